Source: an optimization exercise on an open RTL-to-GDS flow (aim: a short achievable clock period and few clock cycles). Production flows keep margins and buffers that such runs may drop.
Where RTL was checked, it was by simulation tests only, not by an equivalence proof against the original.
The runs stand in the order in which they began. Some may have run side by side, so a run need not build on the results above it, and the first need not be the original design.
The series may have gaps, and a smaller design here may also do less where the tests do not look.
For runs 4 to 7, only the layout was checked, not whether the RTL still works.
Power figures rest on the tool's default switching activity, not on a simulated workload.

### flow/design.v
module ArithUnit
(input[31:0] inpa,	input[31:0] inpb, input cin, input addsub, input carryop,	output[31:0] outp, output cout, output overflow);
	wire [32:0] temp;
  assign temp = addsub ? inpa+inpb+(carryop ? cin : 0) : inpa-inpb-(carryop? (cin ? 0 : 1) : 0);
  assign cout = temp[32];
  assign outp = temp[31:0];
  assign overflow = (inpa[31]^outp[31])&(inpb[31]^outp[31]);
endmodule
module ALUopdecoder(
 input[3:0] instop,
 output reg[2:0] aluop);
	always @ (*)
		case(instop)
		0 : aluop='b011;
		1 : aluop='b111;
		2 : aluop='b000;
		4 : aluop='b001;
		5 : aluop='b101;
		6 : aluop='b100;
		10 : aluop='b000;
		12 : aluop='b010;
		13 : aluop='b001;
		default : aluop='b000;
		endcase
endmodule 
module LogicUnit
(input[31:0] inpa, input[31:0] inpb, input andor, input xorop, output[31:0] outp);
  assign outp = xorop ? inpa^inpb : andor ? inpa&inpb : inpa|inpb;
endmodule
module ALU32bit
(input[31:0] inpa,	input[31:0] inpb,	input cin, input[2:0] aluop,	output[31:0] result, output negative, output zero, output cout, output overflow);
  wire[31:0] resultl;
  wire[31:0] resulta;
  wire carrya, overflowa;
  wire carryl = cin;
  wire overflowl = 1'b0; 
  wire al = aluop[1];  
  LogicUnit logicop(inpa,	inpb,	aluop[0], aluop[2],	resultl);
  ArithUnit arithop(inpa,	inpb,	cin, aluop[0], aluop[2],	resulta, carrya, overflowa);
  assign result = al ? resultl : resulta;
  assign negative = result[31];
  assign zero = (result=='h00000000) ? 'b1 : 'b0; 
  assign cout = al ? carryl : carrya;
  assign overflow = al ? overflowl : overflowa;
endmodule
module signalcontrol(
	input[11:0] flags,
	input zero,
	output reg [2:0] total,  
	output reg [19:0] s2,
	output reg [19:0] s3,
	output reg [19:0] s4);
 always @ (*) begin
  if((flags[11]&flags[10]&flags[9])||(flags[8]^zero)) begin
   if(flags[7]) begin  
    if(~flags[4]) begin  
    s2=20'b00010110001001000100;
    s3=20'b00000000000000000000;
    s4=20'b00000000000000000000;
    total=2;
    end
   else begin  
    s2=20'b00011001001001000100;
    s3=20'b00010101000000000000;
    s4=20'b00000000000000000000;
    total=3;
   end
  end
  else if(flags[6]) begin  
   s2={10'b0001010101,(flags[5]==1 ? 2'b11 : 2'b10),(flags[3]==1 ? 4'b0100 : 4'b0010), 3'b001, (flags[0]==1 ? 1'b0 : 1'b1)};
   if(~flags[0]) begin  
    s3=20'b10000000000000000000;
    s4=20'b00000000000000000000;
    total=3;
   end
   else begin  
    s3=20'b00100000000000000000;
    s4=20'b00010000000000000000;
    total=4;
   end 
  end
  else  
   case(flags[4:1])
    10 : begin  
    s2={10'b0001010101, (flags[5]==1 ? 2'b10 : 2'b11), 8'b00101000};
    s3=20'b00000000000000000000;
    s4=20'b00000000000000000000;
    total=2;
    end
    13 : begin  
    s2={10'b0001010110, (flags[5]==1 ? 2'b10 : 2'b11), 4'b0100 ,flags[0], 3'b000};
    s3=20'b00010001000000000000;
    s4=20'b00000000000000000000;
    total=3; 
    end
    default : begin  
     s2={10'b0001010101, (flags[5]==1 ? 2'b10 : 2'b11), flags[4:0], 3'b000};
     s3=20'b00010001000000000000;
     s4=20'b00000000000000000000;
     total=3;
    end
   endcase
  end
  else begin  
   s2=20'b00010101000000000000;
   s3=20'b00000000000000000000;
   s4=20'b00000000000000000000;
   total=2;
  end
 end
endmodule 
module oneAdder(
	input clk,  
	input reset,  
	input [2:0] current, 
	output reg[2:0] regout);
	wire last;
	assign last=current==regout;
	always @ (posedge clk)
	if(reset)
		regout<='b000;
	else if(last)
		regout<='b000;
	else
		regout<=regout+'b001;	
endmodule
module signalunit
	(input clk, 
	 input reset,  
	 input[11:0] flags,  
	 input zero,
	 output Mwrite,  
	 output IRwrite, 
	 output Mread,  
	 output regwrite,  
	 output[1:0] regdst,  
	 output[1:0] regsrc,  
	 output[1:0] ALUsrcA,  
	 output[1:0] ALUsrcB,  
	 output[3:0] ALUop,  
	 output NZCVwrite,  
	 output [1:0] immsrc,  
	 output regbdst);  
  wire [19:0] s [7:0];  
  assign s[5] = 20'b0;
  assign s[6] = 20'b0;
  assign s[7] = 20'b0;
  assign s[0] = 20'b01110110000101000000;  
  assign s[1] = 20'b00000000000000100000;  
  wire [2:0] total;  
  wire [2:0] step;  
  oneAdder Step(.clk (clk), .reset (reset), .current (total), .regout (step));  
  signalcontrol bringSignal(  
	.flags (flags),
	.zero (zero),
	.total (total),
	.s2 (s[2]),  
	.s3 (s[3]),  
	.s4 (s[4]));    
  assign Mwrite=s[step][19];  
  assign IRwrite=s[step][18];  
  assign Mread=s[step][17];  
  assign regwrite=s[step][16];  
  assign regdst=s[step][15:14];  
  assign regsrc=s[step][13:12];  
  assign ALUsrcA=s[step][11:10];  
  assign ALUsrcB=s[step][9:8];  
  assign ALUop=s[step][7:4];  
  assign NZCVwrite=s[step][3];  
  assign immsrc=s[step][2:1];  
  assign regbdst=s[step][0];  
endmodule
 module signextmux(
	 input [23:0] in,
	 input [1:0] select,
	 output reg[31:0] extVal);
	integer i;
	always @ (*) begin
	case(select)
	0 : begin
		extVal[7:0]=in[7:0];
		for(i=8;i<32;i=i+1) extVal[i]=in[7];
		end
	1 : begin
		extVal[11:0]=in[11:0];
		for(i=12;i<32;i=i+1) extVal[i]='b0;
		end
	2 : begin
		extVal[1:0]=2'b00;
		extVal[25:2]=in[23:0];
		for(i=26;i<32;i=i+1) extVal[i]=in[23];
		end
	default : extVal='h00000000;
	endcase
	end
endmodule
module register_1bit(
	input regin,
	input clk,
	input write,
	input reset,
	output reg regout);
	always @ (posedge clk)
	if(reset) begin
		regout<=0;
	end
	else if(write) begin
		regout<=regin;
	end
endmodule
module register(
	input[31:0] regin,
	input clk,
	input write,
	input reset,
	output reg[31:0] regout);
	always @ (posedge clk)
	if(reset)
		regout<='h0000;
	else if(write)
		regout<=regin;
endmodule
module decoder_4to16(
	input[3:0] in,
	output reg[15:0] out);
	always @ (*)
	case(in)
	0 : out='h0001;
	1 : out='h0002;
	2 : out='h0004;
	3 : out='h0008;
	4 : out='h0010;
	5 : out='h0020;
	6 : out='h0040;
	7 : out='h0080;
	8 : out='h0100;
	9 : out='h0200;
   10 : out='h0400;
   11 : out='h0800;
   12 : out='h1000;
   13 : out='h2000;
   14 : out='h4000;
   15 : out='h8000;
    endcase
endmodule
module registerfile(
	input[3:0] reg1,
	input[3:0] reg2,
	input[3:0] regdst,
	input[31:0] regsrc,
	input clk,
	input reset,
	input we,  
	output[31:0] out1,
	output[31:0] out2,
	output[31:0] pc);
	wire[15:0] write;  
	wire[31:0] registers [15:0];  
	decoder_4to16 selecter(.in (regdst), .out (write));  
	register register0 (.regin (regsrc), .write (write[0]&we), .clk (clk), .reset (reset), .regout (registers[0]));
	register register1 (.regin (regsrc), .write (write[1]&we), .clk (clk), .reset (reset), .regout (registers[1]));
	register register2 (.regin (regsrc), .write (write[2]&we), .clk (clk), .reset (reset), .regout (registers[2]));
	register register3 (.regin (regsrc), .write (write[3]&we), .clk (clk), .reset (reset), .regout (registers[3]));
	register register4 (.regin (regsrc), .write (write[4]&we), .clk (clk), .reset (reset), .regout (registers[4]));
	register register5 (.regin (regsrc), .write (write[5]&we), .clk (clk), .reset (reset), .regout (registers[5]));
	register register6 (.regin (regsrc), .write (write[6]&we), .clk (clk), .reset (reset), .regout (registers[6]));
	register register7 (.regin (regsrc), .write (write[7]&we), .clk (clk), .reset (reset), .regout (registers[7]));
	register register8 (.regin (regsrc), .write (write[8]&we), .clk (clk), .reset (reset), .regout (registers[8]));
	register register9 (.regin (regsrc), .write (write[9]&we), .clk (clk), .reset (reset), .regout (registers[9]));
	register register10 (.regin (regsrc), .write (write[10]&we), .clk (clk), .reset (reset), .regout (registers[10]));
	register register11 (.regin (regsrc), .write (write[11]&we), .clk (clk), .reset (reset), .regout (registers[11]));
	register register12 (.regin (regsrc), .write (write[12]&we), .clk (clk), .reset (reset), .regout (registers[12]));
	register register13 (.regin (regsrc), .write (write[13]&we), .clk (clk), .reset (reset), .regout (registers[13]));
	register register14 (.regin (regsrc), .write (write[14]&we), .clk (clk), .reset (reset), .regout (registers[14]));
	register register15 (.regin (regsrc), .write (write[15]&we), .clk (clk), .reset (reset), .regout (registers[15]));
	assign out1=registers[reg1];
	assign out2=registers[reg2];
	assign pc=registers[15];
endmodule
module armreduced(
	input clk,
	input reset,
	output[31:0] pc,
	input[31:0] inst,
	input nIRQ,
	output [3:0] be,
	output[31:0] memaddr,
	output memwrite,
	output memread,
	output[31:0] writedata,
	input[31:0] readdata);
  wire IRwrite,regwrite,NZCVwrite;
  wire [1:0] regdst,regsrc,ALUsrcA,immsrc,ALUsrcB;
  wire [2:0] ALUop;
  wire [3:0] instop;
  wire regBdst;
  wire[31:0] imm;
  wire [3:0] ALUflags;
  wire [31:0] ALUresult,readA,readB;
  wire [3:0] RFdst [2:0]; 
  wire [31:0] RFsrc [3:0];
  wire [31:0] ALUnum1 [2:0];
  wire [31:0] ALUnum2 [3:0];
  wire [3:0] regBread [1:0];
  assign be = 4'b1111;
  wire[31:0] A,B,instructions,mdr,ALUout;
  reg n,v;
  wire z,c;
  register MDR(.regin (readdata), .write ('b1), .clk (clk), .reset (reset), .regout (mdr));
  register ALUoutRegister(.regin (ALUresult), .write ('b1), .clk (clk), .reset (reset), .regout (ALUout));
  register A_Register(.regin (readA), .write ('b1), .clk (clk), .reset (reset), .regout (A));
  register B_Register(.regin (readB), .write ('b1), .clk (clk), .reset (reset), .regout (B));
  register InstructionRegister(.regin (inst), .write (IRwrite), .clk (clk), .reset (reset), .regout (instructions));
  register_1bit Z(.regin (ALUflags[2]), .reset (reset), .clk (clk), .write (NZCVwrite), .regout (z));
  register_1bit C(.regin (ALUflags[1]), .reset (reset), .clk (clk), .write (NZCVwrite), .regout (c));
	assign RFdst[0]=instructions[15:12];  
	assign RFdst[1]=4'b1111;  
	assign RFdst[2]=4'b1110;  
	assign RFsrc[0]=mdr; 
	assign RFsrc[1]=ALUout;  
	assign RFsrc[2]=ALUresult;  
	assign RFsrc[3]=B;  
	assign regBread[0]=instructions[3:0];
	assign regBread[1]=instructions[15:12];
	assign ALUnum1[0]=pc;
	assign ALUnum1[1]=A;
	assign ALUnum1[2]='h00000000;
	assign ALUnum2[0]='h00000004;
	assign ALUnum2[1]='h00000008;
	assign ALUnum2[2]=imm;
	assign ALUnum2[3]=B<<instructions[11:7];
	assign writedata=B;
	assign memaddr=ALUout;
	signalunit SignalControl(
		.clk (clk),
		.reset (reset),
		.flags (instructions[31:20]),
		.zero (z),
		.Mwrite (memwrite),
		.IRwrite (IRwrite),
		.Mread (memread),
		.regwrite (regwrite),
		.regdst (regdst),
		.regsrc (regsrc),
		.ALUsrcA (ALUsrcA),
		.ALUsrcB (ALUsrcB),
		.ALUop (instop),
		.NZCVwrite (NZCVwrite),
		.immsrc (immsrc),
		.regbdst (regBdst));  
	registerfile RegisterFile(
		.reg1 (instructions[19:16]),
		.reg2 (regBread[regBdst]),
		.regdst (RFdst[regdst]),
		.regsrc (RFsrc[regsrc]),
		.clk (clk),
		.reset (reset),
		.we (regwrite),
		.out1 (readA),
		.out2 (readB),
		.pc (pc));
	signextmux Immidiate(instructions[23:0],immsrc,imm);
	ALUopdecoder ALUopDecoder(
		.instop (instop),
		.aluop (ALUop));
	ALU32bit ALU(
		.inpa (ALUnum1[ALUsrcA]),
		.inpb (ALUnum2[ALUsrcB]),
		.cin (c),
		.aluop (ALUop),
		.result (ALUresult),
		.negative (ALUflags[3]),
		.zero (ALUflags[2]),
		.cout (ALUflags[1]),
		.overflow (ALUflags[0]));
endmodule
### flow/run.sh
#!/bin/bash
# synth_recipe.tcl (not shown) runs the flow's synth.tcl, then flattens the netlist and writes it again
# the make line also repeats each setting of config.mk as NAME=value (left out here)
make -C /OpenROAD-flow-scripts/flow DESIGN_CONFIG=/design/flow/config.mk WORK_HOME=/design/flow/orfs CLKGATE_MAP_FILE= SYNTH_SCRIPT=/design/flow/synth_recipe.tcl finish
### flow/config.mk
export PLATFORM = sky130hd
export DESIGN_NAME = armreduced
export DESIGN_NICKNAME = armreduced
export VERILOG_FILES = /design/flow/design.v
export SDC_FILE = /design/flow/constraint.sdc
export NUM_CORES = 4
export LEC_CHECK = 0
export CAP_MARGIN = 20
export CORE_MARGIN = 2
export CORE_UTILIZATION = 40
export SLEW_MARGIN = 20
### flow/constraint.sdc
create_clock -name core_clock -period 12.0 [get_ports {clk}]
set_input_delay 2.4000 -clock core_clock [delete_from_list [all_inputs] [get_ports {clk}]]
set_output_delay 2.4000 -clock core_clock [all_outputs]
set_load 0.01 [all_outputs]
==> results of run 1 <==
==> Yosys cell counts, types with 12 or more instances <==
cell type  count  area, um^2
o22a_1        13         114
nor2_1       507        1900
nand3b_1      72         541
buf_1         26        97.6
a21o_1        29         218
a31oi_1       21         131
nand2b_1      21         131
mux2i_1       42         420
nor3_1        97         485
a21oi_1      530        2650
nand3_1       79         395
dfxtp_1      677       13600
a22o_1        85         744
nand2_1      794        2980
o22ai_1       13        81.3
xnor2_1       27         236
o21ai_1       33         165
o211ai_1      23         173
nor2b_1       62         388
a22oi_1      345        2590
inv_1        118         443
nor3_2        17         170
ha_1         133        1660
and3_1        14        87.6
and2_1        12        75.1
buf_4         15         113
xor2_1        18         158
nand4_1       90         563
a211oi_1     188        1410
mux4_2        16         360
buf_2         83         415
o21a_1        21         158
clkbuf_1     280        1050
o21ai_0      121         606
a221oi_1      60         526
==> cell type report <==
cell class	count	area share, %
clock inverter	25	0.869
inverter	121	1.06
antenna	2	0.0116
multi-input combinational	3678	51.9
tap	1254	3.65
clock buffer	109	5.34
sequential	677	31.5
timing repair buffer	269	5.71
==> power groups by stage <==
stage / sequential, W / clock (W) / combinational, W
6_report: 0.00300 / 0.00251 / 0.00557
3_5_place_dp: 0.00304 / 0 / 0.00536
2_1_floorplan: 0.00290 / 0 / 0.00330
3_3_place_gp: 0.00303 / 0 / 0.00534
5_1_grt: 0.00304 / 0.00260 / 0.00584
4_1_cts: 0.00299 / 0.00252 / 0.00538
==> critical path, delay by kind of cell, from the launching register on <==
kind | cells | cell delay (ps)
flip-flops | 1 | 440
adder cells (fa/ha/maj) | 4 | 1360
AND/OR/NAND/NOR | 5 | 1920
AO/OA/AOI/OAI | 12 | 3840
XOR/XNOR | 1 | 170
buffers and inverters | 2 | 860
==> metal layers <==
| metal | part of all wire (%) | vias up |
|---|---|---|
| li1 | - | 17438 |
| met1 | 38 | 18645 |
| met2 | 42 | 2655 |
| met3 | 12 | 769 |
| met4 | 7.9 | 10 |
| met5 | 0.035 | - |
==> worst min-delay path by stage <==
stage,from,slack (ps),depth (start not counted),to
6_report,RegisterFile.register0.regout[29]$_SDFFE_PP0P_,470,2,RegisterFile.register0.regout[29]$_SDFFE_PP0P_
5_1_grt,RegisterFile.register9.regout[10]$_SDFFE_PP0P_,490,2,RegisterFile.register9.regout[10]$_SDFFE_PP0P_
3_3_place_gp,RegisterFile.register0.regout[25]$_SDFFE_PP0P_,460,2,RegisterFile.register0.regout[25]$_SDFFE_PP0P_
4_1_cts,RegisterFile.register3.regout[29]$_SDFFE_PP0P_,470,2,RegisterFile.register3.regout[29]$_SDFFE_PP0P_
2_1_floorplan,RegisterFile.register3.regout[29]$_SDFFE_PP0P_,440,2,RegisterFile.register3.regout[29]$_SDFFE_PP0P_
3_5_place_dp,RegisterFile.register9.regout[5]$_SDFFE_PP0P_,460,2,RegisterFile.register9.regout[5]$_SDFFE_PP0P_
==> stage by stage <==
step                      setup WS, ps  hold slack (ps)  total power (W)
after global placement            3650              456          0.00837
after floorplan                   5840              444          0.00620
after CTS                         3540              470           0.0109
after detailed placement          3580              462          0.00839
after global routing              2940              488           0.0115
final                             3200              469           0.0111
==> kinds of logic after synthesis <==
logic type,after synthesis
fa+ha+maj,137
mux,69
compound gates,1594
xor+xnor,46
flops,677
simple gates,1828
buf+inv,529
other cells,1
==> flow_metrics.tcl, run 1 <==
set metrics [dict create \
    status "timing/DRC/antenna clean" \
    final_common_cell "nand2_1" \
    avgSynthCellArea_um2 7.71 \
    p_switching_w 0.00529 \
    async_reset_ff_share_pct 0 \
    p_per_area_nw_per_um2 258 \
    dr.pass1.iters 6 \
    antenna_left 0 \
    synth_ff_type "dfxtp_1" \
    critPathLaunch "SignalControl.Step.regout[1]$_SDFF_PP0_" \
    drt-initial-drc-count 5690 \
    ctsHoldBuffers 0 \
    gp_congestion 1.00 \
    clock_power_share_pct 22.7 \
    finalSetupViolCount 0 \
    viasPerCell 6.44 \
    crit_chain "ha_1 -> nor2b_1 -> o211ai_2 -> nor2_1 -> nand2_1 -> ha_1 -> buf_4 -> nor2b_2 -> buf_4 -> a22o_1 -> ha_1 -> ha_1 -> o211ai_1 -> o21ai_1 -> o221ai_1 -> o211a_1 -> a31oi_2 -> a31oi_1 -> xnor2_1 -> a211oi_1 -> a21oi_1 -> a21oi_1 -> or2_1 -> o21ai_0" \
    antenna_found_initial 10 \
    final_cell_mix "793 x nand2_1, 676 x dfxtp_1, 530 x a21oi_1, 476 x nor2_1, 345 x a22oi_1" \
    synth_cell_type_count 97 \
    synth_fa_ha_area_share_pct 4.63 \
    synth-simple-area-share_pct 21.8 \
    ctsHtreeMaxLevel 3 \
    ys_ff_latch 677 \
    r2r_slack_ps 3200 \
    finalSetupTns_ps 0 \
    rsz0062_at_grt "false" \
    syn_inst 4881 \
    worstSetupPathType "register to register" \
    clock_latency_ps 680 \
    fin_area_um2 43000 \
    synth.area.mux_share_pct 2.40 \
    hold_violations 0 \
    ys_seq_area_share_pct 36.0 \
    cp_common_cell "ha_1" \
    start_util_pct 40.3 \
    die_width_um 311 \
    drc 0 \
    drive_gt1_share_pct 7.89 \
    fin_crit_sh_pct 73.4 \
    core_um2 93300 \
    critPathMaxFanout 35 \
    start_kind "register" \
    wirelength_um 179000 \
    regArea_um2 13600 \
    worstSetupEndpointType "register" \
    io_buffer_count 163 \
    layout.nets 5028 \
    cts_resized 0 \
    relSlewSlack_pct 14.1 \
    multi_input_area_um2 22300 \
    grt_overflow 0 \
    worstSetupEndpoint "RegisterFile.register13.regout[24]$_SDFFE_PP0P_" \
    grt_busiest_layer "met2" \
    stdcell_count 6135 \
    r2r-end "RegisterFile.register13.regout[24]$_SDFFE_PP0P_" \
    syn2layout_area_growth_pct 14.3 \
    cts_buffers 77 \
    holdCritPathClass "register to register" \
    synth_top_family_by_area "compound AO/OA/AOI/OAI gates" \
    utilization_pct 46.1 \
    p_leak_nw 14.9 \
    die_area_um2 96600 \
    grt_use_met3_pct 9.99 \
    crit_arrival_ps 9330 \
    dp_cells 5999 \
    hpwl_um 108000 \
    grt_pass1_wl_um 256000 \
    rows 112 \
    cts-root-buf "clkbuf_16" \
    yosys.area_share.xor_xnor_pct 1.09 \
    synth_area_um2 37600 \
    synth-edff-count 0 \
    avgRoutedWirePerCell_um 29.2 \
    cts_max_path_buffers 3 \
    rr_worst_depth 24 \
    cts_tree "built" \
    postCtsSetupBuffers 0 \
    die_h_um 311 \
    irDropWorstVdd_uv 160 \
    ios 169 \
    path_clk_slew_ps 60 \
    slowest_stage "or2_1" \
    use_met2_pct 53.3 \
    first_global_vias 36470 \
    intPower_w 0.00579 \
    num_vias 39517 \
    slew_violations 0 \
    grt.met1_usage_pct 45.0 \
    crit_required_ps 12520 \
    skew_ps 36.2 \
    p_sw_share_pct 47.7 \
    p_comb_share_pct 50.2 \
    yosysWarnings 10 \
    clock-sinks 677 \
    grtUsageTotal_pct 35.5 \
    fmax_ghz 0.114 \
    postPlaceCellArea_um2 40300 \
    synth_compound_area_share_pct 28.3 \
    max-cap-violations 0 \
    tightest_slew_ps 1280 \
    r2r-start "SignalControl.Step.regout[1]$_SDFF_PP0_" \
    slowest_delay_ps 690 \
    period_needed_ps 8800 \
    nFillCells 9450 \
    sequentialPowerShare_pct 27.1 \
    grt_max_degree 210 \
]
Testbench counts, summed over its fixed seeds: cycles 130,166.
==> inputs of run 2 (changes only) <==
==> flow/design.v (replaced) <==
module alu (
  input  [31:0] a,
  input  [31:0] b,
  input  [4:0]  sh,
  input         sub,       
  input         usec,      
  input         cflag,
  input  [1:0]  lop,       
  output [31:0] result,
  output        cout);
  wire [31:0] op2 = b << sh;
  wire [31:0] b2 = sub ? ~op2 : op2;
  wire        cin = usec ? cflag : sub;
  wire [32:0] sum = {1'b0, a} + {1'b0, b2} + {32'b0, cin};
  reg  [31:0] lres;
  always @(*)
    case (lop)
      2'd1: lres = a & op2;
      2'd2: lres = a ^ op2;
      default: lres = a | op2;
    endcase
  assign result = (lop == 2'd0) ? sum[31:0] : lres;
  assign cout = sub ? ~sum[32] : sum[32];
endmodule
module decode (
  input  [31:0] inst,
  output        isbr,
  output        isld,
  output        isst,
  output        use_rn,
  output        use_rm,
  output        use_rd,      
  output        wreg,        
  output [3:0]  wrd,
  output        setf,        
  output        setc,        
  output        sub,
  output        usec,
  output [1:0]  lop,
  output        zeroa,       
  output        useimm,
  output [31:0] imm);
  wire       b27 = inst[27];
  wire       b26 = inst[26];
  wire       i   = inst[25];
  wire [3:0] op  = inst[24:21];
  wire       s   = inst[20];
  wire       isdp = ~b27 & ~b26;
  wire       ismem = ~b27 & b26;
  assign isbr = b27;
  assign isld = ismem & inst[20];
  assign isst = ismem & ~inst[20];
  wire is_mov = (op == 4'd13);
  wire is_cmp = (op == 4'd10);
  wire is_and = (op == 4'd0);
  wire is_eor = (op == 4'd1);
  wire is_orr = (op == 4'd12);
  wire is_add = (op == 4'd4);
  wire is_adc = (op == 4'd5);
  wire is_sbc = (op == 4'd6);
  wire logic_op = is_and | is_eor | is_orr;
  assign use_rn = ismem | (isdp & ~is_mov);
  assign use_rm = (isdp & ~i) | (ismem & i);
  assign use_rd = isst;
  assign wreg = (isdp & ~is_cmp) | isld | (b27 & inst[24]);
  assign wrd = b27 ? 4'd14 : inst[15:12];
  assign setf = isdp & (s | is_cmp);
  assign setc = isdp & (s | is_cmp) & ~logic_op;
  assign sub = ismem ? ~inst[23] : (isdp & ~(is_add | is_adc | is_mov));
  assign usec = isdp & (is_adc | is_sbc);
  assign lop = ~isdp ? 2'd0 : is_and ? 2'd1 : is_eor ? 2'd2 : is_orr ? 2'd3 : 2'd0;
  assign zeroa = isdp & is_mov;
  assign useimm = b27 | (isdp & i) | (ismem & ~i);
  assign imm = b27 ? 32'd0 : isdp ? {{24{inst[7]}}, inst[7:0]} : {20'd0, inst[11:0]};
endmodule
module armreduced(
  input clk,
  input reset,
  output [31:0] pc,
  input [31:0] inst,
  input nIRQ,
  output [3:0] be,
  output [31:0] memaddr,
  output memwrite,
  output memread,
  output [31:0] writedata,
  input [31:0] readdata);
  reg [31:2] pcf;
  reg [32*15-1:0] rf;           
  reg zf, cf;
  reg        e_valid, e_br, e_ld, e_st, e_wreg, e_setf, e_setc, e_sub, e_usec, e_pt;
  reg [1:0]  e_lop;
  reg [3:0]  e_cond, e_rd;
  reg [4:0]  e_sh;
  reg [31:0] e_a, e_b, e_s;
  reg [31:2] e_tgt;
  reg        e_fa, e_fb, e_fs, e_fsl;
  reg        m_wen, m_ld, m_st, m_setz;
  reg [3:0]  m_rd;
  reg [31:0] m_res, m_sd;
  assign be = 4'b1111;
  assign memaddr = m_res;
  assign memwrite = m_st;
  assign memread = m_ld;
  assign writedata = m_sd;
  assign pc = {pcf, 2'b00};
  wire [31:0] wdata = m_ld ? readdata : m_res;
  wire zeff = m_setz ? (m_res == 32'd0) : zf;
  wire f_br, f_ld, f_st, f_urn, f_urm, f_urd, f_wreg, f_setf, f_setc, f_sub, f_usec, f_zeroa, f_useimm;
  wire [1:0] f_lop;
  wire [3:0] f_wrd;
  wire [31:0] f_imm;
  decode dec (.inst(inst), .isbr(f_br), .isld(f_ld), .isst(f_st), .use_rn(f_urn), .use_rm(f_urm),
    .use_rd(f_urd), .wreg(f_wreg), .wrd(f_wrd), .setf(f_setf), .setc(f_setc), .sub(f_sub),
    .usec(f_usec), .lop(f_lop), .zeroa(f_zeroa), .useimm(f_useimm), .imm(f_imm));
  wire [3:0] rn = inst[19:16];
  wire [3:0] rm = inst[3:0];
  wire [3:0] rd = inst[15:12];
  wire [31:2] pc4 = pcf + 30'd1;
  wire [31:2] pc8 = pcf + 30'd2;
  wire [31:0] vn = (rn == 4'd15) ? {pc8, 2'b00} : (m_wen && m_rd == rn) ? wdata : rf[rn*32 +: 32];
  wire [31:0] vm = (rm == 4'd15) ? {pc8, 2'b00} : (m_wen && m_rd == rm) ? wdata : rf[rm*32 +: 32];
  wire [31:0] vd = (rd == 4'd15) ? {pc8, 2'b00} : (m_wen && m_rd == rd) ? wdata : rf[rd*32 +: 32];
  wire e_w = e_valid & e_wreg;
  wire hit_n = e_w & (e_rd == rn);
  wire hit_m = e_w & (e_rd == rm);
  wire hit_d = e_w & (e_rd == rd);
  wire stall = e_valid & e_ld & ((f_urn & hit_n) | (f_urm & hit_m));
  wire zpred = (e_valid & e_setf) ? 1'b0 : zeff;
  wire f_cok = (inst[31:29] == 3'b111) | (inst[28] ^ zpred);
  wire f_taken = f_br & f_cok;
  wire [31:2] f_tgt = pc8 + {{6{inst[23]}}, inst[23:0]};
  wire e_cok = (e_cond[3:1] == 3'b111) | (e_cond[0] ^ zeff);
  wire e_exec = e_valid & e_cok;
  wire redirect = e_valid & e_br & (e_cok != e_pt);
  wire [31:2] rtgt = e_cok ? e_tgt : e_a[31:2];
  wire [31:0] ea = (e_fa & m_wen) ? m_res : e_a;
  wire [31:0] eb = (e_fb & m_wen) ? m_res : e_b;
  wire [31:0] es = (e_fs & m_wen) ? wdata : e_s;
  wire [31:0] alu_res;
  wire        alu_c;
  alu ex (.a(ea), .b(eb), .sh(e_sh), .sub(e_sub), .usec(e_usec), .cflag(cf), .lop(e_lop),
    .result(alu_res), .cout(alu_c));
  integer k;
  always @(posedge clk) begin
    if (reset) begin
      pcf <= 30'd0;
      rf <= {(32*15){1'b0}};
      zf <= 1'b0;
      cf <= 1'b0;
      e_valid <= 1'b0;
      m_wen <= 1'b0;
      m_ld <= 1'b0;
      m_st <= 1'b0;
      m_setz <= 1'b0;
    end else begin
      if (m_wen)
        for (k = 0; k < 15; k = k + 1)
          if (m_rd == k) rf[k*32 +: 32] <= wdata;
      zf <= zeff;
      if (e_exec & e_setc) cf <= alu_c;
      m_wen <= e_exec & e_wreg;
      m_ld <= e_exec & e_ld;
      m_st <= e_exec & e_st;
      m_setz <= e_exec & e_setf;
      e_valid <= ~redirect & ~stall;
      if (redirect) pcf <= rtgt;
      else if (stall) pcf <= pcf;
      else if (f_taken) pcf <= f_tgt;
      else pcf <= pc4;
    end
    m_rd <= e_rd;
    m_res <= alu_res;
    m_sd <= es;
    e_br <= f_br;
    e_ld <= f_ld;
    e_st <= f_st;
    e_wreg <= f_wreg;
    e_setf <= f_setf;
    e_setc <= f_setc;
    e_sub <= f_sub;
    e_usec <= f_usec;
    e_lop <= f_lop;
    e_pt <= f_taken;
    e_cond <= inst[31:28];
    e_rd <= f_wrd;
    e_sh <= f_useimm ? 5'd0 : inst[11:7];
    e_a <= f_br ? {pc4, 2'b00} : f_zeroa ? 32'd0 : vn;
    e_b <= f_useimm ? f_imm : vm;
    e_s <= vd;
    e_tgt <= f_tgt;
    e_fa <= hit_n & ~f_br & ~f_zeroa;
    e_fb <= hit_m & ~f_useimm;
    e_fs <= hit_d;
  end
endmodule
==> flow_metrics.tcl, run 2 <==
set metrics [dict create \
    tightest_slew_ps 1150 \
    rows 124 \
    synth_area_um2 46300 \
    io_buffer_count 161 \
    dp_cells 6111 \
    grt_overflow 0 \
    path_clk_slew_ps 60 \
    fin_crit_sh_pct 51.0 \
    die_area_um2 119000 \
    min_path_cells 0 \
    viasPerCell 6.29 \
    avgSynthCellArea_um2 9.66 \
    postCtsSetupBuffers 0 \
    grt_max_degree 192 \
    yosysWarnings 2 \
    worstSetupPathType "register to register" \
    p_per_area_nw_per_um2 138 \
    timing.hold.ws_ps 429 \
    antenna_left 0 \
    start_util_pct 40.4 \
    hold_violations 0 \
    synth_common_cells "738 x dfxtp_1, 663 x nor2_1, 529 x a211oi_1" \
    clock-sinks 738 \
    ios 169 \
    drc 0 \
    hpwl_um 113000 \
    hold_start "e_rd[2]$_SDFF_PP1_" \
    cts_max_path_buffers 3 \
    r2r_slack_ps 5880 \
    nFillCells 10856 \
    rr_worst_depth 19 \
    r2r-end "cf$_SDFFE_PP0P_" \
    p_total_w 0.00718 \
    cts-root-buf "clkbuf_16" \
    stdcell_count 6274 \
    cts_buffers 88 \
    p_leak_nw 18.3 \
    irDropWorstVdd_uv 96.9 \
    holdCritPathClass "register to register" \
    period_needed_ps 6120 \
    crit_arrival_ps 6710 \
    cts_tree "built" \
    ctsHtreeMaxLevel 3 \
    rsz0062_at_grt "false" \
    max-cap-violations 0 \
    synth_cell_type_count 80 \
    ctsHoldBuffers 0 \
    synth_ff_type "dfxtp_1" \
    wirelength_um 174000 \
    antenna_found_initial 5 \
    dr.pass1.iters 6 \
    skew_ps 49.6 \
    die_h_um 344 \
    fmax_ghz 0.163 \
    relSlewSlack_pct 23.3 \
    async_reset_ff_share_pct 0 \
    drt-initial-drc-count 4615 \
    grtUsageTotal_pct 28.8 \
    syn2layout_area_growth_pct 12.6 \
    slew_violations 0 \
    synth_most_common_cell "dfxtp_1" \
    crit_required_ps 12590 \
    ys_seq_area_share_pct 31.9 \
    die_width_um 344 \
    postPlaceCellArea_um2 49000 \
    clock_latency_ps 710 \
    synth_top_area_cell "dfxtp_1" \
    yosysTopAreaCellShare_pct 31.9 \
    r2r-start "m_wen$_SDFF_PP0_" \
    final_common_cell "dfxtp_1" \
    diodes 0 \
    start_kind "register" \
    status "timing/DRC/antenna clean" \
    critPathMaxFanout 20 \
    finalSetupTns_ps 0 \
    avgRoutedWirePerCell_um 27.8 \
    layout.nets 4888 \
    ys_ff_latch 738 \
    syn_inst 4799 \
    drive_gt1_share_pct 16.2 \
    synth-edff-count 0 \
    regMostFlops "rf" \
    ys_top_cells_by_area "dfxtp_1 32%, mux4_2 19%, a211oi_1 8.6%, mux2i_1 8.3%, nor2_1 5.4%" \
    gp_congestion 1.03 \
    fin_area_um2 52200 \
    final_cell_mix "733 x dfxtp_1, 650 x nor2_1, 529 x a211oi_1, 384 x mux4_2, 382 x mux2i_1" \
    cts_resized 0 \
    hold-path-endpoint "m_rd[2]$_DFF_P_" \
    finalSetupViolCount 0 \
    first_global_vias 37161 \
    grt_pass1_wl_um 254000 \
    worstSetupEndpointType "register" \
    largest_register_ffs 480 \
    core_um2 115000 \
    num_vias 39448 \
]
==> run 2: changes by cell type after synthesis, sizes merged, moves of 62 or more <==
cell	before	now
a211oi	190	529
a21oi	538	170
a22o	85	1
a22oi	345	6
clkbuf	282	351
mux2i	42	384
mux4	16	384
nand2	794	287
nand3b	72	6
nand4	90	28
nor2	517	663
nor3	114	25
o21ai	157	226
==> run 2: layout make-up <==
cell class,count,area (um^2),share of cell area (%)
Clock buffer,122,2520,4.83
Clock inverter,41,618,1.18
Timing Repair Buffer,273,2500,4.80
Sequential cell,738,14800,28.3
Multi-Input combinational cell,3479,29400,56.4
Tap cell,1512,1890,3.63
Inverter,109,409,0.784
==> run 2: logic make-up (layout without fill, tap and decap cells) <==
logic type / after synthesis / after routing / synth area share, %
compound gates: 1178 / 1178 / 17.2
xor+xnor: 162 / 162 / 3.11
fa+ha+maj: 132 / 132 / 3.61
buf+inv: 586 / 545 / 5.04
flops: 738 / 738 / 31.9
mux: 825 / 825 / 28.3
other cells: 2 / 6 / 0.0162
simple gates: 1176 / 1176 / 10.8
==> run 2: routing by layer <==
metal	global-route usage, %	vias up	part of all wire, %
met4	12.3	6	4.4
met1	39.8	19267	42
met5	0	-	0.021
met3	5.81	430	9.7
li1	-	17733	-
met2	43.8	2012	44
==> run 2: power breakdown <==
group	switching [W]	leakage, nW	internal (W)
sequential	0.000186	5.99	0.00257
clock	0.00118	1.54	0.00174
combinational	0.000955	10.7	0.000550
==> run 2: per-stage QoR <==
step	utilization [%]	setup WS, ps
after CTS	45.5	6070
final	45.5	5880
after global placement	42.8	5660
after detailed placement	42.8	5650
after floorplan	-	7020
after global routing	45.5	5640
==> run 2: worst max-delay path, cell delays in order, from the launching register on <==
cell	delay, ps
dfxtp_1	460
nand2_2	420
buf_4	460
mux2i_1	500
mux2i_1	170
mux2i_1	300
mux2i_1	190
mux2i_1	310
nor2_1	170
xor2_1	170
ha_1	440
o211ai_1	110
a21boi_0	230
a31oi_1	140
a31oi_2	460
a21oi_1	200
o31a_1	300
o41ai_1	620
xnor2_1	220
a21oi_1	90
==> run 2: worst max path at each step <==
| stage | start | end | slack (ps) |
|---|---|---|---|
| detailed placement | inst[16] | pcf[31]$_SDFFE_PP0P_ | 5650 |
| global placement | inst[16] | pcf[31]$_SDFFE_PP0P_ | 5660 |
| global route | m_wen$_SDFF_PP0_ | m_res[31]$_DFF_P_ | 5640 |
| floorplan | inst[0] | pcf[24]$_SDFFE_PP0P_ | 7020 |
| CTS | m_wen$_SDFF_PP0_ | cf$_SDFFE_PP0P_ | 6070 |
| finish | m_wen$_SDFF_PP0_ | cf$_SDFFE_PP0P_ | 5880 |
Testbench counts for the RTL of run 2, summed over its fixed seeds: cycles 35,682.
==> inputs of run 3 (changes only) <==
==> flow/flow/run.sh (new file) <==
#!/bin/bash
# Standard ORFS layout, with timing repair asked to leave extra setup margin
# so that it optimises the paths beyond what the 12 ns clock requires.
set -euo pipefail
bash standard.sh SETUP_SLACK_MARGIN=8 finish > standard.log 2>&1
==> flow/standard.sh (new file) <==
#!/bin/bash
# synth_recipe.tcl (not shown) runs the flow's synth.tcl, then flattens the netlist and writes it again
# the make line also repeats each setting of config.mk as NAME=value (left out here)
make -C /OpenROAD-flow-scripts/flow DESIGN_CONFIG=/design/flow/config.mk WORK_HOME=/design/flow/orfs CLKGATE_MAP_FILE= SYNTH_SCRIPT=/design/flow/synth_recipe.tcl "${@:-finish}"
removed: flow/run.sh
==> flow_metrics.tcl, run 3 <==
set metrics [dict create \
    ios 169 \
    cp_common_cell "buf_4" \
    avgSynthCellArea_um2 9.66 \
    crit_family "multiplexers" \
    die_area_um2 119000 \
    yosysTopAreaCellShare_pct 31.9 \
    r2r-start "m_wen$_SDFF_PP0_" \
    drive_gt1_share_pct 28.7 \
    synth_area_um2 46300 \
    crit_arrival_ps 5030 \
    ys_ff_latch 738 \
    ctsHtreeMaxLevel 3 \
    grt_max_degree 146 \
    synth_most_common_cell "dfxtp_1" \
    hpwl_um 116000 \
    period_needed_ps 4470 \
    slowest_delay_ps 450 \
    path_clk_slew_ps 60 \
    final_cell_mix "675 x dfxtp_1, 625 x nor2_1, 513 x a211oi_1, 384 x mux4_2, 331 x mux2i_1" \
    skew_ps 31.5 \
    avgRoutedWirePerCell_um 30.4 \
    status "timing/DRC/antenna clean" \
    final_common_cell "dfxtp_1" \
    start_util_pct 40.4 \
    hold-path-endpoint "m_rd[1]$_DFF_P_" \
    p_switching_w 0.00256 \
    ys_top_cells_by_area "dfxtp_1 32%, mux4_2 19%, a211oi_1 8.6%, mux2i_1 8.3%, nor2_1 5.4%" \
    cts_buffers 90 \
    synth_top_area_cell "dfxtp_1" \
    worstSetupEndpointType "register" \
    synth_common_cells "738 x dfxtp_1, 663 x nor2_1, 529 x a211oi_1" \
    max-cap-violations 0 \
    setup_ws_ps 7530 \
    layout.nets 5206 \
    rr_worst_depth 23 \
    min_path_cells 0 \
    cp_num_buf_inv 5 \
    cts_tree "built" \
    sequentialPowerShare_pct 36.2 \
    critPathMaxFanout 7 \
    cts-root-buf "clkbuf_16" \
    grt_pass1_wl_um 280000 \
    viasPerCell 6.51 \
    regMostFlops "rf" \
    crit_chain "buf_12 -> nand2_8 -> mux2i_2 -> mux2i_1 -> mux2i_1 -> buf_4 -> mux2i_2 -> inv_1 -> mux2_4 -> nor2_4 -> xor2_1 -> ha_1 -> buf_4 -> buf_4 -> nand2_4 -> o21ai_2 -> a21oi_2 -> o21a_1 -> a31oi_4 -> or4_4 -> a31oi_4 -> xnor2_1 -> o21ai_0" \
    finalSetupTns_ps 0 \
    start_kind "register" \
    gp_congestion 0.991 \
    hold_start "e_rd[1]$_SDFF_PP1_" \
    drt-initial-drc-count 5841 \
    synth_ff_type "dfxtp_1" \
    syn_inst 4799 \
    fmax_ghz 0.224 \
    worstSetupPathType "register to register" \
    grtUsageTotal_pct 32.2 \
    tightest_slew_ps 1130 \
    r2r_slack_ps 7530 \
    cp.depth 23 \
    antenna_left 0 \
    clock_power_share_pct 39.2 \
    relSlewSlack_pct 24.2 \
    dr.pass1.iters 8 \
    clock-sinks 738 \
    finalSetupViolCount 0 \
    dpl_worst_slack_ps 5850 \
    io_buffer_count 161 \
    yosysWarnings 2 \
    async_reset_ff_share_pct 0 \
    crit_required_ps 12560 \
    die_width_um 344 \
    p_comb_share_pct 24.5 \
    synth_cell_type_count 80 \
    grt_overflow 0 \
    slew_violations 0 \
    hold_violations 0 \
    fin_crit_sh_pct 37.2 \
    cts_max_path_buffers 3 \
    num_vias 42972 \
    p_sw_share_pct 33.1 \
    holdCritPathClass "register to register" \
    critPathLaunch "m_wen$_SDFF_PP0_" \
    rsz0062_at_grt "true" \
    syn2layout_area_growth_pct 27.6 \
    p_per_area_nw_per_um2 131 \
    rows 124 \
    antenna_found_initial 13 \
    intPower_w 0.00518 \
    nFillCells 10061 \
    largest_register_ffs 480 \
    wirelength_um 200000 \
    stdcell_count 6600 \
    die_h_um 344 \
    dp_cells 6115 \
    synth-edff-count 0 \
    fin_area_um2 59100 \
    clock_latency_ps 700 \
    slowest_stage "or4_4" \
    ys_seq_area_share_pct 31.9 \
    first_global_vias 39926 \
    r2r-end "m_res[25]$_DFF_P_" \
    drc 0 \
    irDropWorstVdd_uv 103 \
    core_um2 115000 \
    p_leak_nw 21.4 \
    postPlaceCellArea_um2 49200 \
]
run 3: cell count changes in the layout (fill, tap and decap cells not counted), moves of 54 or more:
| cell | previous run | this run |
|---|---|---|
| o21ai_0 | 225 | 152 |
| dfxtp_1 | 733 | 675 |
| clkdlybuf4s50_1 | 148 | 59 |
| dlygate4sd2_1 | 0 | 59 |
| buf_4 | 110 | 265 |
| o21ai_1 | 1 | 55 |
run 3: power by group through the flow:
stage / Clock [W] / Combinational, W / Sequential, W
after floorplan: 0 / 0.000944 / 0.00271
after global placement: 0 / 0.00141 / 0.00284
after detailed placement: 0 / 0.00142 / 0.00284
after CTS: 0.00305 / 0.00171 / 0.00279
after global routing: 0.00315 / 0.00198 / 0.00280
final: 0.00304 / 0.00190 / 0.00280
run 3: metrics by stage:
stage	total power [W]	hold WS [ps]	utilization, %
after CTS	0.00755	433	49.8
after global placement	0.00425	421	42.9
final	0.00774	439	51.6
after global routing	0.00794	440	51.6
after floorplan	0.00366	396	-
after detailed placement	0.00426	422	42.9
run 3: worst max-delay path by stage:
stage / end / slack, ps
2_1_floorplan: pcf[24]$_SDFFE_PP0P_ / 7250
3_3_place_gp: e_s[15]$_DFF_P_ / 5920
3_5_place_dp: e_a[12]$_DFF_P_ / 5850
4_1_cts: pcf[28]$_SDFFE_PP0P_ / 7560
5_1_grt: m_res[31]$_DFF_P_ / 7460
6_report: m_res[25]$_DFF_P_ / 7530
run 3: timing repair:
action | 4_1_cts | 5_1_grt
pin swaps | 115 | 119
hold buffers | 0 | 0
buffers inserted | 173 | 84
gates cloned | 41 | 14
resized for setup | 636 | 240
endpoints found under the setup margin | 323 | 199
run 3: final cells by class:
cell class | count | area (um^2) | area share (%)
inverters | 109 | 413 | 0.698
diodes | 3 | 7.51 | 0.0127
clock inverters | 45 | 663 | 1.12
flip-flops and latches | 738 | 15000 | 25.3
well taps | 1512 | 1890 | 3.20
multi-input cells | 3483 | 31600 | 53.5
repair buffers | 585 | 6950 | 11.7
clock buffers | 125 | 2620 | 4.42
run 3: worst register-to-register path, delay by kind of cell, from the launching register on:
family | cells | cell delay (ps)
compound gates | 6 | 820
xor+xnor | 2 | 300
fa+ha+maj | 1 | 320
buf+inv | 5 | 680
flops | 1 | 430
mux | 5 | 1050
simple gates | 4 | 720
run 3: cells by family (layout without fill, tap and decap cells):
| family | count (synthesis) | in the layout | synth area share [%] |
|---|---|---|---|
| adder cells (fa/ha/maj) | 132 | 132 | 3.61 |
| flip-flops | 738 | 738 | 31.9 |
| buffers and inverters | 586 | 864 | 5.04 |
| AND/OR/NAND/NOR | 1176 | 1180 | 10.8 |
| other | 2 | 9 | 0.0162 |
| XOR/XNOR | 162 | 162 | 3.11 |
| AO/OA/AOI/OAI | 1178 | 1178 | 17.2 |
| multiplexers | 825 | 825 | 28.3 |
run 3: layer usage:
| metal | global-route usage [%] | share of wire, % |
|---|---|---|
| met1 | 42.6 | 38 |
| met2 | 48.2 | 43 |
| met3 | 8.13 | 13 |
| met4 | 17.3 | 6.3 |
| met5 | 0 | 0.024 |
==> inputs of run 4 (changes only) <==
==> flow/design.v (replaced) <==
module alu (
  input  [31:0] a,
  input  [31:0] op2,
  input         sub,       
  input         usec,      
  input         cflag,
  input  [1:0]  lop,       
  output [31:0] result,
  output        cout,
  output        zero);
  wire [31:0] b2 = sub ? ~op2 : op2;
  wire        cin = usec ? cflag : sub;
  wire [32:0] sum = {1'b0, a} + {1'b0, b2} + {32'b0, cin};
  reg  [31:0] lres;
  always @(*)
    case (lop)
      2'd1: lres = a & op2;
      2'd2: lres = a ^ op2;
      default: lres = a | op2;
    endcase
  assign result = (lop == 2'd0) ? sum[31:0] : lres;
  assign cout = sub ? ~sum[32] : sum[32];
  wire [31:0] hs = a ^ b2;
  wire [31:0] cy = {a[30:0] | b2[30:0], cin};
  wire zarith = &(hs ~^ cy);
  assign zero = (lop == 2'd0) ? zarith : ~|lres;
endmodule
module decode (
  input  [31:0] inst,
  output        isbr,
  output        isld,
  output        isst,
  output        use_rn,
  output        use_rm,
  output        use_rd,      
  output        wreg,        
  output [3:0]  wrd,
  output        setf,        
  output        setc,        
  output        sub,
  output        usec,
  output [1:0]  lop,
  output        zeroa,       
  output        useimm,
  output [31:0] imm);
  wire       b27 = inst[27];
  wire       b26 = inst[26];
  wire       i   = inst[25];
  wire [3:0] op  = inst[24:21];
  wire       s   = inst[20];
  wire       isdp = ~b27 & ~b26;
  wire       ismem = ~b27 & b26;
  assign isbr = b27;
  assign isld = ismem & inst[20];
  assign isst = ismem & ~inst[20];
  wire is_mov = (op == 4'd13);
  wire is_cmp = (op == 4'd10);
  wire is_and = (op == 4'd0);
  wire is_eor = (op == 4'd1);
  wire is_orr = (op == 4'd12);
  wire is_add = (op == 4'd4);
  wire is_adc = (op == 4'd5);
  wire is_sbc = (op == 4'd6);
  wire logic_op = is_and | is_eor | is_orr;
  assign use_rn = ismem | (isdp & ~is_mov);
  assign use_rm = (isdp & ~i) | (ismem & i);
  assign use_rd = isst;
  assign wreg = (isdp & ~is_cmp) | isld | (b27 & inst[24]);
  assign wrd = b27 ? 4'd14 : inst[15:12];
  assign setf = isdp & (s | is_cmp);
  assign setc = isdp & (s | is_cmp) & ~logic_op;
  assign sub = ismem ? ~inst[23] : (isdp & ~(is_add | is_adc | is_mov));
  assign usec = isdp & (is_adc | is_sbc);
  assign lop = ~isdp ? 2'd0 : is_and ? 2'd1 : is_eor ? 2'd2 : is_orr ? 2'd3 : 2'd0;
  assign zeroa = isdp & is_mov;
  assign useimm = b27 | (isdp & i) | (ismem & ~i);
  assign imm = b27 ? 32'd0 : isdp ? {{24{inst[7]}}, inst[7:0]} : {20'd0, inst[11:0]};
endmodule
module armreduced(
  input clk,
  input reset,
  output [31:0] pc,
  input [31:0] inst,
  input nIRQ,
  output [3:0] be,
  output [31:0] memaddr,
  output memwrite,
  output memread,
  output [31:0] writedata,
  input [31:0] readdata);
  localparam NB = 8;            
  localparam LB = 3;
  reg [11:2] pcf;               
  reg [31:2] p_t, p_n, a_t, a_n;
  reg        p_s, a_s;
  reg [11:2] d_lo;              
  reg [32*15-1:0] rf;           
  reg zf, cf;
  reg [NB-1:0]    bt_v;
  reg [10*NB-1:0] bt_tag;
  reg [10*NB-1:0] bt_tgt;
  reg             bu_v;         
  reg [11:2]      bu_pc, bu_tgt;
  reg        d_valid, d_pt, d_setf;
  reg [31:0] ir;
  reg        e_valid, e_ld, e_st, e_wreg, e_setf, e_setc, e_sub, e_usec;
  reg [1:0]  e_lop;
  reg [3:0]  e_cond, e_rd;
  reg [31:0] e_a, e_b, e_s;
  reg        e_fa, e_fb, e_fs;
  reg        m_wen, m_ld, m_st;
  reg [3:0]  m_rd;
  reg [31:0] m_res, m_sd;
  assign be = 4'b1111;
  assign memaddr = m_res;
  assign memwrite = m_st;
  assign memread = m_ld;
  assign writedata = m_sd;
  assign pc = {20'd0, pcf, 2'b00};
  wire [31:0] wdata = m_ld ? readdata : m_res;
  wire e_cok = (e_cond[3:1] == 3'b111) | (e_cond[0] ^ zf);
  wire e_exec = e_valid & e_cok;
  wire [31:0] ea = e_fa ? m_res : e_a;
  wire [31:0] eb = e_fb ? m_res : e_b;
  wire [31:0] es = e_fs ? wdata : e_s;
  wire [31:0] alu_res;
  wire        alu_c, alu_z;
  alu ex (.a(ea), .op2(eb), .sub(e_sub), .usec(e_usec), .cflag(cf), .lop(e_lop),
    .result(alu_res), .cout(alu_c), .zero(alu_z));
  wire e_wz = e_exec & e_setf;
  wire znext = e_wz ? alu_z : zf;    
  wire [LB-1:0] bi = pcf[LB+1:2];
  wire          bhit = bt_v[bi] & (bt_tag[bi*10 +: 10] == pcf);
  wire [11:2]   bpred = bt_tgt[bi*10 +: 10];
  wire [11:2]   pcf4 = pcf + 10'd1;
  wire          i_zk = ~(d_valid & d_setf) & ~(e_valid & e_setf);
  wire          i_taken = inst[27] & ((inst[31:29] == 3'b111) | (i_zk & (inst[28] ^ zf)));
  wire [11:2]   i_tgt = pcf + 10'd2 + inst[9:0];
  wire f_br, f_ld, f_st, f_urn, f_urm, f_urd, f_wreg, f_setf, f_setc, f_sub, f_usec, f_zeroa, f_useimm;
  wire [1:0] f_lop;
  wire [3:0] f_wrd;
  wire [31:0] f_imm;
  decode dec (.inst(ir), .isbr(f_br), .isld(f_ld), .isst(f_st), .use_rn(f_urn), .use_rm(f_urm),
    .use_rd(f_urd), .wreg(f_wreg), .wrd(f_wrd), .setf(f_setf), .setc(f_setc), .sub(f_sub),
    .usec(f_usec), .lop(f_lop), .zeroa(f_zeroa), .useimm(f_useimm), .imm(f_imm));
  wire [3:0] rn = ir[19:16];
  wire [3:0] rm = ir[3:0];
  wire [3:0] rd = ir[15:12];
  wire [4:0] sh = ir[11:7];
  wire [31:2] off = {{6{ir[23]}}, ir[23:0]};
  wire [31:2] off2 = off + 30'd2;
  wire [31:2] d_pc8 = p_s ? p_t : p_n;
  wire [31:2] d_pc4 = p_s ? (p_t - 30'd1) : (p_n - 30'd1);
  wire [31:2] d_tgt = p_s ? (p_t + off) : (p_n + off);         
  wire [31:2] d_tgt8 = p_s ? (p_t + off2) : (p_n + off2);      
  wire [31:2] d_nxt8 = p_s ? (p_t + 30'd1) : (p_n + 30'd1);    
  wire [11:2] d_lo4 = d_lo + 10'd1;
  wire [31:0] vn = (rn == 4'd15) ? {d_pc8, 2'b00} : (m_wen && m_rd == rn) ? wdata : rf[rn*32 +: 32];
  wire [31:0] vm = (rm == 4'd15) ? {d_pc8, 2'b00} : (m_wen && m_rd == rm) ? wdata : rf[rm*32 +: 32];
  wire [31:0] vd = (rd == 4'd15) ? {d_pc8, 2'b00} : (m_wen && m_rd == rd) ? wdata : rf[rd*32 +: 32];
  wire e_w = e_valid & e_wreg;
  wire e_wx = e_exec & e_wreg;   
  wire hit_n = e_w & (e_rd == rn);
  wire hit_m = e_w & (e_rd == rm);
  wire hit_d = e_w & (e_rd == rd);
  wire stall = d_valid & ((f_urn & hit_n & e_ld) | (f_urm & hit_m & (e_ld | (sh != 5'd0))));
  wire d_cok = (ir[31:29] == 3'b111) | (ir[28] ^ znext);
  wire d_taken = f_br & d_cok;
  wire d_redirect = d_valid & (d_taken != d_pt);
  integer k;
  always @(posedge clk) begin
    if (reset) begin
      pcf <= 10'd0;
      a_n <= 30'd2;
      a_s <= 1'b0;
      rf <= {(32*15){1'b0}};
      zf <= 1'b0;
      cf <= 1'b0;
      bt_v <= {NB{1'b0}};
      bu_v <= 1'b0;
      d_valid <= 1'b0;
      e_valid <= 1'b0;
      m_wen <= 1'b0;
      m_ld <= 1'b0;
      m_st <= 1'b0;
    end else begin
      if (m_wen)
        for (k = 0; k < 15; k = k + 1)
          if (m_rd == k) rf[k*32 +: 32] <= wdata;
      if (e_wz) zf <= alu_z;
      if (e_exec & e_setc) cf <= alu_c;
      m_wen <= e_exec & e_wreg;
      m_ld <= e_exec & e_ld;
      m_st <= e_exec & e_st;
      e_valid <= d_valid & ~stall & (~f_br | f_wreg);
      if (d_redirect) d_valid <= 1'b0;
      else if (!stall) d_valid <= 1'b1;
      bu_v <= d_redirect & d_taken;
      if (bu_v)
        for (k = 0; k < NB; k = k + 1)
          if (bu_pc[LB+1:2] == k) begin
            bt_v[k] <= 1'b1;
            bt_tag[k*10 +: 10] <= bu_pc;
            bt_tgt[k*10 +: 10] <= bu_tgt;
          end
      if (d_redirect) pcf <= d_taken ? d_tgt[11:2] : d_lo4;
      else if (stall) pcf <= pcf;
      else if (i_taken) pcf <= i_tgt;
      else if (bhit) pcf <= bpred;
      else pcf <= pcf4;
    end
    if (!stall) begin
      ir <= inst;
      p_t <= d_valid ? d_tgt8 : a_t;
      p_n <= d_valid ? d_nxt8 : a_n;
      d_lo <= pcf;
      p_s <= d_valid ? d_taken : a_s;
      d_pt <= i_taken | bhit;
      d_setf <= ~inst[27] & ~inst[26] & (inst[20] | (inst[24:21] == 4'd10));
    end
    if (d_valid) begin
      a_t <= d_tgt8;
      a_n <= d_nxt8;
      a_s <= d_taken;
    end
    bu_pc <= d_lo;
    bu_tgt <= d_tgt[11:2];
    m_rd <= e_rd;
    m_res <= alu_res;
    m_sd <= es;
    e_ld <= f_ld;
    e_st <= f_st;
    e_wreg <= f_wreg;
    e_setf <= f_setf;
    e_setc <= f_setc;
    e_sub <= f_sub;
    e_usec <= f_usec;
    e_lop <= f_lop;
    e_cond <= ir[31:28];
    e_rd <= f_wrd;
    e_a <= f_br ? {d_pc4, 2'b00} : f_zeroa ? 32'd0 : vn;
    e_b <= f_useimm ? f_imm : (vm << sh);
    e_s <= vd;
    e_fa <= e_wx & (e_rd == rn) & ~f_br & ~f_zeroa;
    e_fb <= e_wx & (e_rd == rm) & ~f_useimm;
    e_fs <= e_wx & (e_rd == rd);
  end
endmodule
==> flow_metrics.tcl, run 4 <==
set metrics [dict create \
    async_reset_ff_share_pct 0 \
    critPathMaxFanout 8 \
    ys_seq_area_share_pct 39.6 \
    die_width_um 391 \
    slew_violations 0 \
    intPower_w 0.00771 \
    clock_latency_ps 790 \
    start_util_pct 40.4 \
    crit_arrival_ps 4760 \
    dpl_worst_slack_ps 6340 \
    gp_congestion 0.958 \
    r2r-end "pcf[11]$_SDFFE_PP0P_" \
    relSlewSlack_pct 16.5 \
    layout.nets 6093 \
    cts_tree "built" \
    path_clk_slew_ps 70 \
    rsz0062_at_grt "true" \
    slowest_delay_ps 390 \
    antenna_left 0 \
    final_cell_mix "749 x nor2_1, 692 x dfxtp_1, 517 x a211oi_1, 318 x mux4_2, 296 x edfxtp_1" \
    holdCritPathClass "register to register" \
    drc 0 \
    worstSetupEndpointType "register" \
    r2r_slack_ps 7920 \
    synth_area_um2 59800 \
    setup_ws_ps 7920 \
    crit_family "simple AND/OR/NAND/NOR gates" \
    synth-edff-count 296 \
    rows 141 \
    syn_inst 5779 \
    cp.depth 16 \
    io_buffer_count 141 \
    r2r-start "e_fb$_DFF_P_" \
    stdcell_count 7863 \
    tightest_slew_ps 1250 \
    p_leak_nw 26.2 \
    syn2layout_area_growth_pct 19.5 \
    p_sw_share_pct 35.4 \
    crit_required_ps 12680 \
    hold_start "ir[30]$_DFFE_PN_" \
    p_switching_w 0.00423 \
    finalSetupTns_ps 0 \
    p_per_area_nw_per_um2 167 \
    finalSetupViolCount 0 \
    skew_ps 72.2 \
    synth_top_area_cell "dfxtp_1" \
    grtUsageTotal_pct 28.2 \
    synth_ff_type "dfxtp_1" \
    synth_common_cells "774 x nor2_1, 740 x dfxtp_1, 523 x a211oi_1" \
    period_needed_ps 4080 \
    fmax_ghz 0.245 \
    hpwl_um 135000 \
    ios 169 \
    synth_cell_type_count 99 \
    reg.largest.list "rf: 480 flops, bt_tag: 80 flops, bt_tgt: 80 flops" \
    viasPerCell 6.25 \
    die_h_um 391 \
    worstSetupEndpoint "pcf[11]$_SDFFE_PP0P_" \
    first_global_vias 46288 \
    critPathLaunch "e_fb$_DFF_P_" \
    avgRoutedWirePerCell_um 28.2 \
    grt_overflow 0 \
    grt_pass1_wl_um 320000 \
    crit_chain "buf_12 -> clkbuf_16 -> mux2i_4 -> ha_4 -> a22oi_2 -> mux2i_4 -> nor4bb_4 -> nand4_1 -> o31ai_4 -> buf_12 -> mux2i_4 -> nand2_4 -> xnor2_4 -> buf_6 -> and2_4 -> o32ai_2" \
    cts_buffers 115 \
    fin_crit_sh_pct 34.0 \
    cp_num_buf_inv 4 \
    ys_top_cells_by_area "dfxtp_1 25%, edfxtp_1 15%, mux4_2 12%, a211oi_1 6.6%, mux2i_1 6.5%" \
    regMostFlops "rf" \
    synth_most_common_cell "nor2_1" \
    p_comb_share_pct 31.2 \
    dp_cells 7471 \
    cts_max_path_buffers 3 \
    wirelength_um 222000 \
    yosysTopAreaCellShare_pct 24.8 \
    clock_power_share_pct 31.7 \
    ctsHoldBuffers 0 \
    max-cap-violations 0 \
    status "timing/DRC/antenna clean" \
    worstSetupPathType "register to register" \
    final_common_cell "nor2_1" \
    cts-root-buf "clkbuf_16" \
    largest_register_ffs 480 \
    grt_max_degree 114 \
    hold_violations 0 \
    sequentialPowerShare_pct 37.1 \
    clock-sinks 1036 \
    avgSynthCellArea_um2 10.4 \
    irDropWorstVdd_uv 123 \
    ctsHtreeMaxLevel 3 \
    drt-initial-drc-count 6064 \
    drive_gt1_share_pct 23.7 \
    cp_common_cell "mux2i_4" \
    die_area_um2 153000 \
    num_vias 49154 \
    dr.pass1.iters 8 \
    antenna_found_initial 11 \
    start_kind "register" \
    rr_worst_depth 16 \
    core_um2 148000 \
    slowest_stage "nor4bb_4" \
    yosysWarnings 2 \
    ys_ff_latch 1036 \
]
## run 4: how the worst min path moves through the flow
stage | end | depth (start not counted)
final | e_cond[2]$_DFF_P_ | 0
after global placement | e_cond[2]$_DFF_P_ | 0
after floorplan | bu_pc[11]$_DFF_P_ | 0
after CTS | e_cond[2]$_DFF_P_ | 0
after detailed placement | e_cond[2]$_DFF_P_ | 0
after global routing | e_cond[2]$_DFF_P_ | 0
## run 4: per-stage QoR
step	total power [W]	hold WS, ps	area [um^2]	util [%]
2_1_floorplan	0.00635	369	60300	-
3_3_place_gp	0.00750	383	62900	42.5
3_5_place_dp	0.00754	387	62900	42.5
4_1_cts	0.0117	403	69800	47.1
5_1_grt	0.0124	424	71500	48.2
6_report	0.0119	405	71500	48.2
## run 4: repair_timing
action	in CTS	in global routing
gates cloned	20	3
pin swaps	52	89
setup endpoints to repair	502	231
gates resized for setup	469	260
setup buffers	104	48
## run 4: cells by family after synthesis
| family | after synthesis | synth area share [%] |
|---|---|---|
| xor+xnor | 250 | 3.66 |
| flops | 1036 | 39.6 |
| buf+inv | 712 | 5.28 |
| mux | 839 | 21.3 |
| other cells | 2 | 0.0125 |
| simple gates | 1355 | 9.92 |
| fa+ha+maj | 193 | 4.10 |
| compound gates | 1392 | 16.1 |
## run 4: area by class of cell
| class | instances | area, um^2 |
|---|---|---|
| timing repair buffer | 439 | 4650 |
| antenna | 1 | 2.50 |
| clock inverter | 58 | 744 |
| inverter | 184 | 723 |
| multi-input combinational | 4057 | 35800 |
| tap | 1930 | 2410 |
| clock buffer | 158 | 3330 |
| sequential | 1036 | 23900 |
| fill | 13340 | 76700 |
## run 4: worst register-to-register path, stage by stage (launching register included)
cell	delay, ps
dfxtp_4	370
buf_12	140
clkbuf_16	210
mux2i_4	320
ha_4	240
a22oi_2	190
mux2i_4	130
nor4bb_4	390
nand4_1	280
o31ai_4	350
buf_12	160
mux2i_4	260
nand2_4	140
xnor2_4	240
buf_6	170
and2_4	150
o32ai_2	250
## run 4: routing by layer
layer / global-route usage (%) / wire, um / vias to the layer above
met3: 6.29 / 23000 / 537
li1: - / - / 21689
met5: 0 / 44 / -
met1: 39.1 / 91500 / 24310
met2: 42.2 / 97300 / 2612
met4: 12.2 / 9900 / 6
## run 4: power groups by stage
stage	clock network, W	registers (W)	logic (W)
2_1_floorplan	0	0.00429	0.00206
3_3_place_gp	0	0.00442	0.00308
3_5_place_dp	0	0.00443	0.00310
4_1_cts	0.00384	0.00440	0.00345
5_1_grt	0.00397	0.00447	0.00393
6_report	0.00379	0.00443	0.00372
==> inputs of run 5 (changes only) <==
==> flow/flow/run.sh (replaced) <==
#!/bin/bash
# Standard ORFS layout, with timing repair asked to leave extra setup margin
# so that it optimises the paths beyond what the 12 ns clock requires.
set -euo pipefail
bash standard.sh SETUP_SLACK_MARGIN=10 finish > standard.log 2>&1
==> flow_metrics.tcl, run 5 <==
set metrics [dict create \
    irDropWorstVdd_uv 143 \
    hold-path-endpoint "e_cond[1]$_DFF_P_" \
    grtUsageTotal_pct 34.9 \
    utilization_pct 60.2 \
    cts_tree "built" \
    clock_power_share_pct 26.1 \
    reg.largest.list "rf: 480 flops, bt_tag: 80 flops, bt_tgt: 80 flops" \
    postPlaceCellArea_um2 66800 \
    cts_max_path_buffers 3 \
    grt_pass1_wl_um 387000 \
    tightest_slew_ps 1210 \
    finalSetupViolCount 0 \
    ctsHoldBuffers 0 \
    slowest_delay_ps 440 \
    cts-root-buf "clkbuf_16" \
    r2r-end "e_b[19]$_DFF_P_" \
    num_vias 56856 \
    largest_register_ffs 480 \
    grt_overflow 0 \
    regMostFlops "rf" \
    drive_gt1_share_pct 47.3 \
    antenna_found_initial 6 \
    cts_buffers 113 \
    p_leak_nw 33.2 \
    min_path_cells 0 \
    status "timing/DRC/antenna clean" \
    ios 169 \
    skew_ps 101 \
    drc 0 \
    final_cell_mix "718 x nor2_1, 657 x dfxtp_1, 481 x a211oi_2, 395 x buf_4, 320 x mux4_2" \
    drt-initial-drc-count 8493 \
    worstSetupEndpointType "register" \
    viasPerCell 6.61 \
    wirelength_um 281000 \
    fmax_ghz 0.242 \
    yosysWarnings 2 \
    layout.nets 6823 \
    synth_cell_type_count 99 \
    slew_violations 0 \
    intPower_w 0.00917 \
    io_buffer_count 141 \
    avgSynthCellArea_um2 10.4 \
    slowest_stage "edfxtp_1" \
    worstSetupPathType "register to register" \
    dpl_worst_slack_ps 6110 \
    r2r_slack_ps 7870 \
    path_clk_slew_ps 60 \
    ys_top_cells_by_area "dfxtp_1 25%, edfxtp_1 15%, mux4_2 12%, a211oi_1 6.6%, mux2i_1 6.5%" \
    synth-edff-count 296 \
    synth_most_common_cell "nor2_1" \
    synth_common_cells "774 x nor2_1, 740 x dfxtp_1, 523 x a211oi_1" \
    die_width_um 391 \
    clock_latency_ps 820 \
    p_comb_share_pct 43.7 \
    grt_max_degree 65 \
    p_total_w 0.0145 \
    hpwl_um 141000 \
    antenna_left 0 \
    hold_violations 0 \
    p_sw_share_pct 36.6 \
    critPathLaunch "ir[2]$_DFFE_PN_" \
    rr_worst_depth 16 \
    async_reset_ff_share_pct 0 \
    crit_required_ps 12630 \
    synth_ff_type "dfxtp_1" \
    synth_area_um2 59800 \
    dr.pass1.iters 9 \
    gp_congestion 0.959 \
    r2r-start "ir[2]$_DFFE_PN_" \
    max-cap-violations 0 \
    finalSetupTns_ps 0 \
    syn_inst 5779 \
    p_per_area_nw_per_um2 162 \
    final_common_cell "nor2_1" \
    period_needed_ps 4130 \
    hold_start "ir[29]$_DFFE_PN_" \
    critPathMaxFanout 7 \
    nFillCells 11156 \
    avgRoutedWirePerCell_um 32.7 \
    rsz0062_at_grt "true" \
    core_um2 148000 \
    rows 141 \
    crit_arrival_ps 4760 \
    start_kind "register" \
    first_global_vias 53700 \
    yosysTopAreaCellShare_pct 24.8 \
    ys_ff_latch 1036 \
    fin_area_um2 89100 \
    synth_top_area_cell "dfxtp_1" \
    p_switching_w 0.00529 \
    crit_chain "buf_12 -> buf_4 -> buf_12 -> buf_8 -> and3b_2 -> clkbuf_16 -> a221oi_2 -> a221o_1 -> nand3_2 -> a22oi_2 -> buf_4 -> o21a_1 -> mux2_2 -> mux2i_2 -> mux2_4 -> a221o_1" \
    die_h_um 391 \
    ctsHtreeMaxLevel 3 \
    ys_seq_area_share_pct 39.6 \
    clock-sinks 1036 \
    syn2layout_area_growth_pct 49.0 \
    die_area_um2 153000 \
    start_util_pct 40.4 \
    sequentialPowerShare_pct 30.2 \
    relSlewSlack_pct 19.1 \
    setup_ws_ps 7870 \
    fin_crit_sh_pct 34.4 \
    holdCritPathClass "register to register" \
]
run 5: timing repair:
item / 4_1_cts / 5_1_grt
buffers inserted: 555 / 188
gates resized for setup: 1849 / 426
gates cloned: 167 / 16
pin swaps: 240 / 218
endpoints found under the hold margin: 0 / 0
setup endpoints to repair: 1205 / 1170
run 5: cells by family (layout without fill, tap and decap cells):
group / count (synthesis) / after routing / synth area share [%]
adder cells (fa/ha/maj): 193 / 193 / 4.10
other: 2 / 33 / 0.0125
AND/OR/NAND/NOR: 1355 / 1379 / 9.92
buffers and inverters: 712 / 1545 / 5.28
AO/OA/AOI/OAI: 1392 / 1392 / 16.1
multiplexers: 839 / 841 / 21.3
XOR/XNOR: 250 / 250 / 3.66
flip-flops: 1036 / 1036 / 39.6
run 5: final cells by class:
type                    instances  area (um^2)  area share, %
inverters                     184          779          0.874
flip-flops and latches       1036        23900           26.8
multi-input cells            4081        41800           46.9
well taps                    1930         2410           2.71
clock buffers                 153         3190           3.58
repair buffers               1147        16200           18.2
diodes                          7         17.5         0.0197
clock inverters                61          791          0.887
run 5: worst max-delay path by stage:
stage,endpoint,slack (ps),depth (start not counted)
2_1_floorplan,pcf[11]$_SDFFE_PP0P_,7520,16
3_3_place_gp,rf[31]$_SDFFE_PP0P_,6180,5
3_5_place_dp,rf[88]$_SDFFE_PP0P_,6110,5
4_1_cts,p_t[29]$_DFFE_PN_,7930,18
5_1_grt,p_t[28]$_DFFE_PN_,7720,19
6_report,e_b[19]$_DFF_P_,7870,16
run 5: through the flow:
step / cells / hold slack, ps
floorplan: 5803 / 369
global placement: 7448 / 384
detailed placement: 7451 / 383
CTS: 8387 / 399
global route: 8592 / 407
finish: 8599 / 397
run 5: routing by layer:
layer	global-route usage (%)	wire, um	vias to the layer above
met1	46.0	104000	28174
met4	21.9	22200	6
li1	-	-	23304
met5	0	59	-
met2	50.2	117000	4218
met3	9.79	37600	1154
run 5: power by group through the flow:
stage	sequential, W	clock, W	combinational, W
5_1_grt	0.00440	0.00393	0.00651
6_report	0.00437	0.00377	0.00632
3_5_place_dp	0.00460	0	0.00346
4_1_cts	0.00435	0.00377	0.00566
3_3_place_gp	0.00459	0	0.00341
2_1_floorplan	0.00437	0	0.00263
run 5: worst max-delay path: cells and delay by family (launching register included):
kind / cells / cell delay, ps
DFF: 1 / 440
muxes: 3 / 560
and+or+nand+nor: 2 / 530
buffers and inverters: 6 / 1020
AOI/OAI and AO/OA: 5 / 1360
==> inputs of run 6 (changes only) <==
==> flow/design.v (replaced) <==
module alu (
  input  [31:0] a,
  input  [31:0] b2,
  input         sub,       
  input         usec,      
  input         cflag,
  input  [1:0]  lop,       
  output [31:0] result,
  output        cout,
  output        zero);
  wire        cin = usec ? cflag : sub;
  wire [33:0] sum2 = {1'b0, a, 1'b1} + {1'b0, b2, cin};
  wire [32:0] sum = sum2[33:1];
  reg  [31:0] lres;
  always @(*)
    case (lop)
      2'd1: lres = a & b2;
      2'd2: lres = a ^ b2;
      default: lres = a | b2;
    endcase
  assign result = (lop == 2'd0) ? sum[31:0] : lres;
  assign cout = sub ? ~sum[32] : sum[32];
  wire [31:0] hs = a ^ b2;
  wire [31:0] cy = {a[30:0] | b2[30:0], cin};
  wire zarith = &(hs ~^ cy);
  assign zero = (lop == 2'd0) ? zarith : ~|lres;
endmodule
module decode (
  input  [31:0] inst,
  output        isbr,
  output        isld,
  output        isst,
  output        use_rn,
  output        use_rm,
  output        use_rd,      
  output        wreg,        
  output [3:0]  wrd,
  output        setf,        
  output        setc,        
  output        sub,
  output        usec,
  output [1:0]  lop,
  output        zeroa,       
  output        useimm,
  output [31:0] imm);
  wire       b27 = inst[27];
  wire       b26 = inst[26];
  wire       i   = inst[25];
  wire [3:0] op  = inst[24:21];
  wire       s   = inst[20];
  wire       isdp = ~b27 & ~b26;
  wire       ismem = ~b27 & b26;
  assign isbr = b27;
  assign isld = ismem & inst[20];
  assign isst = ismem & ~inst[20];
  wire is_mov = (op == 4'd13);
  wire is_cmp = (op == 4'd10);
  wire is_and = (op == 4'd0);
  wire is_eor = (op == 4'd1);
  wire is_orr = (op == 4'd12);
  wire is_add = (op == 4'd4);
  wire is_adc = (op == 4'd5);
  wire is_sbc = (op == 4'd6);
  wire logic_op = is_and | is_eor | is_orr;
  assign use_rn = ismem | (isdp & ~is_mov);
  assign use_rm = (isdp & ~i) | (ismem & i);
  assign use_rd = isst;
  assign wreg = (isdp & ~is_cmp) | isld | (b27 & inst[24]);
  assign wrd = b27 ? 4'd14 : inst[15:12];
  assign setf = isdp & (s | is_cmp);
  assign setc = isdp & (s | is_cmp) & ~logic_op;
  assign sub = ismem ? ~inst[23] : (isdp & ~(is_add | is_adc | is_mov | logic_op));
  assign usec = isdp & (is_adc | is_sbc);
  assign lop = ~isdp ? 2'd0 : is_and ? 2'd1 : is_eor ? 2'd2 : is_orr ? 2'd3 : 2'd0;
  assign zeroa = isdp & is_mov;
  assign useimm = b27 | (isdp & i) | (ismem & ~i);
  assign imm = b27 ? 32'd0 : isdp ? {{24{inst[7]}}, inst[7:0]} : {20'd0, inst[11:0]};
endmodule
module armreduced(
  input clk,
  input reset,
  output [31:0] pc,
  input [31:0] inst,
  input nIRQ,
  output [3:0] be,
  output [31:0] memaddr,
  output memwrite,
  output memread,
  output [31:0] writedata,
  input [31:0] readdata);
  reg [11:2] pcf;               
  reg [32*15-1:0] rf;           
  reg zf, cf;
  reg [31:2] p_t, p_n, a_t, a_n;
  reg        p_s, a_s;
  reg        d_valid, d_pt, d_setf;
  reg [31:0] ir;
  reg [31:2] d_off2;            
  reg [11:2] d_lo;              
  reg        e_valid, e_ld, e_st, e_wreg, e_setf, e_setc, e_sub, e_usec;
  reg [1:0]  e_lop;
  reg [3:0]  e_cond, e_rd;
  reg [31:0] e_a, e_b, e_s;
  reg        e_fa, e_fb, e_fs;
  reg        m_wen, m_ld, m_st;
  reg [3:0]  m_rd;
  reg [31:0] m_res, m_sd;
  assign be = 4'b1111;
  assign memaddr = m_res;
  assign memwrite = m_st;
  assign memread = m_ld;
  assign writedata = m_sd;
  assign pc = {20'd0, pcf, 2'b00};
  wire [31:0] wdata = m_ld ? readdata : m_res;
  wire e_cok = (e_cond[3:1] == 3'b111) | (e_cond[0] ^ zf);
  wire e_exec = e_valid & e_cok;
  wire [31:0] ea = e_fa ? m_res : e_a;
  wire [31:0] eb = e_fb ? (m_res ^ {32{e_sub}}) : e_b;
  wire [31:0] es = e_fs ? wdata : e_s;
  wire [31:0] alu_res;
  wire        alu_c, alu_z;
  alu ex (.a(ea), .b2(eb), .sub(e_sub), .usec(e_usec), .cflag(cf), .lop(e_lop),
    .result(alu_res), .cout(alu_c), .zero(alu_z));
  wire e_wz = e_exec & e_setf;
  wire znext = e_wz ? alu_z : zf;    
  wire f_br, f_ld, f_st, f_urn, f_urm, f_urd, f_wreg, f_setf, f_setc, f_sub, f_usec, f_zeroa, f_useimm;
  wire [1:0] f_lop;
  wire [3:0] f_wrd;
  wire [31:0] f_imm;
  decode dec (.inst(ir), .isbr(f_br), .isld(f_ld), .isst(f_st), .use_rn(f_urn), .use_rm(f_urm),
    .use_rd(f_urd), .wreg(f_wreg), .wrd(f_wrd), .setf(f_setf), .setc(f_setc), .sub(f_sub),
    .usec(f_usec), .lop(f_lop), .zeroa(f_zeroa), .useimm(f_useimm), .imm(f_imm));
  wire [3:0] rn = ir[19:16];
  wire [3:0] rm = ir[3:0];
  wire [3:0] rd = ir[15:12];
  wire [4:0] sh = ir[11:7];
  wire [31:2] off = {{6{ir[23]}}, ir[23:0]};
  wire [31:2] d_pc8 = p_s ? p_t : p_n;
  wire [31:2] d_pc4 = p_s ? (p_t - 30'd1) : (p_n - 30'd1);
  wire [31:2] d_tgt = p_s ? (p_t + off) : (p_n + off);           
  wire [31:2] d_tgt8 = p_s ? (p_t + d_off2) : (p_n + d_off2);    
  wire [31:2] d_nxt8 = p_s ? (p_t + 30'd1) : (p_n + 30'd1);      
  wire [11:2] d_lo4 = d_lo + 10'd1;
  wire m_alu = m_wen & ~m_ld;
  wire ld_n = m_ld & m_wen & (m_rd == rn);
  wire ld_m = m_ld & m_wen & (m_rd == rm);
  wire ld_d = m_ld & m_wen & (m_rd == rd);
  wire [31:0] vn = (rn == 4'd15) ? {d_pc8, 2'b00} : (m_alu && m_rd == rn) ? m_res : rf[rn*32 +: 32];
  wire [31:0] vm = (rm == 4'd15) ? {d_pc8, 2'b00} : (m_alu && m_rd == rm) ? m_res : rf[rm*32 +: 32];
  wire [31:0] vd = (rd == 4'd15) ? {d_pc8, 2'b00} : (m_alu && m_rd == rd) ? m_res : rf[rd*32 +: 32];
  wire d_zek = (ir[31:29] == 3'b111) & (ir[27:25] == 3'b001) &
               ((ir[24:20] == 5'b00101) | (ir[24:21] == 4'd10)) &
               ~(e_valid & e_wreg & (e_rd == rn)) & ~(m_ld & m_wen & (m_rd == rn));
  wire d_ze = (vn == f_imm);
  wire [11:2]   pcf4 = pcf + 10'd1;
  wire          i_zk = ~(d_valid & d_setf) & ~(e_valid & e_setf);
  wire          i_z = (d_valid & d_setf) ? (d_zek & d_ze) : (i_zk & zf);
  wire          i_taken = inst[27] & ((inst[31:29] == 3'b111) | (inst[28] ^ i_z));
  wire [11:1]   i_tgt1 = {pcf4, 1'b1} + {inst[9:0], 1'b1};
  wire [11:2]   i_tgt = i_tgt1[11:2];
  wire e_w = e_valid & e_wreg;
  wire e_wx = e_exec & e_wreg;   
  wire hit_n = e_w & (e_rd == rn);
  wire hit_m = e_w & (e_rd == rm);
  wire nosh = (sh == 5'd0);
  wire stall = d_valid & ((f_urn & hit_n & e_ld) | (f_urm & hit_m & (e_ld | ~nosh)) |
                          (f_urm & ~f_useimm & ld_m & ~nosh));
  wire d_al = (ir[31:29] == 3'b111);
  wire taken1 = f_br & (d_al | ~ir[28]);
  wire taken0 = f_br & (d_al | ir[28]);
  wire red1 = d_valid & (taken1 != d_pt);
  wire red0 = d_valid & (taken0 != d_pt);
  wire d_taken = znext ? taken1 : taken0;
  wire d_redirect = znext ? red1 : red0;
  wire [11:2] pcf_seq = stall ? pcf : i_taken ? i_tgt : pcf4;
  wire [11:2] pcf_z1 = red1 ? (taken1 ? d_tgt[11:2] : d_lo4) : pcf_seq;
  wire [11:2] pcf_z0 = red0 ? (taken0 ? d_tgt[11:2] : d_lo4) : pcf_seq;
  integer k;
  always @(posedge clk) begin
    if (reset) begin
      pcf <= 10'd0;
      a_n <= 30'd2;
      a_s <= 1'b0;
      rf <= {(32*15){1'b0}};
      zf <= 1'b0;
      cf <= 1'b0;
      d_valid <= 1'b0;
      e_valid <= 1'b0;
      m_wen <= 1'b0;
      m_ld <= 1'b0;
      m_st <= 1'b0;
    end else begin
      if (m_wen)
        for (k = 0; k < 15; k = k + 1)
          if (m_rd == k) rf[k*32 +: 32] <= wdata;
      if (e_wz) zf <= alu_z;
      if (e_exec & e_setc) cf <= alu_c;
      m_wen <= e_exec & e_wreg;
      m_ld <= e_exec & e_ld;
      m_st <= e_exec & e_st;
      e_valid <= d_valid & ~stall & (~f_br | f_wreg);
      if (d_redirect) d_valid <= 1'b0;
      else if (!stall) d_valid <= 1'b1;
      pcf <= znext ? pcf_z1 : pcf_z0;
    end
    if (!stall) begin
      ir <= inst;
      d_off2 <= {{6{inst[23]}}, inst[23:0]} + 30'd2;
      d_pt <= i_taken;
      d_setf <= ~inst[27] & ~inst[26] & (inst[20] | (inst[24:21] == 4'd10));
      p_t <= d_valid ? d_tgt8 : a_t;
      p_n <= d_valid ? d_nxt8 : a_n;
      p_s <= d_valid ? d_taken : a_s;
      d_lo <= pcf;
    end
    if (d_valid) begin
      a_t <= d_tgt8;
      a_n <= d_nxt8;
      a_s <= d_taken;
    end
    m_rd <= e_rd;
    m_res <= alu_res;
    m_sd <= es;
    e_ld <= f_ld;
    e_st <= f_st;
    e_wreg <= f_wreg;
    e_setf <= f_setf;
    e_setc <= f_setc;
    e_sub <= f_sub;
    e_usec <= f_usec;
    e_lop <= f_lop;
    e_cond <= ir[31:28];
    e_rd <= f_wrd;
    e_a <= f_br ? {d_pc4, 2'b00} : f_zeroa ? 32'd0 : ld_n ? readdata : vn;
    e_b <= (f_useimm ? f_imm : ld_m ? readdata : (vm << sh)) ^ {32{f_sub}};
    e_s <= ld_d ? readdata : vd;
    e_fa <= e_wx & (e_rd == rn) & ~f_br & ~f_zeroa;
    e_fb <= e_wx & (e_rd == rm) & ~f_useimm;
    e_fs <= e_wx & (e_rd == rd);
  end
endmodule
==> flow/flow/run.sh (replaced) <==
#!/bin/bash
# Standard ORFS layout, with timing repair asked to leave extra setup margin
# so that it optimises the paths beyond what the 12 ns clock requires.
set -euo pipefail
bash standard.sh SETUP_SLACK_MARGIN=8 finish > standard.log 2>&1
==> flow_metrics.tcl, run 6 <==
set metrics [dict create \
    r2r-start "ir[16]$_DFFE_PN_" \
    async_reset_ff_share_pct 0 \
    ios 169 \
    p_leak_nw 23.9 \
    synth-edff-count 160 \
    cts_max_path_buffers 3 \
    clock_latency_ps 770 \
    synth_most_common_cell "nor2_1" \
    crit_required_ps 12680 \
    ctsHtreeMaxLevel 3 \
    gp_congestion 1.01 \
    regMostFlops "rf" \
    synth_top_area_cell "dfxtp_1" \
    antenna_left 0 \
    synth_ff_type "dfxtp_1" \
    critPathMaxFanout 11 \
    p_total_w 0.0107 \
    fin_crit_sh_pct 38.1 \
    core_um2 136000 \
    syn_inst 5694 \
    layout.nets 5958 \
    max-cap-violations 0 \
    start_kind "register" \
    avgRoutedWirePerCell_um 30.2 \
    grtUsageTotal_pct 31.7 \
    status "timing/DRC/antenna clean" \
    path_clk_slew_ps 70 \
    grt_max_degree 104 \
    drc 0 \
    ys_top_cells_by_area "dfxtp_1 26%, mux4_2 12%, edfxtp_1 8.8%, a211oi_1 7.6%, mux2i_1 6.1%" \
    skew_ps 51.0 \
    final_common_cell "nor2_1" \
    postPlaceCellArea_um2 57600 \
    cts-root-buf "clkbuf_16" \
    p_per_area_nw_per_um2 162 \
    critPathLaunch "ir[16]$_DFFE_PN_" \
    wirelength_um 231000 \
    syn2layout_area_growth_pct 20.9 \
    synth_common_cells "747 x nor2_1, 711 x dfxtp_1, 552 x a211oi_1" \
    nFillCells 12365 \
    r2r_slack_ps 7430 \
    tightest_slew_ps 1080 \
    first_global_vias 45556 \
    ys_ff_latch 871 \
    rsz0062_at_grt "true" \
    synth_area_um2 54700 \
    period_needed_ps 4570 \
    crit_arrival_ps 5240 \
    avgSynthCellArea_um2 9.60 \
    grt_pass1_wl_um 328000 \
    dr.pass1.iters 8 \
    viasPerCell 6.42 \
    antenna_found_initial 4 \
    worstSetupPathType "register to register" \
    rows 135 \
    irDropWorstVdd_uv 131 \
    clock-sinks 871 \
    die_width_um 374 \
    synth_cell_type_count 92 \
    worstSetupEndpoint "pcf[3]$_SDFF_PP0_" \
    worstSetupEndpointType "register" \
    io_buffer_count 141 \
    fmax_ghz 0.219 \
    grt_overflow 0 \
    rr_worst_depth 17 \
    finalSetupViolCount 0 \
    hold_violations 0 \
    drive_gt1_share_pct 22.6 \
    num_vias 49039 \
    slew_violations 0 \
    cts_buffers 101 \
    holdCritPathClass "register to register" \
    relSlewSlack_pct 28.0 \
    start_util_pct 40.3 \
    r2r-end "pcf[3]$_SDFF_PP0_" \
    yosysTopAreaCellShare_pct 26.0 \
    cts_tree "built" \
    drt-initial-drc-count 6477 \
    finalSetupTns_ps 0 \
    largest_register_ffs 480 \
    fin_area_um2 66100 \
    die_area_um2 140000 \
    die_h_um 374 \
    yosysWarnings 2 \
    ys_seq_area_share_pct 34.8 \
    hpwl_um 144000 \
    final_cell_mix "726 x nor2_1, 663 x dfxtp_1, 517 x a211oi_1, 302 x mux4_2, 298 x mux2i_1" \
]
[run 6: cell types whose count changed after synthesis, moves of 30 or more]
cell       before  now
nor2b_1        26   77
a221oi_1       57   20
o21ai_0       183  229
o211ai_1       78   26
clkbuf_1      357  401
nand2_1       235  267
xnor2_1       163  193
o22ai_1         9   45
edfxtp_1      296  160
ha_1          188  118
o2bb2ai_1       3   44
mux2i_1       388  336
[run 6: area by class of cell]
class	instances	area [um^2]	area share (%)
Antenna cell	4	10.0	0.0151
Multi-Input combinational cell	4131	34900	52.7
Timing Repair Buffer	508	5710	8.64
Tap cell	1781	2230	3.37
Sequential cell	871	19200	29.0
Clock buffer	138	2890	4.37
Inverter	156	638	0.965
Clock inverter	46	598	0.905
[run 6: logic make-up (layout without fill, tap and decap cells)]
kind of cell / after synthesis / after routing / synth area share [%]
flops: 871 / 871 / 34.8
fa+ha+maj: 122 / 122 / 2.85
simple gates: 1452 / 1454 / 11.7
mux: 753 / 753 / 21.7
compound gates: 1508 / 1508 / 19.0
xor+xnor: 268 / 268 / 4.29
other cells: 2 / 30 / 0.0137
buf+inv: 718 / 848 / 5.59
[run 6: metrics by stage]
stage	instances	setup slack (ps)	util (%)	hold slack, ps
after floorplan	5718	7570	-	348
final	7635	7430	48.7	380
after global routing	7632	7470	48.7	389
after global placement	7237	5260	42.4	353
after CTS	7548	7630	47.4	374
after detailed placement	7239	5580	42.5	362
[run 6: where the power goes]
group          leakage (nW)  switching (W)  internal [W]
registers              7.54       0.000258       0.00336
clock network          1.72        0.00137       0.00193
logic                  14.7        0.00239       0.00143
[run 6: worst max-delay path, cell delays in order (launching register included)]
cell and delay (ps):
edfxtp_1 440, buf_6 180, buf_16 170, buf_16 170
nor2_4 250, buf_6 240, a221oi_1 200, a2111oi_4 440
nor3_1 170, or4_1 540, o22a_1 230, a2111oi_4 290
buf_6 210, mux2i_4 80, buf_12 150, or3_2 400
a31oi_1 190, a31o_2 130
[run 6: worst min-delay path by stage]
stage	from	to	slack (ps)	cells past startpoint
after CTS	ir[30]$_DFFE_PN_	e_cond[2]$_DFF_P_	370	0
final	ir[30]$_DFFE_PN_	e_cond[2]$_DFF_P_	380	0
after global routing	ir[29]$_DFFE_PN_	e_cond[1]$_DFF_P_	390	0
after detailed placement	ir[30]$_DFFE_PN_	e_cond[2]$_DFF_P_	360	0
after floorplan	ir[29]$_DFFE_PN_	e_cond[1]$_DFF_P_	350	0
after global placement	ir[29]$_DFFE_PN_	e_cond[1]$_DFF_P_	350	0
[run 6: metal layers]
metal	track usage [%]	part of all wire (%)
met1	41.2	39
met2	48.1	43
met3	7.32	11
met4	19.1	7.3
met5	0	0.012
[run 6: repair_timing]
item	CTS	global route
pin swaps	31	87
resized for setup	468	234
cloned	35	4
hold buffers	0	0
setup endpoints to repair	469	148
setup buffers	90	79
==> inputs of run 7 (changes only) <==
--- a/flow/design.v
+++ b/flow/design.v
@@ -105,6 +105,7 @@
   reg        m_wen, m_ld, m_st;
   reg [3:0]  m_rd;
   reg [31:0] m_res, m_sd;
+  integer k, j;
   assign be = 4'b1111;
   assign memaddr = m_res;
   assign memwrite = m_st;
@@ -151,7 +152,14 @@
   wire d_zek = (ir[31:29] == 3'b111) & (ir[27:25] == 3'b001) &
                ((ir[24:20] == 5'b00101) | (ir[24:21] == 4'd10)) &
                ~(e_valid & e_wreg & (e_rd == rn)) & ~(m_ld & m_wen & (m_rd == rn));
-  wire d_ze = (vn == f_imm);
+  reg  [15:0] req;
+  always @(*) begin
+    for (j = 0; j < 15; j = j + 1)
+      req[j] = (rf[j*32 +: 8] == ir[7:0]) & (ir[7] ? (&rf[j*32+8 +: 24]) : ~(|rf[j*32+8 +: 24]));
+    req[15] = 1'b0;
+  end
+  wire meq = (m_res[7:0] == ir[7:0]) & (ir[7] ? (&m_res[31:8]) : ~(|m_res[31:8]));
+  wire d_ze = (m_alu && m_rd == rn) ? meq : req[rn];
   wire [11:2]   pcf4 = pcf + 10'd1;
   wire          i_zk = ~(d_valid & d_setf) & ~(e_valid & e_setf);
   wire          i_z = (d_valid & d_setf) ? (d_zek & d_ze) : (i_zk & zf);
@@ -175,7 +183,6 @@
   wire [11:2] pcf_seq = stall ? pcf : i_taken ? i_tgt : pcf4;
   wire [11:2] pcf_z1 = red1 ? (taken1 ? d_tgt[11:2] : d_lo4) : pcf_seq;
   wire [11:2] pcf_z0 = red0 ? (taken0 ? d_tgt[11:2] : d_lo4) : pcf_seq;
-  integer k;
   always @(posedge clk) begin
     if (reset) begin
       pcf <= 10'd0;
==> flow_metrics.tcl, run 7 <==
set metrics [dict create \
    core_um2 143000 \
    critPathMaxFanout 7 \
    hold_violations 0 \
    largest_register_ffs 480 \
    drc 0 \
    drive_gt1_share_pct 21.7 \
    dpl_worst_slack_ps 6360 \
    synth_cell_type_count 102 \
    ys_seq_area_share_pct 33.0 \
    synth_most_common_cell "nor2_1" \
    gp_congestion 0.998 \
    p_sw_share_pct 37.6 \
    utilization_pct 47.6 \
    syn_inst 6131 \
    cts_buffers 103 \
    cts_tree "built" \
    hpwl_um 173000 \
    finalSetupViolCount 0 \
    path_clk_slew_ps 60 \
    crit_arrival_ps 4940 \
    finalSetupTns_ps 0 \
    clock_latency_ps 770 \
    io_buffer_count 141 \
    ios 169 \
    grt_overflow 0 \
    irDropWorstVdd_uv 178 \
    cts_max_path_buffers 3 \
    die_width_um 384 \
    worstSetupPathType "register to register" \
    ctsHoldBuffers 0 \
    first_global_vias 49124 \
    intPower_w 0.00686 \
    grt_pass1_wl_um 360000 \
    p_leak_nw 24.4 \
    ys_top_cells_by_area "dfxtp_1 25%, mux4_2 13%, edfxtp_1 8.3%, a211oi_1 7.0%, mux2i_1 6.0%" \
    synth_area_um2 57600 \
    async_reset_ff_share_pct 0 \
    relSlewSlack_pct 19.2 \
    p_switching_w 0.00413 \
    layout.nets 6353 \
    p_comb_share_pct 36.5 \
    rows 139 \
    die_h_um 384 \
    fmax_ghz 0.231 \
    viasPerCell 6.52 \
    max-cap-violations 0 \
    fin_crit_sh_pct 36.0 \
    synth_common_cells "764 x nor2_1, 711 x dfxtp_1, 539 x a211oi_1" \
    setup_ws_ps 7680 \
    start_kind "register" \
    synth_top_area_cell "dfxtp_1" \
    wirelength_um 256000 \
    slew_violations 0 \
    skew_ps 48.8 \
    dr.pass1.iters 9 \
    avgSynthCellArea_um2 9.40 \
    yosysTopAreaCellShare_pct 24.7 \
    avgRoutedWirePerCell_um 31.4 \
    worstSetupEndpointType "register" \
    clock-sinks 871 \
    synth_ff_type "dfxtp_1" \
    cts-root-buf "clkbuf_16" \
    sequentialPowerShare_pct 32.9 \
    grt_max_degree 193 \
    antenna_left 0 \
    rsz0062_at_grt "true" \
    holdCritPathClass "register to register" \
    timing.hold.ws_ps 367 \
    die_area_um2 147000 \
    yosysWarnings 2 \
    ys_ff_latch 871 \
    start_util_pct 40.2 \
    num_vias 53197 \
    crit_required_ps 12620 \
    final_cell_mix "747 x nor2_1, 661 x dfxtp_1, 533 x a211oi_1, 330 x mux4_2, 282 x nand2_1" \
    p_per_area_nw_per_um2 161 \
    antenna_found_initial 11 \
    clock_power_share_pct 30.7 \
    grtUsageTotal_pct 33.4 \
    syn2layout_area_growth_pct 18.4 \
    drt-initial-drc-count 7155 \
    regMostFlops "rf" \
    tightest_slew_ps 1190 \
    final_common_cell "nor2_1" \
    period_needed_ps 4320 \
    status "timing/DRC/antenna clean" \
    synth-edff-count 160 \
    ctsHtreeMaxLevel 3 \
]
[run 7: timing repair]
action                     CTS  global route
pin swaps                   61            60
setup endpoints to repair  454           240
cloned                      19             6
resized for setup          454           157
setup buffers              145            41
[run 7: final timing paths]
kind | from | to | slack, ps | depth (start not counted)
setup / recovery | e_sub$_DFF_P_ | pcf[8]$_SDFF_PP0_ | 7680 | 17
hold / removal | ir[29]$_DFFE_PN_ | e_cond[1]$_DFF_P_ | 370 | 0
setup reg to reg | e_sub$_DFF_P_ | pcf[8]$_SDFF_PP0_ | 7680 | 17
hold reg to reg | ir[29]$_DFFE_PN_ | e_cond[1]$_DFF_P_ | 370 | 0
[run 7: worst max-delay path, cell delays in order, from the launching register on]
cell	delay, ps
dfxtp_4	370
buf_12	130
buf_16	130
xnor2_1	150
a21oi_2	250
ha_4	260
a22oi_2	140
mux2i_2	120
nor4_4	540
nand4_1	350
o31ai_4	340
buf_12	190
mux2i_4	240
xor2_1	160
a21o_1	230
nor2_4	90
buf_4	160
a221o_1	340
[run 7: area by class of cell]
cell class,instances,area (um^2)
antenna,3,7.51
clock inverter,52,609
tap,1903,2380
multi-input combinational,4548,37500
inverter,148,619
clock buffer,141,2990
fill,13305,75000
timing repair buffer,491,4960
sequential,871,19200
[run 7: through the flow]
step / instance area [um^2] / total power [W] / instances
detailed placement: 60400 / 0.00688 / 7750
floorplan: 57900 / 0.00554 / 6155
CTS: 67100 / 0.0107 / 8107
finish: 68300 / 0.0110 / 8157
global route: 68300 / 0.0113 / 8154
global placement: 60400 / 0.00685 / 7749
[run 7: power by group through the flow]
stage	Clock (W)	Combinational, W	Sequential (W)
6_report	0.00337	0.00400	0.00361
5_1_grt	0.00352	0.00417	0.00363
4_1_cts	0.00339	0.00370	0.00360
3_5_place_dp	0	0.00313	0.00375
3_3_place_gp	0	0.00310	0.00374
2_1_floorplan	0	0.00204	0.00350
[run 7: cells by family (layout without fill, tap and decap cells)]
group,after synthesis,count (layout),synth area share [%]
xor gates and xnor gates,375,375,5.72
DFF,871,871,33.0
other,2,29,0.0130
adders and majority gates,123,123,2.72
and+or+nand+nor,1763,1765,14.2
AOI/OAI and AO/OA,1475,1475,17.5
muxes,784,784,21.1
buffers and inverters,738,832,5.64
[run 7: per-layer routing]
layer | vias up | GRT usage [%] | share of wire (%)
met1 | 26073 | 42.3 | 38
met2 | 3249 | 50.4 | 43
met4 | 10 | 19.5 | 7.3
li1 | 23149 | - | -
met3 | 716 | 10.0 | 12
met5 | - | 0 | 0.023
==> inputs of run 8 (changes only) <==
--- a/flow/design.v
+++ b/flow/design.v
@@ -93,7 +93,7 @@
   reg zf, cf;
   reg [31:2] p_t, p_n, a_t, a_n;
   reg        p_s, a_s;
-  reg        d_valid, d_pt, d_setf;
+  reg        d_valid, d_pt, d_exact, d_setf, stall_r;
   reg [31:0] ir;
   reg [31:2] d_off2;            
   reg [11:2] d_lo;              
@@ -123,7 +123,6 @@
   alu ex (.a(ea), .b2(eb), .sub(e_sub), .usec(e_usec), .cflag(cf), .lop(e_lop),
     .result(alu_res), .cout(alu_c), .zero(alu_z));
   wire e_wz = e_exec & e_setf;
-  wire znext = e_wz ? alu_z : zf;    
   wire f_br, f_ld, f_st, f_urn, f_urm, f_urd, f_wreg, f_setf, f_setc, f_sub, f_usec, f_zeroa, f_useimm;
   wire [1:0] f_lop;
   wire [3:0] f_wrd;
@@ -135,6 +134,7 @@
   wire [3:0] rm = ir[3:0];
   wire [3:0] rd = ir[15:12];
   wire [4:0] sh = ir[11:7];
+  wire nosh = (sh == 5'd0);
   wire [31:2] off = {{6{ir[23]}}, ir[23:0]};
   wire [31:2] d_pc8 = p_s ? p_t : p_n;
   wire [31:2] d_pc4 = p_s ? (p_t - 30'd1) : (p_n - 30'd1);
@@ -160,38 +160,45 @@
   end
   wire meq = (m_res[7:0] == ir[7:0]) & (ir[7] ? (&m_res[31:8]) : ~(|m_res[31:8]));
   wire d_ze = (m_alu && m_rd == rn) ? meq : req[rn];
-  wire [11:2]   pcf4 = pcf + 10'd1;
-  wire          i_zk = ~(d_valid & d_setf) & ~(e_valid & e_setf);
-  wire          i_z = (d_valid & d_setf) ? (d_zek & d_ze) : (i_zk & zf);
-  wire          i_taken = inst[27] & ((inst[31:29] == 3'b111) | (inst[28] ^ i_z));
-  wire [11:1]   i_tgt1 = {pcf4, 1'b1} + {inst[9:0], 1'b1};
-  wire [11:2]   i_tgt = i_tgt1[11:2];
-  wire e_w = e_valid & e_wreg;
-  wire e_wx = e_exec & e_wreg;   
-  wire hit_n = e_w & (e_rd == rn);
-  wire hit_m = e_w & (e_rd == rm);
-  wire nosh = (sh == 5'd0);
-  wire stall = d_valid & ((f_urn & hit_n & e_ld) | (f_urm & hit_m & (e_ld | ~nosh)) |
-                          (f_urm & ~f_useimm & ld_m & ~nosh));
+  wire stall = d_valid & stall_r;
   wire d_al = (ir[31:29] == 3'b111);
-  wire taken1 = f_br & (d_al | ~ir[28]);
-  wire taken0 = f_br & (d_al | ir[28]);
-  wire red1 = d_valid & (taken1 != d_pt);
-  wire red0 = d_valid & (taken0 != d_pt);
-  wire d_taken = znext ? taken1 : taken0;
-  wire d_redirect = znext ? red1 : red0;
+  wire taken_z = f_br & (d_al | (ir[28] ^ zf));
+  wire d_taken = d_exact ? d_pt : taken_z;
+  wire d_redirect = d_valid & ~d_exact & ~stall_r & (taken_z != d_pt);
+  wire [11:2] pcf4 = pcf + 10'd1;
+  wire i_al = (inst[31:29] == 3'b111);
+  wire i_zk = ~(d_valid & d_setf) & ~(e_valid & e_setf);
+  wire i_zx = (d_valid & d_setf) ? d_zek : i_zk;      
+  wire i_z = (d_valid & d_setf) ? (d_zek & d_ze) : (i_zk & zf);
+  wire i_taken = inst[27] & (i_al | (inst[28] ^ i_z));
+  wire i_exact = ~inst[27] | i_al | i_zx;
+  wire [11:1] i_tgt1 = {pcf4, 1'b1} + {inst[9:0], 1'b1};
+  wire [11:2] i_tgt = i_tgt1[11:2];
+  wire i_dp = ~inst[27] & ~inst[26];
+  wire i_mem = ~inst[27] & inst[26];
+  wire i_urn = i_mem | (i_dp & (inst[24:21] != 4'd13));
+  wire i_urm = (i_dp & ~inst[25]) | (i_mem & inst[25]);
+  wire i_nosh = (inst[11:7] == 5'd0);
+  wire [3:0] i_rn = inst[19:16];
+  wire [3:0] i_rm = inst[3:0];
+  wire to_e = d_valid & ~stall & (~f_br | f_wreg);
+  wire s_a = (to_e & f_wreg & ((f_ld & ((i_urn & (i_rn == f_wrd)) | (i_urm & (i_rm == f_wrd)))) |
+                               (i_urm & ~i_nosh & (i_rm == f_wrd)))) |
+             (e_exec & e_ld & e_wreg & i_urm & ~i_nosh & (i_rm == e_rd)) |
+             (~i_exact & to_e & d_setf);
+  wire s_b = e_exec & e_ld & e_wreg & f_urm & ~nosh & (rm == e_rd);
   wire [11:2] pcf_seq = stall ? pcf : i_taken ? i_tgt : pcf4;
-  wire [11:2] pcf_z1 = red1 ? (taken1 ? d_tgt[11:2] : d_lo4) : pcf_seq;
-  wire [11:2] pcf_z0 = red0 ? (taken0 ? d_tgt[11:2] : d_lo4) : pcf_seq;
   always @(posedge clk) begin
     if (reset) begin
       pcf <= 10'd0;
+      a_t <= 30'd0;
       a_n <= 30'd2;
       a_s <= 1'b0;
       rf <= {(32*15){1'b0}};
       zf <= 1'b0;
       cf <= 1'b0;
       d_valid <= 1'b0;
+      stall_r <= 1'b0;
       e_valid <= 1'b0;
       m_wen <= 1'b0;
       m_ld <= 1'b0;
@@ -205,25 +212,27 @@
       m_wen <= e_exec & e_wreg;
       m_ld <= e_exec & e_ld;
       m_st <= e_exec & e_st;
-      e_valid <= d_valid & ~stall & (~f_br | f_wreg);
+      e_valid <= to_e;
       if (d_redirect) d_valid <= 1'b0;
       else if (!stall) d_valid <= 1'b1;
-      pcf <= znext ? pcf_z1 : pcf_z0;
+      stall_r <= stall ? s_b : s_a;
+      pcf <= d_redirect ? (taken_z ? d_tgt[11:2] : d_lo4) : pcf_seq;
+      if (d_valid) begin
+        a_t <= d_tgt8;
+        a_n <= d_nxt8;
+        a_s <= d_taken;
+      end
     end
     if (!stall) begin
       ir <= inst;
       d_off2 <= {{6{inst[23]}}, inst[23:0]} + 30'd2;
       d_pt <= i_taken;
+      d_exact <= i_exact;
       d_setf <= ~inst[27] & ~inst[26] & (inst[20] | (inst[24:21] == 4'd10));
       p_t <= d_valid ? d_tgt8 : a_t;
       p_n <= d_valid ? d_nxt8 : a_n;
       p_s <= d_valid ? d_taken : a_s;
       d_lo <= pcf;
-    end
-    if (d_valid) begin
-      a_t <= d_tgt8;
-      a_n <= d_nxt8;
-      a_s <= d_taken;
     end
     m_rd <= e_rd;
     m_res <= alu_res;
@@ -241,8 +250,8 @@
     e_a <= f_br ? {d_pc4, 2'b00} : f_zeroa ? 32'd0 : ld_n ? readdata : vn;
     e_b <= (f_useimm ? f_imm : ld_m ? readdata : (vm << sh)) ^ {32{f_sub}};
     e_s <= ld_d ? readdata : vd;
-    e_fa <= e_wx & (e_rd == rn) & ~f_br & ~f_zeroa;
-    e_fb <= e_wx & (e_rd == rm) & ~f_useimm;
-    e_fs <= e_wx & (e_rd == rd);
+    e_fa <= e_exec & e_wreg & (e_rd == rn) & ~f_br & ~f_zeroa;
+    e_fb <= e_exec & e_wreg & (e_rd == rm) & ~f_useimm;
+    e_fs <= e_exec & e_wreg & (e_rd == rd);
   end
 endmodule
==> flow_metrics.tcl, run 8 <==
set metrics [dict create \
    status "timing/DRC/antenna clean" \
    io_buffer_count 141 \
    regMostFlops "rf" \
    yosysTopAreaCellShare_pct 25.7 \
    rr_worst_depth 13 \
    largest_register_ffs 480 \
    gp_congestion 1.02 \
    dr.pass1.iters 6 \
    r2r_slack_ps 7960 \
    avgSynthCellArea_um2 9.36 \
    finalSetupViolCount 0 \
    yosysWarnings 2 \
    setup_ws_ps 7900 \
    finalSetupTns_ps 0 \
    p_leak_nw 23.9 \
    antenna_left 0 \
    cts-root-buf "clkbuf_16" \
    p_per_area_nw_per_um2 157 \
    fmax_ghz 0.244 \
    nFillCells 13461 \
    start_util_pct 40.3 \
    die_width_um 384 \
    crit_arrival_ps 4600 \
    period_needed_ps 4100 \
    hold_violations 0 \
    crit_family "multiplexers" \
    syn_inst 6171 \
    ys_seq_area_share_pct 32.5 \
    antenna_found_initial 10 \
    dpl_worst_slack_ps 6320 \
    min_path_cells 0 \
    r2r-end "e_b[30]$_DFF_P_" \
    cts_max_path_buffers 3 \
    sequentialPowerShare_pct 32.9 \
    first_global_vias 48015 \
    p_switching_w 0.00394 \
    synth_ff_type "dfxtp_1" \
    cts_buffers 99 \
    wl_met3_um 30400 \
    layout.nets 6324 \
    wl_met1_um 94500 \
    dr_wl_met2_um 108000 \
    drive_gt1_share_pct 20.3 \
    cp_num_buf_inv 1 \
    relSlewSlack_pct 19.6 \
    drc 0 \
    die_area_um2 147000 \
    skew_ps 87.8 \
    worstSetupEndpointType "register" \
    hpwl_um 169000 \
    max-cap-violations 0 \
    async_reset_ff_share_pct 0 \
    synth_most_common_cell "nor2_1" \
    intPower_w 0.00658 \
    ys_top_cells_by_area "dfxtp_1 26%, mux4_2 14%, a211oi_1 7.1%, edfxtp_1 6.8%, nor2_1 5.2%" \
    ios 169 \
    num_vias 52670 \
    synth_top_area_cell "dfxtp_1" \
    synth_cell_type_count 104 \
    slew_violations 0 \
    crit_required_ps 12500 \
    avgRoutedWirePerCell_um 30.5 \
    final_common_cell "nor2_1" \
    fin_crit_sh_pct 34.2 \
    ys_ff_latch 873 \
    wirelength_um 248000 \
    worstSetupPathType "input port to register" \
    grt_max_degree 191 \
    synth_area_um2 57800 \
    hold-path-endpoint "e_cond[1]$_DFF_P_" \
    critPathMaxFanout 16 \
    hold_start "ir[29]$_DFFE_PN_" \
    grt_pass1_wl_um 349000 \
    grtUsageTotal_pct 32.2 \
    postPlaceCellArea_um2 60400 \
    cts_tree "built" \
    core_um2 143000 \
    slowest_stage "mux2i_2" \
    p_comb_share_pct 35.8 \
    crit_chain "clkdlybuf4s50_1 -> mux2i_2 -> a21oi_1" \
    clock_power_share_pct 31.2 \
    die_h_um 384 \
    holdCritPathClass "register to register" \
    tightest_slew_ps 1170 \
    grt_overflow 0 \
    p_total_w 0.0105 \
    r2r-start "ir[2]$_DFFE_PN_" \
    p_sw_share_pct 37.5 \
    irDropWorstVdd_uv 198 \
    routed.top_layer "met5" \
    ctsHtreeMaxLevel 3 \
    clock-sinks 873 \
    final_cell_mix "788 x nor2_1, 692 x dfxtp_1, 536 x a211oi_1, 351 x mux4_2, 287 x nand2_1" \
    viasPerCell 6.49 \
    start_kind "input port" \
    rows 139 \
    fin_area_um2 67100 \
    path_clk_slew_ps 60 \
    slowest_delay_ps 990 \
    clock_latency_ps 790 \
    rsz0062_at_grt "true" \
    synth-edff-count 130 \
    synth_common_cells "805 x nor2_1, 743 x dfxtp_1, 547 x a211oi_1" \
    drt-initial-drc-count 7284 \
    syn2layout_area_growth_pct 16.1 \
]
[run 8: how the worst max path moves through the flow]
stage	depth (start not counted)	to	slack, ps	from
2_1_floorplan	12	pcf[11]$_SDFFE_PP0P_	7400	inst[1]
3_3_place_gp	12	pcf[11]$_SDFFE_PP0P_	6340	inst[2]
3_5_place_dp	12	pcf[11]$_SDFFE_PP0P_	6320	inst[2]
4_1_cts	14	pcf[11]$_SDFFE_PP0P_	7910	inst[1]
5_1_grt	14	pcf[11]$_SDFFE_PP0P_	7820	inst[1]
6_report	3	m_sd[0]$_DFF_P_	7900	readdata[0]
[run 8: repair_timing]
item	in CTS	in global routing
resized for setup	382	135
setup endpoints to repair	308	165
pin swaps	35	39
hold buffers	0	0
buffers inserted	73	54
cloned	13	10
[run 8: kinds of logic after synthesis]
| family | count (synthesis) | synth area share (%) |
|---|---|---|
| AOI/OAI and AO/OA | 1454 | 17.1 |
| and+or+nand+nor | 1806 | 14.7 |
| buffers and inverters | 736 | 5.60 |
| xor gates and xnor gates | 406 | 6.19 |
| muxes | 770 | 21.2 |
| adders and majority gates | 124 | 2.75 |
| other | 2 | 0.0130 |
| DFF | 873 | 32.5 |
[run 8: layer usage]
layer	track usage (%)	up-vias
met1	41.8	25738
met3	9.65	643
met2	48.4	3323
met5	0	-
met4	16.3	12
li1	-	22954
[run 8: through the flow]
step	utilization (%)	cells	hold WS [ps]
finish	46.8	8118	371
global route	46.8	8117	374
CTS	45.9	8052	373
detailed placement	42.1	7784	358
global placement	42.1	7784	355
floorplan	-	6195	329
[run 8: layout make-up]
type / count / area (um^2) / area share [%]
antenna: 1 / 2.50 / 0.00373
clock buffer: 133 / 2800 / 4.17
clock inverter: 49 / 689 / 1.03
inverter: 139 / 567 / 0.845
multi-input combinational: 4586 / 37300 / 55.6
sequential: 873 / 18900 / 28.2
tap: 1903 / 2380 / 3.55
timing repair buffer: 434 / 4420 / 6.59
[run 8: power by group through the flow]
stage | Clock [W] | Sequential, W | Combinational (W)
finish | 0.00329 | 0.00347 | 0.00377
global route | 0.00343 | 0.00349 | 0.00394
CTS | 0.00331 | 0.00346 | 0.00349
detailed placement | 0 | 0.00366 | 0.00308
global placement | 0 | 0.00366 | 0.00306
floorplan | 0 | 0.00343 | 0.00205
Testbench counts for the RTL of run 8, summed over its fixed seeds: cycles 35,345.
==> inputs of run 9 (changes only) <==
--- a/flow/design.v
+++ b/flow/design.v
@@ -101,13 +101,14 @@
   reg [1:0]  e_lop;
   reg [3:0]  e_cond, e_rd;
   reg [31:0] e_a, e_b, e_s;
-  reg        e_fa, e_fb, e_fs;
+  reg        e_fa, e_fb, e_fsa, e_fsl;
   reg        m_wen, m_ld, m_st;
   reg [3:0]  m_rd;
   reg [31:0] m_res, m_sd;
+  reg [31:0] m_addr;            
   integer k, j;
   assign be = 4'b1111;
-  assign memaddr = m_res;
+  assign memaddr = m_addr;
   assign memwrite = m_st;
   assign memread = m_ld;
   assign writedata = m_sd;
@@ -117,7 +118,7 @@
   wire e_exec = e_valid & e_cok;
   wire [31:0] ea = e_fa ? m_res : e_a;
   wire [31:0] eb = e_fb ? (m_res ^ {32{e_sub}}) : e_b;
-  wire [31:0] es = e_fs ? wdata : e_s;
+  wire [31:0] es = e_fsl ? readdata : e_fsa ? m_res : e_s;
   wire [31:0] alu_res;
   wire        alu_c, alu_z;
   alu ex (.a(ea), .b2(eb), .sub(e_sub), .usec(e_usec), .cflag(cf), .lop(e_lop),
@@ -187,7 +188,8 @@
              (e_exec & e_ld & e_wreg & i_urm & ~i_nosh & (i_rm == e_rd)) |
              (~i_exact & to_e & d_setf);
   wire s_b = e_exec & e_ld & e_wreg & f_urm & ~nosh & (rm == e_rd);
-  wire [11:2] pcf_seq = stall ? pcf : i_taken ? i_tgt : pcf4;
+  wire        sel_it = ~d_redirect & ~stall & i_taken;
+  wire [11:2] pcf_oth = d_redirect ? (taken_z ? d_tgt[11:2] : d_lo4) : stall ? pcf : pcf4;
   always @(posedge clk) begin
     if (reset) begin
       pcf <= 10'd0;
@@ -216,7 +218,7 @@
       if (d_redirect) d_valid <= 1'b0;
       else if (!stall) d_valid <= 1'b1;
       stall_r <= stall ? s_b : s_a;
-      pcf <= d_redirect ? (taken_z ? d_tgt[11:2] : d_lo4) : pcf_seq;
+      pcf <= sel_it ? i_tgt : pcf_oth;
       if (d_valid) begin
         a_t <= d_tgt8;
         a_n <= d_nxt8;
@@ -236,7 +238,8 @@
     end
     m_rd <= e_rd;
     m_res <= alu_res;
-    m_sd <= es;
+    if (e_exec & (e_ld | e_st)) m_addr <= alu_res;
+    if (e_exec & e_st) m_sd <= es;
     e_ld <= f_ld;
     e_st <= f_st;
     e_wreg <= f_wreg;
@@ -247,11 +250,12 @@
     e_lop <= f_lop;
     e_cond <= ir[31:28];
     e_rd <= f_wrd;
-    e_a <= f_br ? {d_pc4, 2'b00} : f_zeroa ? 32'd0 : ld_n ? readdata : vn;
-    e_b <= (f_useimm ? f_imm : ld_m ? readdata : (vm << sh)) ^ {32{f_sub}};
+    e_a <= (ld_n & ~f_br & ~f_zeroa) ? readdata : f_br ? {d_pc4, 2'b00} : f_zeroa ? 32'd0 : vn;
+    e_b <= (ld_m & ~f_useimm) ? (readdata ^ {32{f_sub}}) : ((f_useimm ? f_imm : (vm << sh)) ^ {32{f_sub}});
     e_s <= ld_d ? readdata : vd;
     e_fa <= e_exec & e_wreg & (e_rd == rn) & ~f_br & ~f_zeroa;
     e_fb <= e_exec & e_wreg & (e_rd == rm) & ~f_useimm;
-    e_fs <= e_exec & e_wreg & (e_rd == rd);
+    e_fsa <= e_exec & e_wreg & (e_rd == rd) & ~e_ld;
+    e_fsl <= e_exec & e_wreg & (e_rd == rd) & e_ld;
   end
 endmodule
==> flow_metrics.tcl, run 9 <==
set metrics [dict create \
    yosysWarnings 2 \
    first_global_vias 49948 \
    clock-sinks 906 \
    cts_tree "built" \
    skew_ps 58.6 \
    crit_required_ps 12630 \
    fmax_ghz 0.246 \
    rows 141 \
    utilization_pct 46.4 \
    clock_latency_ps 780 \
    grt_overflow 0 \
    slew_violations 0 \
    start_util_pct 40.3 \
    antenna_found_initial 10 \
    relSlewSlack_pct 20.7 \
    hold_violations 0 \
    rsz0062_at_grt "true" \
    period_needed_ps 4060 \
    largest_register_ffs 480 \
    crit_arrival_ps 4690 \
    die_h_um 390 \
    p_leak_nw 24.4 \
    cts-root-buf "clkbuf_16" \
    r2r_slack_ps 7940 \
    holdCritPathClass "register to register" \
    max-cap-violations 0 \
    wirelength_um 263000 \
    layout.nets 6432 \
    irDropWorstVdd_uv 138 \
    ctsHoldBuffers 0 \
    start_kind "register" \
    regMostFlops "rf" \
    yosysTopAreaCellShare_pct 24.0 \
    ios 169 \
    viasPerCell 6.60 \
    drt-initial-drc-count 7622 \
    synth_most_common_cell "nor2_1" \
    status "timing/DRC/antenna clean" \
    grtUsageTotal_pct 33.3 \
    dr.pass1.iters 6 \
    drc 0 \
    slowest_delay_ps 680 \
    synth_cell_type_count 95 \
    synth_top_area_cell "dfxtp_1" \
    worstSetupEndpointType "register" \
    grt_max_degree 231 \
    die_area_um2 152000 \
    cp_num_buf_inv 1 \
    hpwl_um 181000 \
    synth-edff-count 194 \
    syn_inst 6305 \
    synth_ff_type "dfxtp_1" \
    tightest_slew_ps 1180 \
    path_clk_slew_ps 60 \
    final_cell_mix "748 x nor2_1, 680 x dfxtp_1, 525 x a211oi_1, 354 x nand2_1, 343 x mux4_2" \
    finalSetupTns_ps 0 \
    async_reset_ff_share_pct 0 \
    syn2layout_area_growth_pct 15.3 \
    ys_top_cells_by_area "dfxtp_1 24%, mux4_2 13%, edfxtp_1 9.8%, a211oi_1 6.7%, mux2i_1 5.5%" \
    avgRoutedWirePerCell_um 31.8 \
    cts_max_path_buffers 3 \
    ys_seq_area_share_pct 33.8 \
    avgSynthCellArea_um2 9.43 \
    crit_chain "buf_4 -> or2b_2 -> nor4_1 -> a41oi_2 -> a21oi_2 -> a31oi_4 -> or3_4 -> or3_1 -> a311oi_2" \
    io_buffer_count 141 \
    slowest_stage "nor4_1" \
    ys_ff_latch 906 \
    antenna_left 0 \
    stdcell_count 8264 \
    crit_family "simple AND/OR/NAND/NOR gates" \
    dpl_worst_slack_ps 6490 \
    nFillCells 13873 \
    critPathMaxFanout 30 \
    fin_crit_sh_pct 33.8 \
    gp_congestion 1.02 \
    synth_area_um2 59500 \
    ctsHtreeMaxLevel 3 \
    drive_gt1_share_pct 18.3 \
    final_common_cell "nor2_1" \
    setup_ws_ps 7940 \
    cts_buffers 103 \
    finalSetupViolCount 0 \
    die_width_um 390 \
    synth_common_cells "764 x nor2_1, 712 x dfxtp_1, 530 x a211oi_1" \
    num_vias 54506 \
    grt_pass1_wl_um 370000 \
    dp_cells 7963 \
    worstSetupPathType "register to register" \
    p_per_area_nw_per_um2 153 \
    core_um2 148000 \
]
run 9: cell count changes after synthesis, sizes merged, moves of 25 or more:
| cell | delta |
|---|---|
| nor2 | -42 |
| a21oi | -30 |
| xor2 | +45 |
| xnor2 | -57 |
| a22oi | -28 |
| dfxtp | -31 |
| edfxtp | +64 |
| o21ai | +50 |
| a22o | +25 |
| nand2 | +69 |
| mux2i | +30 |
| o2bb2ai | +25 |
| mux2 | -35 |
run 9: repair_timing:
action	in CTS	in global routing
setup buffers	40	42
cloned	13	7
setup endpoints to repair	214	79
pin swaps	34	54
resized for setup	294	155
run 9: layout make-up:
type	instances	area, um^2	share of cell area [%]
inverters	141	564	0.823
clock inverters	63	733	1.07
multi-input cells	4684	37700	55.0
flip-flops and latches	906	20100	29.4
repair buffers	405	4160	6.06
well taps	1930	2410	3.52
clock buffers	131	2860	4.18
diodes	4	10.0	0.0146
run 9: routing by layer:
layer | global-route usage, % | vias to the layer above | share of wire, %
met3 | 8.93 | 869 | 12
met2 | 49.3 | 3656 | 42
li1 | - | 23555 | -
met1 | 41.9 | 26416 | 37
met4 | 24.1 | 10 | 8.9
met5 | 0 | - | 0.022
run 9: final timing paths:
path | from | endpoint | cells past startpoint
max | ir[17]$_DFFE_PN_ | pcf[3]$_SDFFE_PP0P_ | 9
min | ir[29]$_DFFE_PN_ | e_cond[1]$_DFF_P_ | 0
max reg2reg | ir[17]$_DFFE_PN_ | pcf[3]$_SDFFE_PP0P_ | 9
min reg2reg | ir[29]$_DFFE_PN_ | e_cond[1]$_DFF_P_ | 0
run 9: cell families (layout without fill, tap and decap cells):
family                     Yosys count  count (layout)  share of synthesized area, %
and+or+nand+nor                   1883            1883                          14.9
xor gates and xnor gates           394             394                          5.80
buffers and inverters              739             740                          5.37
DFF                                906             906                          33.8
adders and majority gates          124             124                          2.67
muxes                              764             764                          20.4
other                                2              30                        0.0126
AOI/OAI and AO/OA                 1493            1493                          17.1
run 9: metrics by stage:
stage               hold slack [ps]  instance area [um^2]  power (W)
finish                          359                 68600     0.0105
global route                    365                 68600     0.0108
detailed placement              348                 62200    0.00673
CTS                             361                 67400     0.0102
global placement                347                 62200    0.00669
floorplan                       339                 59600    0.00551
run 9: report_power, final:
| group | total [W] | switching, W | internal [W] |
|---|---|---|---|
| Clock | 0.00340 | 0.00144 | 0.00196 |
| Combinational | 0.00328 | 0.00211 | 0.00117 |
| Sequential | 0.00379 | 0.000366 | 0.00342 |
Testbench counts for the RTL of run 9, summed over its fixed seeds: cycles 35,345.
==> inputs of run 10 (changes only) <==
==> flow/flow/run.sh (replaced) <==
#!/bin/bash
# Standard ORFS layout, with timing repair asked to leave extra setup margin
# so that it optimises the paths beyond what the 12 ns clock requires.
set -euo pipefail
bash standard.sh SETUP_SLACK_MARGIN=9 finish > standard.log 2>&1
==> flow_metrics.tcl, run 10 <==
set metrics [dict create \
    synth_ff_type "dfxtp_1" \
    yosysWarnings 2 \
    final_common_cell "nor2_1" \
    cts_max_path_buffers 3 \
    slowest_delay_ps 630 \
    synth_top_area_cell "dfxtp_1" \
    ios 169 \
    core_um2 148000 \
    drc 0 \
    die_area_um2 152000 \
    dr.pass1.iters 6 \
    crit_required_ps 12680 \
    cts-root-buf "clkbuf_16" \
    fmax_ghz 0.248 \
    num_vias 58511 \
    ys_seq_area_share_pct 33.8 \
    io_buffer_count 141 \
    crit_arrival_ps 4700 \
    ctsHtreeMaxLevel 3 \
    clock_latency_ps 800 \
    relSlewSlack_pct 20.6 \
    fin_crit_sh_pct 33.6 \
    tightest_slew_ps 1190 \
    cp_common_cell "or4b_4" \
    grtUsageTotal_pct 36.7 \
    skew_ps 61.5 \
    status "timing/DRC/antenna clean" \
    hold_violations 0 \
    irDropWorstVdd_uv 136 \
    avgSynthCellArea_um2 9.43 \
    hpwl_um 186000 \
    max-cap-violations 0 \
    cts_tree "built" \
    gp_congestion 1.01 \
    viasPerCell 6.76 \
    syn_inst 6305 \
    holdCritPathClass "register to register" \
    grt_max_degree 89 \
    wirelength_um 292000 \
    async_reset_ff_share_pct 0 \
    worstSetupPathType "register to register" \
    stdcell_count 8659 \
    clock-sinks 906 \
    rows 141 \
    finalSetupViolCount 0 \
    grt_pass1_wl_um 405000 \
    final_cell_mix "717 x nor2_1, 678 x dfxtp_1, 455 x a211oi_2, 373 x buf_4, 346 x mux4_2" \
    yosysTopAreaCellShare_pct 24.0 \
    cts_buffers 105 \
    dp_cells 7935 \
    grt_overflow 0 \
    p_leak_nw 28.4 \
    synth_cell_type_count 95 \
    layout.nets 6826 \
    regMostFlops "rf" \
    start_util_pct 40.3 \
    start_kind "register" \
    syn2layout_area_growth_pct 33.7 \
    drt-initial-drc-count 8352 \
    synth_common_cells "764 x nor2_1, 712 x dfxtp_1, 530 x a211oi_1" \
    slowest_stage "or4b_4" \
    first_global_vias 54211 \
    synth_most_common_cell "nor2_1" \
    synth_area_um2 59500 \
    antenna_left 0 \
    p_per_area_nw_per_um2 149 \
    rsz0062_at_grt "true" \
    avgRoutedWirePerCell_um 33.7 \
    critPathMaxFanout 7 \
    ys_ff_latch 906 \
    drive_gt1_share_pct 37.9 \
    slew_violations 0 \
    ys_top_cells_by_area "dfxtp_1 24%, mux4_2 13%, edfxtp_1 9.8%, a211oi_1 6.7%, mux2i_1 5.5%" \
    finalSetupTns_ps 0 \
    path_clk_slew_ps 70 \
    crit_chain "buf_12 -> mux2i_4 -> inv_2 -> ha_4 -> a22oi_2 -> mux2_4 -> nor3b_4 -> nand4b_1 -> or4b_4 -> or4b_4 -> a221oi_2" \
    antenna_found_initial 12 \
    worstSetupEndpointType "register" \
    die_width_um 390 \
    synth-edff-count 194 \
    largest_register_ffs 480 \
    period_needed_ps 4030 \
    die_h_um 390 \
]
[run 10: cell counts after synthesis]
Identical to the previous run, type by type.
[run 10: logic make-up (layout without fill, tap and decap cells)]
logic type               Yosys count  count (layout)  share of synthesized area (%)
buffers and inverters            739            1128                           5.37
XOR/XNOR                         394             394                           5.80
adder cells (fa/ha/maj)          124             124                           2.67
flip-flops                       906             906                           33.8
other                              2              35                         0.0126
AND/OR/NAND/NOR                 1883            1885                           14.9
AO/OA/AOI/OAI                   1493            1493                           17.1
multiplexers                     764             764                           20.4
[run 10: metal layers]
| layer | share of wire [%] | GRT usage [%] | vias up |
|---|---|---|---|
| met5 | 0.095 | 0.415 | - |
| met2 | 42 | 54.1 | 4062 |
| li1 | - | - | 24396 |
| met1 | 36 | 44.1 | 28836 |
| met4 | 9.7 | 28.4 | 22 |
| met3 | 12 | 12.2 | 1195 |
[run 10: final cells by class]
cell class	instances	area (um^2)
Sequential cell	906	20200
Fill cell	12624	68100
Antenna cell	9	22.5
Tap cell	1930	2410
Multi-Input combinational cell	4686	43600
Inverter	141	626
Clock inverter	38	440
Timing Repair Buffer	795	9140
Clock buffer	154	3090
[run 10: timing repair]
item	CTS	global route
resized for setup	1189	411
hold buffers	0	0
cloned	45	10
buffers inserted	323	143
pin swaps	205	219
endpoints found under the setup margin	860	480
[run 10: worst paths after layout]
kind              depth (start not counted)           endpoint  slack, ps        startpoint
setup / recovery                         11    zf$_SDFFE_PP0P_       7970      e_fa$_DFF_P_
hold / removal                            0  e_cond[1]$_DFF_P_        370  ir[29]$_DFFE_PN_
setup reg to reg                         11    zf$_SDFFE_PP0P_       7970      e_fa$_DFF_P_
hold reg to reg                           0  e_cond[1]$_DFF_P_        370  ir[29]$_DFFE_PN_
[run 10: worst max-delay path, delay by kind of cell (launching register included)]
family	cells	cell delay, ps
multiplexers	2	520
AND/OR/NAND/NOR	4	2050
flip-flops	1	470
AO/OA/AOI/OAI	2	380
buffers and inverters	2	240
adder cells (fa/ha/maj)	1	250
[run 10: metrics by stage]
step | power, W | cell area [um^2] | setup slack, ps | utilization, % | hold WS, ps
finish | 0.0119 | 79500 | 7970 | 53.9 | 366
global route | 0.0121 | 79500 | 7990 | 53.9 | 371
CTS | 0.0113 | 76500 | 8110 | 51.8 | 364
detailed placement | 0.00701 | 65300 | 6400 | 44.2 | 349
global placement | 0.00698 | 65300 | 6360 | 44.2 | 346
floorplan | 0.00600 | 64700 | 7830 | - | 339
[run 10: power breakdown]
group	total [W]	switching (W)	internal [W]
Sequential	0.00377	0.000345	0.00343
Combinational	0.00471	0.00274	0.00196
Clock	0.00338	0.00145	0.00194
==> inputs of run 11 (changes only) <==
--- a/flow/design.v
+++ b/flow/design.v
@@ -7,7 +7,7 @@
   input  [1:0]  lop,       
   output [31:0] result,
   output        cout,
-  output        zero);
+  output [7:0]  zpart);    
   wire        cin = usec ? cflag : sub;
   wire [33:0] sum2 = {1'b0, a, 1'b1} + {1'b0, b2, cin};
   wire [32:0] sum = sum2[33:1];
@@ -22,8 +22,13 @@
   assign cout = sub ? ~sum[32] : sum[32];
   wire [31:0] hs = a ^ b2;
   wire [31:0] cy = {a[30:0] | b2[30:0], cin};
-  wire zarith = &(hs ~^ cy);
-  assign zero = (lop == 2'd0) ? zarith : ~|lres;
+  wire [31:0] zbit = (lop == 2'd0) ? (hs ~^ cy) : ~lres;
+  genvar g;
+  generate
+    for (g = 0; g < 8; g = g + 1) begin : zp
+      assign zpart[g] = &zbit[g*4 +: 4];
+    end
+  endgenerate
 endmodule
 module decode (
   input  [31:0] inst,
@@ -91,10 +96,15 @@
   reg [11:2] pcf;               
   reg [32*15-1:0] rf;           
   reg zf, cf;
+  reg m_setz;                   
+  reg [7:0] m_zp;               
+  wire zfe = m_setz ? (&m_zp) : zf;    
   reg [31:2] p_t, p_n, a_t, a_n;
   reg        p_s, a_s;
   reg        d_valid, d_pt, d_exact, d_setf, stall_r;
   reg [31:0] ir;
+  reg [15:0] oh_n;              
+  reg [14:0] hi0, hi1;          
   reg [31:2] d_off2;            
   reg [11:2] d_lo;              
   reg        e_valid, e_ld, e_st, e_wreg, e_setf, e_setc, e_sub, e_usec;
@@ -114,15 +124,16 @@
   assign writedata = m_sd;
   assign pc = {20'd0, pcf, 2'b00};
   wire [31:0] wdata = m_ld ? readdata : m_res;
-  wire e_cok = (e_cond[3:1] == 3'b111) | (e_cond[0] ^ zf);
+  wire e_cok = (e_cond[3:1] == 3'b111) | (e_cond[0] ^ zfe);
   wire e_exec = e_valid & e_cok;
   wire [31:0] ea = e_fa ? m_res : e_a;
   wire [31:0] eb = e_fb ? (m_res ^ {32{e_sub}}) : e_b;
   wire [31:0] es = e_fsl ? readdata : e_fsa ? m_res : e_s;
   wire [31:0] alu_res;
-  wire        alu_c, alu_z;
+  wire        alu_c;
+  wire [7:0]  alu_zp;
   alu ex (.a(ea), .b2(eb), .sub(e_sub), .usec(e_usec), .cflag(cf), .lop(e_lop),
-    .result(alu_res), .cout(alu_c), .zero(alu_z));
+    .result(alu_res), .cout(alu_c), .zpart(alu_zp));
   wire e_wz = e_exec & e_setf;
   wire f_br, f_ld, f_st, f_urn, f_urm, f_urd, f_wreg, f_setf, f_setc, f_sub, f_usec, f_zeroa, f_useimm;
   wire [1:0] f_lop;
@@ -138,10 +149,11 @@
   wire nosh = (sh == 5'd0);
   wire [31:2] off = {{6{ir[23]}}, ir[23:0]};
   wire [31:2] d_pc8 = p_s ? p_t : p_n;
-  wire [31:2] d_pc4 = p_s ? (p_t - 30'd1) : (p_n - 30'd1);
-  wire [31:2] d_tgt = p_s ? (p_t + off) : (p_n + off);           
-  wire [31:2] d_tgt8 = p_s ? (p_t + d_off2) : (p_n + d_off2);    
-  wire [31:2] d_nxt8 = p_s ? (p_t + 30'd1) : (p_n + 30'd1);      
+  wire [31:2] ps = {30{p_s}};
+  wire [31:2] d_pc4 = (ps & (p_t - 30'd1)) | (~ps & (p_n - 30'd1));
+  wire [31:2] d_tgt = (ps & (p_t + off)) | (~ps & (p_n + off));           
+  wire [31:2] d_tgt8 = (ps & (p_t + d_off2)) | (~ps & (p_n + d_off2));    
+  wire [31:2] d_nxt8 = (ps & (p_t + 30'd1)) | (~ps & (p_n + 30'd1));      
   wire [11:2] d_lo4 = d_lo + 10'd1;
   wire m_alu = m_wen & ~m_ld;
   wire ld_n = m_ld & m_wen & (m_rd == rn);
@@ -156,21 +168,21 @@
   reg  [15:0] req;
   always @(*) begin
     for (j = 0; j < 15; j = j + 1)
-      req[j] = (rf[j*32 +: 8] == ir[7:0]) & (ir[7] ? (&rf[j*32+8 +: 24]) : ~(|rf[j*32+8 +: 24]));
+      req[j] = (rf[j*32 +: 8] == ir[7:0]) & (ir[7] ? hi1[j] : hi0[j]);
     req[15] = 1'b0;
   end
   wire meq = (m_res[7:0] == ir[7:0]) & (ir[7] ? (&m_res[31:8]) : ~(|m_res[31:8]));
-  wire d_ze = (m_alu && m_rd == rn) ? meq : req[rn];
+  wire d_ze = (m_alu && m_rd == rn) ? meq : |(req & oh_n);
   wire stall = d_valid & stall_r;
   wire d_al = (ir[31:29] == 3'b111);
-  wire taken_z = f_br & (d_al | (ir[28] ^ zf));
+  wire taken_z = f_br & (d_al | (ir[28] ^ zfe));
   wire d_taken = d_exact ? d_pt : taken_z;
   wire d_redirect = d_valid & ~d_exact & ~stall_r & (taken_z != d_pt);
   wire [11:2] pcf4 = pcf + 10'd1;
   wire i_al = (inst[31:29] == 3'b111);
   wire i_zk = ~(d_valid & d_setf) & ~(e_valid & e_setf);
   wire i_zx = (d_valid & d_setf) ? d_zek : i_zk;      
-  wire i_z = (d_valid & d_setf) ? (d_zek & d_ze) : (i_zk & zf);
+  wire i_z = (d_valid & d_setf) ? (d_zek & d_ze) : (i_zk & zfe);
   wire i_taken = inst[27] & (i_al | (inst[28] ^ i_z));
   wire i_exact = ~inst[27] | i_al | i_zx;
   wire [11:1] i_tgt1 = {pcf4, 1'b1} + {inst[9:0], 1'b1};
@@ -197,7 +209,10 @@
       a_n <= 30'd2;
       a_s <= 1'b0;
       rf <= {(32*15){1'b0}};
+      hi0 <= {15{1'b1}};
+      hi1 <= {15{1'b0}};
       zf <= 1'b0;
+      m_setz <= 1'b0;
       cf <= 1'b0;
       d_valid <= 1'b0;
       stall_r <= 1'b0;
@@ -208,8 +223,13 @@
     end else begin
       if (m_wen)
         for (k = 0; k < 15; k = k + 1)
-          if (m_rd == k) rf[k*32 +: 32] <= wdata;
-      if (e_wz) zf <= alu_z;
+          if (m_rd == k) begin
+            rf[k*32 +: 32] <= wdata;
+            hi0[k] <= ~(|wdata[31:8]);
+            hi1[k] <= &wdata[31:8];
+          end
+      zf <= zfe;
+      m_setz <= e_wz;
       if (e_exec & e_setc) cf <= alu_c;
       m_wen <= e_exec & e_wreg;
       m_ld <= e_exec & e_ld;
@@ -227,6 +247,8 @@
     end
     if (!stall) begin
       ir <= inst;
+      for (k = 0; k < 16; k = k + 1)
+        oh_n[k] <= (inst[19:16] == k);
       d_off2 <= {{6{inst[23]}}, inst[23:0]} + 30'd2;
       d_pt <= i_taken;
       d_exact <= i_exact;
@@ -238,6 +260,7 @@
     end
     m_rd <= e_rd;
     m_res <= alu_res;
+    m_zp <= alu_zp;
     if (e_exec & (e_ld | e_st)) m_addr <= alu_res;
     if (e_exec & e_st) m_sd <= es;
     e_ld <= f_ld;
==> flow_metrics.tcl, run 11 <==
set metrics [dict create \
    layout.nets 7328 \
    dp_cells 8575 \
    die_h_um 403 \
    ys_top_cells_by_area "dfxtp_1 24%, mux4_2 13%, edfxtp_1 9.9%, a211oi_1 6.3%, nor2_1 5.2%" \
    yosysTopAreaCellShare_pct 23.6 \
    slew_violations 0 \
    ys_ff_latch 960 \
    regMostFlops "rf" \
    synth_most_common_cell "nor2_1" \
    rsz0062_at_grt "true" \
    viasPerCell 6.51 \
    stdcell_count 9268 \
    synth_ff_type "dfxtp_1" \
    crit_chain "buf_12 -> buf_16 -> mux2i_2 -> inv_1 -> ha_4 -> and4_4 -> nand4_1 -> nor2_1 -> a311oi_2 -> buf_4 -> a211oi_4 -> a41o_1 -> a221o_1 -> a31oi_4 -> xor2_4 -> o21ai_1" \
    fin_crit_sh_pct 32.1 \
    hpwl_um 170000 \
    worstSetupEndpointType "register" \
    yosys.area_share.xor_xnor_pct 6.37 \
    slowest_delay_ps 440 \
    largest_register_ffs 480 \
    path_clk_slew_ps 70 \
    relSlewSlack_pct 14.6 \
    synth_area_um2 63700 \
    critPathLaunch "e_fa$_DFF_P_" \
    core_um2 158000 \
    max-cap-violations 0 \
    hold_violations 0 \
    clock_latency_ps 780 \
    synth_common_cells "888 x nor2_1, 751 x dfxtp_1, 537 x a211oi_1" \
    irDropWorstVdd_uv 129 \
    synth-edff-count 209 \
    crit_arrival_ps 4500 \
    synth_fa_ha_area_share_pct 3.29 \
    slowest_stage "dfxtp_4" \
    cts-root-buf "clkbuf_16" \
    p_per_area_nw_per_um2 145 \
    cts_tree "built" \
    drc 0 \
    antenna_found_initial 14 \
    synth_top_area_cell "dfxtp_1" \
    final_cell_mix "851 x nor2_1, 706 x dfxtp_1, 465 x nand2_1, 378 x buf_4, 374 x a211oi_2" \
    num_vias 60315 \
    drt-initial-drc-count 7783 \
    skew_ps 43.7 \
    tightest_slew_ps 1270 \
    wirelength_um 280000 \
    period_needed_ps 3850 \
    worstSetupPathType "register to register" \
    syn_inst 6892 \
    p_leak_nw 28.7 \
    start_util_pct 40.3 \
    hold_start "ir[29]$_DFFE_PN_" \
    syn2layout_area_growth_pct 29.2 \
    antenna_left 0 \
    synth_compound_area_share_pct 17.9 \
    ys_seq_area_share_pct 33.4 \
    synth_cell_type_count 98 \
    rows 146 \
    yosysWarnings 2 \
    ios 169 \
    critPathMaxFanout 8 \
    dr.pass1.iters 13 \
    grt_pass1_wl_um 397000 \
    crit_required_ps 12650 \
    grt_max_degree 89 \
    fmax_ghz 0.260 \
    first_global_vias 56640 \
    cts_max_path_buffers 3 \
    ctsHoldBuffers 0 \
    status "timing/DRC/antenna clean" \
    holdCritPathClass "register to register" \
    avgRoutedWirePerCell_um 30.2 \
    async_reset_ff_share_pct 0 \
    synth.area.mux_share_pct 19.2 \
    grtUsageTotal_pct 33.0 \
    synth_top_family_by_area "multiplexers" \
    drive_gt1_share_pct 34.2 \
    cts_buffers 106 \
    ctsHtreeMaxLevel 3 \
    synth-simple-area-share_pct 14.3 \
    clock-sinks 960 \
    die_area_um2 162000 \
    start_kind "register" \
    avgSynthCellArea_um2 9.24 \
    final_common_cell "nor2_1" \
    io_buffer_count 141 \
    finalSetupTns_ps 0 \
    finalSetupViolCount 0 \
    grt_overflow 0 \
    r2r-start "e_fa$_DFF_P_" \
    die_width_um 403 \
    gp_congestion 0.990 \
]
[run 11: cell types whose count changed in the layout (fill, tap and decap cells not counted), sizes merged, moves of 41 or more]
| cell | before | now |
|---|---|---|
| xor2 | 178 | 130 |
| xnor2 | 216 | 333 |
| a21oi | 220 | 315 |
| and2 | 10 | 65 |
| o211ai | 32 | 73 |
| nor2 | 766 | 892 |
| mux2i | 328 | 259 |
| nand4 | 141 | 81 |
| nand2 | 358 | 489 |
| nor4 | 144 | 55 |
[run 11: timing repair]
item | 4_1_cts | 5_1_grt
endpoints found under the hold margin | 0 | 0
cloned | 44 | 12
pin swaps | 231 | 219
endpoints found under the setup margin | 950 | 582
buffers inserted | 330 | 100
resized for setup | 1330 | 358
[run 11: routing by layer]
layer  track usage (%)  wire (um)  vias to the layer above
met3              7.58      30800                      996
met4              21.3      21300                       12
met5                 0         71                        -
met1              42.2     106000                    29493
met2              50.1     122000                     3929
li1                  -          -                    25885
[run 11: cell type report]
cell class / instances / area (um^2)
Clock buffer: 144 / 3020
Fill cell: 13850 / 75900
Multi-Input combinational cell: 5118 / 45500
Tap cell: 2072 / 2590
Timing Repair Buffer: 759 / 8440
Antenna cell: 7 / 17.5
Clock inverter: 56 / 684
Sequential cell: 960 / 21400
Inverter: 152 / 614
[run 11: path summary, 6_finish.rpt]
path / end / slack (ps) / depth (start not counted)
setup / recovery: cf$_SDFFE_PP0P_ / 8150 / 16
hold / removal: e_cond[1]$_DFF_P_ / 360 / 0
setup reg to reg: cf$_SDFFE_PP0P_ / 8150 / 16
hold reg to reg: e_cond[1]$_DFF_P_ / 360 / 0
[run 11: logic make-up after synthesis]
kind of cell    count (synthesis)
compound gates               1695
xor+xnor                      463
fa+ha+maj                     164
buf+inv                       845
flops                         960
mux                           744
other cells                     2
simple gates                 2019
[run 11: power by group]
part	switching, W	internal, W	total [W]
logic	0.00260	0.00184	0.00444
clock network	0.00150	0.00203	0.00352
registers	0.000415	0.00357	0.00398
[run 11: through the flow]
| step | total power, W | cell area [um^2] | util, % | worst slack [ps] | hold slack [ps] |
|---|---|---|---|---|---|
| finish | 0.0119 | 82300 | 52.0 | 8150 | 359 |
| global placement | 0.00720 | 68900 | 43.6 | 6090 | 344 |
| floorplan | 0.00628 | 68000 | - | 7870 | 339 |
| detailed placement | 0.00723 | 68900 | 43.6 | 6080 | 356 |
| CTS | 0.0115 | 79700 | 50.4 | 8210 | 337 |
| global route | 0.0123 | 82300 | 52.0 | 8090 | 350 |
[run 11: worst max-delay path, delay by kind of cell, from the launching register on]
kind / cells / cell delay, ps
xor gates and xnor gates: 1 / 340
muxes: 1 / 240
adders and majority gates: 1 / 300
and+or+nand+nor: 3 / 650
buffers and inverters: 4 / 590
AOI/OAI and AO/OA: 6 / 1160
DFF: 1 / 440
Testbench counts for the RTL of run 11, summed over its fixed seeds: cycles 35,345.

[port drivers added, routing unchanged]
No port has a modelled driver above. Below, the same layouts with a new extraction and two added sets of constraints.
Step 1 assumes that a clkbuf_16 drives the clock port and a buf_2 every other input.
Step 2 also shifts input and output timing later by t, the mid clock arrival at the registers, as if the neighbouring blocks saw the same clock.
Three values: ideal, step 1, step 2; two values: the first two.
| run | shift t [ns] | slack for setup (ns) | cell pins on the clock port's net |
|---|---|---|---|
| run 1 | 0.731 | 3.197 / 3.197 / 3.197 | 1 |
| run 2 | 0.756 | 5.875 / 5.875 / 5.578 | 1 |
| run 3 | 0.764 | 7.530 / 7.524 / 6.760 | 1 |
| run 4 | 0.844 | 7.924 / 7.924 / 7.158 | 1 |
| run 5 | 0.858 | 7.869 / 7.869 / 7.170 | 1 |
| run 6 | 0.815 | 7.433 / 7.433 / 6.918 | 1 |
| run 7 | 0.825 | 7.678 / 7.678 / 7.142 | 1 |
| run 8 | 0.826 | 7.900 / 7.947 / 7.130 | 1 |
| run 9 | 0.831 | 7.942 / 7.942 / 7.262 | 1 |
| run 10 | 0.846 | 7.973 / 7.973 / 7.309 | 1 |
| run 11 | 0.844 | 8.149 / 8.149 / 7.619 | 1 |
After both steps setup and hold are still met in every run listed.
